This is an optimization exercise on Yosys and OpenROAD, whose aim is small area, not a production implementation.
Where RTL was checked, it was by simulation tests only, not by an equivalence proof against the original.
Runs are listed by start time; runs that overlapped did not see each other's results, and the first one shown may already differ from the original design.
Some runs may be left out. An edit can pass the tests and still lose a function that they never use.
The RTL of run 4 was laid out without a check of its function.
In runs 11, 13 and 14 the design's own scripts or RTL, not TritonCTS, make the clock network.
The clock input has no modelled driver; a real chip could not lean on it and would need a root buffer or a full tree.
Power figures rest on the tool's default switching activity, not on a simulated workload.

$ cat design/flow/run.sh
#!/bin/bash
# synth_recipe.tcl (not shown) runs the flow's synth.tcl, then flattens the netlist and writes it again
# the make line also repeats each setting of config.mk as NAME=value (left out here)
make -C /OpenROAD-flow-scripts/flow DESIGN_CONFIG=/design/flow/config.mk WORK_HOME=/design/flow/orfs CLKGATE_MAP_FILE= SYNTH_SCRIPT=/design/flow/synth_recipe.tcl finish
$ cat design/flow/config.mk
export PLATFORM = sky130hd
export DESIGN_NAME = lab4_2
export DESIGN_NICKNAME = lab4_2
export VERILOG_FILES = /design/flow/design.v
export SDC_FILE = /design/flow/constraint.sdc
export NUM_CORES = 4
export LEC_CHECK = 0
export CAP_MARGIN = 20
export CORE_MARGIN = 2
export CORE_UTILIZATION = 25
export SLEW_MARGIN = 20
$ cat design/flow/constraint.sdc
create_clock -name core_clock -period 12.0 [get_ports {CLK}]
set_input_delay 2.4000 -clock core_clock [delete_from_list [all_inputs] [get_ports {CLK}]]
set_output_delay 2.4000 -clock core_clock [all_outputs]
set_load 0.01 [all_outputs]
$ cat design/flow/design.v
`timescale 1ns / 1ps
module lab4_2(
			input[2:0] studentID,
			input[2:0] credit,
			input [1:0] mode,
			input  incTime,
			input CLK, 
			input rst,
			output reg [4:0]  stime,
			output reg  [2:0] idOutput,
			output reg endOfListWar,
			output reg  [3:0] studentCount,
			output reg  [6:0] totalCredits
	);
	reg [14:0]students[1:7];
	always @(posedge CLK) 
	begin
	if (rst == 1)
	begin
		stime = 0;
		idOutput = 0;
		endOfListWar = 0;
		studentCount = 0;
		totalCredits = 0;
		students[1] = 15'b0;
		students[2] = 15'b0;
		students[3] = 15'b0;
		students[4] = 15'b0;
		students[5] = 15'b0;
		students[6] = 15'b0;
		students[7] = 15'b0;
	end
	else if (incTime == 1)
	begin
		if(stime < 24)
		begin
		stime = stime +1;
		end
		if(stime == 24)
		begin
		stime = 0;
		end
		if (students[1][14:12] == 3'b001)
		begin
		students[1][4:0] = 5'b00000;
		end
		if (students[2][14:12] == 3'b010)
		begin
		students[2][4:0] = 5'b00000;
		end
		if (students[3][14:12] == 3'b011)
		begin
		students[3][4:0] = 5'b00000;
		end
		if (students[4][14:12] == 3'b100)
		begin
		students[4][4:0] = 5'b00000;
		end
		if (students[5][14:12] == 3'b101)
		begin
		students[5][4:0] = 5'b00000;
		end
		if (students[6][14:12] == 3'b110)
		begin
		students[6][4:0] = 5'b00000;
		end
		if (students[7][14:12] == 3'b111)
		begin
		students[7][4:0] = 5'b00000;
		end
	end
	else if (mode==0)
	begin
		if (students[studentID[2]*4 + studentID[1]*2 + studentID[0]][14:12] != studentID && studentID[2]*4 + studentID[1]*2 + studentID[0] != 0)
		begin
		students[studentID[2]*4 + studentID[1]*2 + studentID[0]][14:12] = studentID;
		students[studentID[2]*4 + studentID[1]*2 + studentID[0]][11:6] = 6'b000000;
		students[studentID[2]*4 + studentID[1]*2 + studentID[0]][5] = 0;
		students[studentID[2]*4 + studentID[1]*2 + studentID[0]][4:0] = 5'b00000;
		studentCount = studentCount + 1;
		end
		idOutput = 0;
		endOfListWar = 0;
		students[1][5] = 0;
		students[2][5] = 0;
		students[3][5] = 0;
		students[4][5] = 0;
		students[5][5] = 0;
		students[6][5] = 0;
		students[7][5] = 0;
	end
	else if (mode==1)
	begin
		if (studentID[2]*4 + studentID[1]*2 + studentID[0] != 0 && students[studentID[2]*4 + studentID[1]*2 + studentID[0]][14:12] == studentID && students[studentID[2]*4 + studentID[1]*2 + studentID[0]][6] + students[studentID[2]*4 + studentID[1]*2 + studentID[0]][7]*2 + students[studentID[2]*4 + studentID[1]*2 + studentID[0]][8]*4 + students[studentID[2]*4 + studentID[1]*2 + studentID[0]][9]*8 + students[studentID[2]*4 + studentID[1]*2 + studentID[0]][10]*16 + students[studentID[2]*4 + studentID[1]*2 + studentID[0]][11]*32 > credit[2]*4 + credit[1]*2 + credit[0])
		begin
		students[studentID[2]*4 + studentID[1]*2 + studentID[0]][11:6] = students[studentID[2]*4 + studentID[1]*2 + studentID[0]][11:6] - credit;
		totalCredits = totalCredits - credit;
		students[studentID[2]*4 + studentID[1]*2 + studentID[0]][4:0] = students[studentID[2]*4 + studentID[1]*2 + studentID[0]][4:0] + credit;
		end
		idOutput = 0;
		endOfListWar = 0;
		students[1][5] = 0;
		students[2][5] = 0;
		students[3][5] = 0;
		students[4][5] = 0;
		students[5][5] = 0;
		students[6][5] = 0;
		students[7][5] = 0;
	end
	else if (mode==2)
	begin
		if (students[1][14:12] == 3'b001 && students[1][0] + students[1][1]*2 + students[1][2]*4 + students[1][3]*8 + students[1][4]*16 < 5)
		begin
		students[1][11:6] = students[1][11:6] + credit;
		totalCredits = totalCredits + credit;
		end
		if(students[1][0] + students[1][1]*2 + students[1][2]*4 + students[1][3]*8 + students[1][4]*16 > 4)
		begin
		students[1][4:0] = 5'b00000;
		end
		if (students[2][14:12] == 3'b010 && students[2][0] + students[2][1]*2 + students[2][2]*4 + students[2][3]*8 + students[2][4]*16 < 5)
		begin
		students[2][11:6] = students[2][11:6] + credit;
		totalCredits = totalCredits + credit;
		end
		if(students[2][0] + students[2][1]*2 + students[2][2]*4 + students[2][3]*8 + students[2][4]*16 > 4)
		begin
		students[2][4:0] = 5'b00000;
		end
		if (students[3][14:12] == 3'b011 && students[3][0] + students[3][1]*2 + students[3][2]*4 + students[3][3]*8 + students[3][4]*16 < 5)	
		begin
		students[3][11:6] = students[3][11:6] +  credit;
		totalCredits = totalCredits + credit;
		end
		if(students[3][0] + students[3][1]*2 + students[3][2]*4 + students[3][3]*8 + students[3][4]*16 > 4)
		begin
		students[3][4:0] = 5'b00000;
		end
		if (students[4][14:12] == 3'b100 && students[4][0] + students[4][1]*2 + students[4][2]*4 + students[4][3]*8 + students[4][4]*16 < 5)	
		begin
		students[4][11:6] = students[4][11:6] + credit;
		totalCredits = totalCredits + credit;
		end
		if(students[4][0] + students[4][1]*2 + students[4][2]*4 + students[4][3]*8 + students[4][4]*16 > 4)
		begin
		students[4][4:0] = 5'b00000;
		end
		if (students[5][14:12] == 3'b101 && students[5][0] + students[5][1]*2 + students[5][2]*4 + students[5][3]*8 + students[5][4]*16 < 5)	
		begin
		students[5][11:6] = students[5][11:6] + credit;
		totalCredits = totalCredits + credit;
		end
		if(students[5][0] + students[5][1]*2 + students[5][2]*4 + students[5][3]*8 + students[5][4]*16 > 4)
		begin
		students[5][4:0] = 5'b00000;
		end
		if (students[6][14:12] == 3'b110 && students[6][0] + students[6][1]*2 + students[6][2]*4 + students[6][3]*8 + students[6][4]*16 < 5)	
		begin
		students[6][11:6] = students[6][11:6] + credit;
		totalCredits = totalCredits + credit;
		end
		if(students[6][0] + students[6][1]*2 + students[6][2]*4 + students[6][3]*8 + students[6][4]*16 > 4)
		begin
		students[6][4:0] = 5'b00000;
		end
		if (students[7][14:12] == 3'b111 && students[7][0] + students[7][1]*2 + students[7][2]*4 + students[7][3]*8 + students[7][4]*16 < 5)	
		begin
		students[7][11:6] = students[7][11:6] + credit;
		totalCredits = totalCredits + credit;
		end
		if(students[7][0] + students[7][1]*2 + students[7][2]*4 + students[7][3]*8 + students[7][4]*16 > 4)
		begin
		students[7][4:0] = 5'b00000;
		end
		idOutput = 0;
		endOfListWar = 0;
		students[1][5] = 0;
		students[2][5] = 0;
		students[3][5] = 0;
		students[4][5] = 0;
		students[5][5] = 0;
		students[6][5] = 0;
		students[7][5] = 0;
	end
	else if (mode==3)
	begin
		if (((students[1][6] + students[1][7]*2 + students[1][8]*4 + students[1][9]*8 + students[1][10]*16 + students[1][11]*32) < (credit[2]*4 + credit[1]*2 + credit[0])) && (students[1][14:12] == 3'b001) && students[1][5] == 0)
		begin
		idOutput[2:0] = students[1][14:12];
		students[1][5] = 1;
		end
		else if (((students[2][6] + students[2][7]*2 + students[2][8]*4 + students[2][9]*8 + students[2][10]*16 + students[2][11]*32) < (credit[2]*4 + credit[1]*2 + credit[0])) && (students[2][14:12] == 3'b010) && students[2][5] == 0)
		begin
		idOutput[2:0] = students[2][14:12];
		students[2][5] = 1;
		end
		else if (((students[3][6] + students[3][7]*2 + students[3][8]*4 + students[3][9]*8 + students[3][10]*16 + students[3][11]*32) < (credit[2]*4 + credit[1]*2 + credit[0])) && (students[3][14:12] == 3'b011) && students[3][5] == 0)
		begin
		idOutput[2:0] = students[3][14:12];
		students[3][5] = 1;
		end
		else if (((students[4][6] + students[4][7]*2 + students[4][8]*4 + students[4][9]*8 + students[4][10]*16 + students[4][11]*32) < (credit[2]*4 + credit[1]*2 + credit[0])) && (students[4][14:12] == 3'b100) && students[4][5] == 0)
		begin
		idOutput[2:0] = students[4][14:12];
		students[4][5] = 1;
		end
		else if (((students[5][6] + students[5][7]*2 + students[5][8]*4 + students[5][9]*8 + students[5][10]*16 + students[5][11]*32) < (credit[2]*4 + credit[1]*2 + credit[0])) && (students[5][14:12] == 3'b101) && students[5][5] == 0)
		begin
		idOutput[2:0] = students[5][14:12];
		students[5][5] = 1;
		end
		else if (((students[6][6] + students[6][7]*2 + students[6][8]*4 + students[6][9]*8 + students[6][10]*16 + students[6][11]*32) < (credit[2]*4 + credit[1]*2 + credit[0])) && (students[6][14:12] == 3'b110) && students[6][5] == 0)
		begin
		idOutput[2:0] = students[6][14:12];
		students[6][5] = 1;
		end
		else if (((students[7][6] + students[7][7]*2 + students[7][8]*4 + students[7][9]*8 + students[7][10]*16 + students[7][11]*32) < (credit[2]*4 + credit[1]*2 + credit[0])) && (students[7][14:12] == 3'b111) && students[7][5] == 0)
		begin
		idOutput[2:0] = students[7][14:12];
		students[7][5] = 1;
		end
		else
		begin
		idOutput = 0;
		endOfListWar = 1;
		end
	end
	end
endmodule
==> results of run 1 <==
[cell type report]
type                       count  area (µm²)
sequential                   139        2920
inverter                      63         236
clock inverter                12         111
clock buffer                  20         447
fill                        4383       29100
tap                          532         666
multi-input combinational   1039        7040
timing repair buffer          49         430
[state kept, by name, indices dropped and copies added, names as in the netlist]
name and flops:
endOfListWar 1, stime 5, idOutput 3, students 119
studentCount 4, totalCredits 7
[tightest hold or removal path: stages, from the launching register on]
cell	delay (ns)
dfxtp_1	0.31
nand2_1	0.05
a21oi_1	0.05
[worst max-delay path by stage]
stage | end | slack [ns]
finish | totalCredits[6] | 2.49
global route | totalCredits[6] | 2.09
CTS | totalCredits[6] | 2.49
detailed placement | totalCredits[6] | 2.04
global placement | totalCredits[6] | 2.14
floorplan | totalCredits[6] | 3.20
[layer usage]
layer,vias up,global-route usage
met5,-,0
met4,0,0.0773
met3,75,0.0238
met2,283,0.256
met1,4611,0.177
li1,4646,-
[cells in the mapped netlist, drive strengths merged, types with 6 or more instances]
master   count
nor2b       25
a21oi      159
or3          7
o211ai      26
nor3        15
o31ai        9
a21o        11
a221oi      21
o21ai       75
o2bb2ai      6
and2        14
fa          17
ha          79
nand2      106
nand3       54
xor2        12
mux2i       19
a31oi        8
and3         8
nor4        12
nand4        7
edfxtp      14
a22oi        7
xnor2       31
nand4b       6
nand2b      25
a211oi      25
or2         44
nor2       116
inv         63
buf         19
mux2        19
dfxtp      125
clkbuf      39
[cells by family after synthesis]
group	after synthesis
DFF	139
and+or+nand+nor	459
adders and majority gates	97
xor gates and xnor gates	43
other	1
muxes	40
buffers and inverters	121
AOI/OAI and AO/OA	386
[power by group through the flow]
stage	logic [W]	clock network [W]	registers (W)
after floorplan	0.000154	0	0.000507
after global placement	0.000215	0	0.000511
after detailed placement	0.000220	0	0.000512
after CTS	0.000221	0.000521	0.000502
after global routing	0.000247	0.000540	0.000504
final	0.000222	0.000513	0.000502
[stage by stage]
stage / cell area (µm²) / utilization / hold slack (ns) / setup WS [ns] / total power [W]
floorplan: 10400 / - / 0.431 / 3.20 / 0.000661
global placement: 11300 / 0.276 / 0.450 / 2.14 / 0.000726
detailed placement: 11300 / 0.276 / 0.451 / 2.04 / 0.000732
CTS: 11900 / 0.290 / 0.459 / 2.49 / 0.00124
global route: 11900 / 0.290 / 0.495 / 2.09 / 0.00129
finish: 11900 / 0.290 / 0.455 / 2.49 / 0.00124
==> qor.csv, run 1 <==
stage,metric,value,unit
run_status,status,"complete, no violations",
placement,dpl cells,1822,
global_routing,total track usage,0.148,
global_routing,gr ovfl total,0,
global_routing,initial antenna violation count,0,
placement,post-DP HPWL,24000,µm
sta,fin crit share,0.793,
drt,via/cell ratio,5.19,
final_layout,"non-filler cells, final",1854,
placement,gp weighted congestion,0.864,
power_and_ir_drop,Net Switching,0.000377,W
floorplan,die area,43200,µm²
logic_synthesis,Post-Synth Adder-Cell Area,0.129,
worst_hold_path,worst hold start,idOutput[0],
drt,routed length per instance,17.6,µm
final_layout,Area growth syn-to-layout,14.1,%
logic_synthesis,dominant cell type by area after synthesis,dfxtp_1,
logic_synthesis,Simple-Gate Fraction of Synth Area,0.225,
sta,Final Max Tran Viols,0,
drt,final wirelength,32600,µm
critical_path,CP max-delay cell,or4b_1,
floorplan,initial core utilization,0.254,
critical_path,Worst Path Arrival,9.87,ns
drt,Highest Signal Layer,met4,
global_routing,largest net degree at the start of global routing,82,
logic_synthesis,"Cell Area, Synth",10400,µm²
drt,DRT met1 WL,13700,µm
clock_network,Post-CTS Hold Fix Bufs,0,
final_layout,nets@finish,1416,
logic_synthesis,"EDFF count, synth",14,
global_routing,first-pass GRT wire length,50700,µm
floorplan,Ports,31,
critical_path,Max Fanout on Critical Path,24,
final_layout,"commonest non-fill, non-tap cell in the layout",a21oi_1,
critical_path,"delay-heaviest family, CP",adder cells,
worst_hold_path,hold endpoint,idOutput[0],
logic_synthesis,main combinational cell family by area after synthesis,compound AO/OA/AOI/OAI gates,
clock_network,post-cts resize count,0,
sta,Setup TNS,0,ns
logic_synthesis,Synth Area in Compound Gates,0.236,
clock_network,Clock Tree Root,clkbuf_16,
placement,I/O Buffers,30,
logic_synthesis,Synth Area in XOR/XNOR,0.0377,
critical_path,RR Startpoint,students[1][12],
clock_network,CTS tree,done,
critical_path,R2R depth,25,
floorplan,core box area,40900,µm²
logic_synthesis,Async SR Flop Fraction,0,
floorplan,Rows,74,
critical_path,kind of start point of the critical path,input port,
floorplan,die height,208,µm
logic_synthesis,"Seq/Total Area, Yosys",0.281,
sta,Clock Skew,0.0118,ns
logic_synthesis,yosys warns,2,
logic_synthesis,Synth top area share,0.241,
worst_hold_path,hold path depth,2,
drt,DR DRC count,0,
clock_network,clock sink count,139,
flow_run,max cap viols,0,
logic_synthesis,Mapped Cells,1286,
power_and_ir_drop,switch share,0.305,
clock_network,CTS Buffer Depth,2,
clock_network,Inserted Clock Buffers,17,
power_and_ir_drop,peak supply drop,0.0828,mV
worst_hold_path,HP Class,reg2reg,
power_and_ir_drop,power share of the clock group,0.415,
power_and_ir_drop,internal power,0.000860,W
sta,final hold vios,0,
final_layout,Ant. Diodes,0,
drt,metal3 WL,1510,µm
global_routing,vias in the first global route,9090,
critical_path,Worst path max stage delay,0.48,ns
power_and_ir_drop,pwr/cell area,104,nW/µm²
critical_path,critical path required time,12.36,ns
power_and_ir_drop,sequential share of power,0.406,
final_layout,share of cells above drive strength 1,0.106,
clock_network,Max H-tree Level,4,
critical_path,R2R Path End,totalCredits[6],
critical_path,CP bufs+invs,3,
logic_synthesis,Netlist cell types,90,
logic_synthesis,mux cell area share after synthesis,0.0433,
final_layout,"commonest non-fill, non-tap cells in the layout","a21oi_1, dfxtp_1, nor2_1",
sta,minimum clock period after layout,9.51,ns
power_and_ir_drop,combinational group share of total power,0.180,
power_and_ir_drop,leakage power,4.38,nW
sta,RSZ-0062 raised after global routing,false,
logic_synthesis,top post-synthesis cells by area,"dfxtp_1, ha_1, a21oi_1",
critical_path,FF-to-FF setup slack,4.50,ns
drt,Vias,9615,
drt,met2 WL,15800,µm
drt,DRT Pass-1 Iters,6,
clock_network,worst skew pair latency,0.44,ns
drt,Detail Route Antenna Nets,0,
sta,Fmax,0.105,GHz
sta,# setup viols final,0,
critical_path,crit path from,credit[0],
clock_network,Clock transition at path regs,0.06,ns
sta,max_slew headroom,0.304,
logic_synthesis,ys flop type,dfxtp_1,
floorplan,Die Width,208,µm
drt,1st-iter DRT viols,860,
critical_path,CP endpoint kind,flop,
logic_synthesis,syn_area_per_cell,8.07,µm²
sta,Slew @ Worst Pin,1.04,ns
logic_synthesis,Seq cells post-synth,139,
critical_path,crit path kind,in2reg,
critical_path,Crit. path cell count,26,
clock_network,postcts setup bufs,0,
==> run 2, diff against run 1 <==
==> design/flow/design.v (replaced) <==
`timescale 1ns / 1ps
module lab4_2(
			input[2:0] studentID,
			input[2:0] credit,
			input [1:0] mode,
			input  incTime,
			input CLK,
			input rst,
			output reg [4:0]  stime,
			output reg  [2:0] idOutput,
			output reg endOfListWar,
			output [3:0] studentCount,
			output reg  [6:0] totalCredits
	);
	reg [7:1] rg, rp;
	reg [5:0] R [1:7];
	reg [4:0] S [1:7];
	function [7:0] radd;
		input [7:0] a, b;
		input ci;
		input integer n;
		integer i;
		reg c;
		begin
			radd = 8'd0;
			c = ci;
			for (i = 0; i < 8; i = i + 1)
				if (i < n) begin
					radd[i] = a[i] ^ b[i] ^ c;
					c = (a[i] & b[i]) | (c & (a[i] ^ b[i]));
				end else if (i == n)
					radd[i] = c;
		end
	endfunction
	function [2:0] pop7;
		input [6:0] x;
		reg s1, c1, s2, c2, c3;
		begin
			s1 = x[0] ^ x[1] ^ x[2]; c1 = (x[0] & x[1]) | (x[2] & (x[0] ^ x[1]));
			s2 = x[3] ^ x[4] ^ x[5]; c2 = (x[3] & x[4]) | (x[5] & (x[3] ^ x[4]));
			pop7[0] = s1 ^ s2 ^ x[6]; c3 = (s1 & s2) | (x[6] & (s1 ^ s2));
			pop7[1] = c1 ^ c2 ^ c3;
			pop7[2] = (c1 & c2) | (c3 & (c1 ^ c2));
		end
	endfunction
	wire sub = mode[0];      
	wire [5:0] opnd = {{3{sub}}, credit ^ {3{sub}}};
	reg [7:1] sel, spend, elig, big, low;
	reg [5:0] sum [1:7];
	reg [6:0] t;
	integer k;
	always @* begin
		for (k = 1; k <= 7; k = k + 1) begin
			t = radd({2'b0, R[k]}, {2'b0, opnd}, sub, 6);
			sum[k]   = t[5:0];
			sel[k]   = (studentID == k);
			spend[k] = sel[k] & rg[k] & t[6] & (|sum[k]);
			big[k]   = (S[k] > 4);
			elig[k]  = rg[k] & ~big[k];
			low[k]   = rg[k] & ~rp[k] & ~t[6];
		end
	end
	reg [4:0] Ssel;
	always @* begin
		Ssel = 5'd0;
		for (k = 1; k <= 7; k = k + 1)
			Ssel = Ssel | (S[k] & {5{sel[k]}});
	end
	wire [7:0] Sn = radd({3'b0, Ssel}, {5'b0, credit}, 1'b0, 5);
	wire [4:0] Snew = Sn[4:0];
	reg [7:1] win;
	reg [2:0] wid;
	always @* begin
		win = 7'd0;
		wid = 3'd0;
		for (k = 7; k >= 1; k = k - 1)
			if (low[k]) begin
				win = 7'd0;
				win[k] = 1'b1;
				wid = k;
			end
	end
	wire [2:0] N = pop7(elig);
	wire [5:0] P = ({3'b0, credit & {3{N[0]}}}) + ({2'b0, credit & {3{N[1]}}, 1'b0}) + ({1'b0, credit & {3{N[2]}}, 2'b0});
	wire anyspend = |spend;
	wire [6:0] tadd = mode[1] ? {1'b0, P} : {4'b1111, ~credit};
	wire [7:0] tn = radd({1'b0, totalCredits}, {1'b0, tadd}, ~mode[1], 7);
	assign studentCount = {1'b0, pop7(rg)};
	always @(posedge CLK) begin
		if (rst) begin
			stime <= 0;
			idOutput <= 0;
			endOfListWar <= 0;
			totalCredits <= 0;
			rg <= 0;
			rp <= 0;
			for (k = 1; k <= 7; k = k + 1) begin
				R[k] <= 0;
				S[k] <= 0;
			end
		end else if (incTime) begin
			stime <= (stime == 5'd23) ? 5'd0 : stime + 5'd1;
			for (k = 1; k <= 7; k = k + 1)
				S[k] <= 0;
		end else begin
			if (mode == 2'd3) begin
				idOutput <= wid;
				if (~|low) endOfListWar <= 1'b1;
				rp <= rp | win;
			end else begin
				idOutput <= 0;
				endOfListWar <= 0;
				rp <= 0;
			end
			if (mode == 2'd0)
				rg <= rg | sel;
			if (mode == 2'd2 || (mode == 2'd1 && anyspend))
				totalCredits <= tn[6:0];
			for (k = 1; k <= 7; k = k + 1) begin
				if ((mode == 2'd1 && spend[k]) || (mode == 2'd2 && elig[k]))
					R[k] <= sum[k];
				if (mode == 2'd1 && spend[k])
					S[k] <= Snew;
				if (mode == 2'd2 && big[k])
					S[k] <= 0;
			end
		end
	end
endmodule
--- a/design/flow/config.mk
+++ b/design/flow/config.mk
@@ -6,6 +6,8 @@
 export NUM_CORES = 4
 export LEC_CHECK = 0
-export CAP_MARGIN = 20
+export ABC_AREA = 1
+export CAP_MARGIN = 0
 export CORE_MARGIN = 2
-export CORE_UTILIZATION = 25
-export SLEW_MARGIN = 20
+export CORE_UTILIZATION = 50
+export CTS_BUF_LIST = sky130_fd_sc_hd__clkbuf_8
+export SLEW_MARGIN = 0
==> qor.csv, run 2 <==
stage,metric,value,unit
logic_synthesis,"Seq/Total Area, Yosys",0.332,
placement,worst slack at placement,4.79,ns
sta,final hold vios,0,
global_routing,total track usage,0.258,
final_layout,share of cells above drive strength 1,0.0613,
final_layout,Area growth syn-to-layout,10.0,%
critical_path,critical path required time,12.30,ns
worst_hold_path,worst hold start,rp[4],
clock_network,Max H-tree Level,3,
floorplan,Rows,41,
critical_path,RR Startpoint,S[1][1],
logic_synthesis,Async SR Flop Fraction,0,
worst_hold_path,hold path depth,2,
placement,I/O Buffers,29,
placement,post-DP HPWL,13300,µm
logic_synthesis,syn_area_per_cell,7.58,µm²
floorplan,Die Width,118,µm
floorplan,die height,118,µm
drt,via/cell ratio,5.31,
final_layout,Reg area,2140,µm²
final_layout,nets@finish,948,
power_and_ir_drop,pwr/cell area,100,nW/µm²
final_layout,Final Core Density,0.562,
sta,Clock Skew,0.0129,ns
clock_network,postcts setup bufs,0,
final_layout,max reg flops,42,
critical_path,R2R depth,20,
drt,DRT Pass-1 Iters,5,
sta,RSZ-0062 raised after global routing,false,
critical_path,Max Fanout on Critical Path,8,
drt,final wirelength,17100,µm
logic_synthesis,top post-synthesis cells by area,"dfxtp_1, fa_1, o21ai_0",
drt,Detail Route Antenna Nets,0,
floorplan,core box area,12600,µm²
drt,Vias,5589,
critical_path,crit path kind,in2reg,
critical_path,"most used cell, CP",fa_1,
final_layout,multi-input logic area,3680,µm²
drt,DR DRC count,0,
logic_synthesis,"EDFF count, synth",0,
critical_path,kind of start point of the critical path,input port,
sta,Fmax,0.146,GHz
critical_path,Worst path max stage delay,0.93,ns
final_layout,Ant. Diodes,0,
logic_synthesis,yosys warns,4,
power_and_ir_drop,leakage power,2.88,nW
drt,routed length per instance,16.2,µm
global_routing,largest net degree at the start of global routing,31,
power_and_ir_drop,peak supply drop,0.0751,mV
sta,Final Max Tran Viols,0,
logic_synthesis,Mapped Cells,850,
logic_synthesis,"Cell Area, Synth",6440,µm²
logic_synthesis,Post-synth top cells,"inv_1, nand2_1, dfxtp_1",
critical_path,CP endpoint kind,flop,
final_layout,"commonest non-fill, non-tap cells in the layout","inv_1, nand2_1, dfxtp_1",
critical_path,crit path from,credit[1],
sta,fin crit share,0.571,
critical_path,CP max-delay cell,xor2_1,
sta,Final WS setup,5.15,ns
logic_synthesis,Netlist cell types,36,
floorplan,initial core utilization,0.511,
sta,Setup TNS,0,ns
logic_synthesis,dominant cell type by area after synthesis,dfxtp_1,
floorplan,die area,13800,µm²
critical_path,critical path cell sequence,clkdlybuf4s50_1 -> xor2_1 -> fa_1 -> inv_1 -> fa_1 -> inv_1 -> fa_1 -> fa_1 -> inv_1 -> fa_1 -> nor3_1 -> nand3_2 -> o21ai_0 -> nand2_1 -> inv_2 -> o21ai_0 -> a21oi_1,
placement,gp weighted congestion,0.924,
sta,# setup viols final,0,
clock_network,Post-CTS Hold Fix Bufs,0,
clock_network,CTS tree,done,
run_status,status,"complete, no violations",
drt,1st-iter DRT viols,348,
logic_synthesis,Synth top area share,0.332,
final_layout,"commonest non-fill, non-tap cell in the layout",inv_1,
clock_network,Clock Tree Root,clkbuf_8,
logic_synthesis,Seq cells post-synth,107,
clock_network,CTS Buffer Depth,2,
clock_network,post-cts resize count,0,
global_routing,first-pass GRT wire length,28100,µm
worst_hold_path,HP Class,reg2reg,
sta,max_slew headroom,0.226,
global_routing,vias in the first global route,5469,
final_layout,fill cell count,1243,
floorplan,Ports,31,
clock_network,clock sink count,107,
sta,minimum clock period after layout,6.85,ns
sta,Slew @ Worst Pin,1.16,ns
global_routing,gr ovfl total,0,
clock_network,Inserted Clock Buffers,9,
critical_path,Worst Path Arrival,7.16,ns
flow_run,max cap viols,0,
logic_synthesis,ys flop type,dfxtp_1,
clock_network,worst skew pair latency,0.39,ns
clock_network,Clock transition at path regs,0.10,ns
global_routing,initial antenna violation count,0,
==> run 2: cell type report <==
class                   count  area share
repair buffers             31      0.0424
inverters                 140      0.0741
clock inverters             5      0.0108
flip-flops and latches    107       0.302
clock buffers              11      0.0214
well taps                 172      0.0304
multi-input cells         587       0.519
==> run 2: final timing paths <==
check             slack, ns               to
setup reg to reg       6.47  totalCredits[6]
setup / recovery       5.15          R[3][2]
hold reg to reg        0.47            rp[4]
hold / removal         0.47            rp[4]
==> run 2: layer usage <==
metal	GRT usage	part of all wire	wire (µm)
met4	0.0685	0.023	395
met1	0.337	0.44	7590
met5	0	0	0
met3	0.0533	0.039	670
met2	0.436	0.49	8400
==> run 2: cells by family (layout without fill, tap and decap cells) <==
family | count (synthesis) | count (layout) | share of synthesized area
XOR/XNOR | 7 | 7 | 0.00951
flip-flops | 107 | 107 | 0.332
adder cells (fa/ha/maj) | 61 | 61 | 0.180
AND/OR/NAND/NOR | 311 | 311 | 0.212
buffers and inverters | 156 | 187 | 0.0977
other | 1 | 1 | 0.000582
AO/OA/AOI/OAI | 207 | 207 | 0.167
==> run 2: per-stage QoR <==
stage	total power [W]	hold slack [ns]	cell area, µm²	cells
final	0.000709	0.466	7090	1053
after global routing	0.000741	0.496	7090	1053
after CTS	0.000716	0.465	7090	1053
after detailed placement	0.000462	0.450	6860	1037
after global placement	0.000461	0.443	6860	1037
after floorplan	0.000431	0.435	6440	850
==> run 2: power by group <==
group / total [W] / internal [W] / switching, W / leakage, nW
Combinational: 0.0000938 / 0.0000335 / 0.0000603 / 1.90
Clock: 0.000254 / 0.000128 / 0.000126 / 0.117
Sequential: 0.000360 / 0.000358 / 0.00000263 / 0.863
Total: 0.000709 / 0.000519 / 0.000189 / 2.88
==> run 2: worst max-delay path, delay by kind of cell <==
kind	cells	cell delay, ns
xor gates and xnor gates	1	0.93
adders and majority gates	5	1.52
AOI/OAI and AO/OA	3	0.45
and+or+nand+nor	3	0.85
buffers and inverters	5	1.01
==> run 3, diff against run 2 <==
==> design/flow/flow/run.sh (new file) <==
#!/bin/bash
# Own layout flow: the standard synthesis, then an area-oriented re-mapping of the
# combinational logic with ABC (registers, adder cells and tie cells kept as they are),
# then the rest of the standard layout (floorplan to finish) on that netlist.
set -euo pipefail
WORK=$(pwd)
RES=$WORK/orfs/results/$FLOW_PLATFORM/lab4_2/base
YOSYS=yosys
if [[ -x $FLOW_HOME/../tools/install/yosys/bin/yosys ]]; then
  YOSYS=$FLOW_HOME/../tools/install/yosys/bin/yosys
fi

# 1. standard synthesis, unchanged
bash standard.sh synth > $WORK/flow_1_synth.log 2>&1

# 2. re-map the combinational logic for area
cp $RES/1_2_yosys.v $WORK/1_2_yosys_standard.v
LIB=$FLOW_HOME/platforms/$FLOW_PLATFORM/lib/sky130_fd_sc_hd__tt_025C_1v80.lib
DU=$(sed -n '/DONT_USE_CELLS +=/,/^$/p' $FLOW_HOME/platforms/$FLOW_PLATFORM/config.mk \
  | grep -o 'sky130_fd_sc_hd__[A-Za-z0-9_]*' | sed 's/^/-dont_use /' | tr '\n' ' ')
sed -e "s#@LIB@#$LIB#g" -e "s#@IN@#$WORK/1_2_yosys_standard.v#g" \
    -e "s#@OUT@#$WORK/1_2_yosys_remap.v#g" -e "s#@ABC@#$WORK/flow/area.abc#g" \
    -e "s#@DU@#$DU#g" flow/remap.ys > $WORK/remap.ys
$YOSYS -s $WORK/remap.ys > $WORK/flow_2_remap.log 2>&1
cp $WORK/1_2_yosys_remap.v $RES/1_2_yosys.v
rm -f $RES/1_synth.odb $RES/1_synth.sdc

# 3. the rest of the standard layout: ports buffered with the smallest buffer, and a clock
# tree without dummy loads
bash standard.sh \
  "BUFFER_PORTS_ARGS=-buffer_cell sky130_fd_sc_hd__buf_1" \
  "CTS_ARGS=-sink_clustering_enable -repair_clock_nets -dont_use_dummy_load -buf_list sky130_fd_sc_hd__clkbuf_8" \
  finish > $WORK/flow_3_layout.log 2>&1
==> design/flow/flow/area.abc (new file) <==
strash
&get -n
&dch -f
&nf -p -C 32 -R 1000
&put
topo
==> design/flow/flow/remap.ys (new file) <==
read_liberty -ignore_miss_func @LIB@
read_verilog @IN@
hierarchy -top lab4_2
setattr -mod -set keep_hierarchy 1 sky130_fd_sc_hd__*df* sky130_fd_sc_hd__conb_* sky130_fd_sc_hd__fa_* sky130_fd_sc_hd__ha_*
flatten -noscopeinfo
opt_clean
stat -liberty @LIB@
abc -script @ABC@ -liberty @LIB@ @DU@
opt_clean -purge
hilomap -singleton -hicell sky130_fd_sc_hd__conb_1 HI -locell sky130_fd_sc_hd__conb_1 LO
insbuf -buf sky130_fd_sc_hd__buf_4 A X
splitnets
opt_clean -purge
stat -liberty @LIB@
blackbox sky130_fd_sc_hd__*
write_verilog -noattr -nohex -nodec @OUT@
==> design/flow/standard.sh (new file) <==
#!/bin/bash
# synth_recipe.tcl (not shown) runs the flow's synth.tcl, then flattens the netlist and writes it again
# the make line also repeats each setting of config.mk as NAME=value (left out here)
make -C /OpenROAD-flow-scripts/flow DESIGN_CONFIG=/design/flow/config.mk WORK_HOME=/design/flow/orfs CLKGATE_MAP_FILE= SYNTH_SCRIPT=/design/flow/synth_recipe.tcl "${@:-finish}"
--- a/design/flow/config.mk
+++ b/design/flow/config.mk
@@ -10,4 +10,3 @@
 export CORE_MARGIN = 2
 export CORE_UTILIZATION = 50
-export CTS_BUF_LIST = sky130_fd_sc_hd__clkbuf_8
 export SLEW_MARGIN = 0
removed: design/flow/run.sh
==> qor.csv, run 3 <==
stage,metric,value,unit
sta,Setup TNS,0,ns
final_layout,Area growth syn-to-layout,5.47,%
clock_network,Clock Tree Root,clkbuf_8,
drt,DR DRC count,0,
clock_network,post-cts resize count,0,
floorplan,Ports,31,
power_and_ir_drop,pwr/cell area,96.7,nW/µm²
sta,Slew @ Worst Pin,1.09,ns
final_layout,"commonest non-fill, non-tap cell in the layout",nor2_1,
worst_hold_path,HP Class,reg2reg,
sta,Fmax,0.137,GHz
drt,via/cell ratio,5.66,
drt,metal3 WL,540,µm
global_routing,first-pass GRT wire length,24000,µm
final_layout,nets@finish,755,
floorplan,Die Width,114,µm
power_and_ir_drop,peak supply drop,0.0648,mV
sta,WHS,0.482,ns
sta,final hold vios,0,
drt,1st-iter DRT viols,354,
clock_network,postcts setup bufs,0,
sta,minimum clock period after layout,7.33,ns
critical_path,critical path required time,12.22,ns
sta,fin crit share,0.610,
global_routing,gr ovfl total,0,
logic_synthesis,"Cell Area, Synth",6010,µm²
flow_run,max cap viols,0,
logic_synthesis,syn_area_per_cell,9.18,µm²
clock_network,CTS tree,done,
floorplan,core box area,11900,µm²
global_routing,largest net degree at the start of global routing,47,
global_routing,initial antenna violation count,0,
power_and_ir_drop,Final Power,0.000613,W
drt,met2 WL,6810,µm
drt,final wirelength,14100,µm
critical_path,Max Fanout on Critical Path,22,
drt,Detail Route Antenna Nets,0,
floorplan,die height,114,µm
clock_network,Post-CTS Hold Fix Bufs,0,
worst_hold_path,hold path depth,1,
clock_network,Inserted Clock Buffers,9,
drt,Vias,4686,
final_layout,max reg flops,42,
placement,post-DP HPWL,10700,µm
sta,Clock Skew,0.0318,ns
floorplan,Rows,40,
floorplan,die area,12900,µm²
logic_synthesis,yosys warns,4,
clock_network,clock sink count,107,
drt,Highest Signal Layer,met4,
clock_network,CTS Buffer Depth,2,
clock_network,worst skew pair latency,0.38,ns
final_layout,"non-filler cells, final",828,
power_and_ir_drop,leakage power,2.07,nW
sta,# setup viols final,0,
sta,RSZ-0062 raised after global routing,false,
clock_network,Clock transition at path regs,0.10,ns
sta,Final Max Tran Viols,0,
logic_synthesis,Mapped Cells,655,
placement,dpl cells,819,
critical_path,kind of start point of the critical path,input port,
final_layout,share of cells above drive strength 1,0.0220,
global_routing,total track usage,0.240,
drt,DRT Pass-1 Iters,5,
drt,DRT met1 WL,6450,µm
drt,routed length per instance,17.0,µm
final_layout,"commonest non-fill, non-tap cells in the layout","nor2_1, dfxtp_1, clkinv_1",
run_status,status,"complete, no violations",
critical_path,Worst Path Arrival,7.55,ns
critical_path,R2R depth,19,
placement,I/O Buffers,29,
sta,max_slew headroom,0.273,
clock_network,Max H-tree Level,3,
critical_path,crit path kind,in2reg,
placement,gp weighted congestion,0.844,
critical_path,CP endpoint kind,flop,
global_routing,vias in the first global route,4733,
final_layout,Ant. Diodes,0,
floorplan,initial core utilization,0.507,
run 3: final timing paths:
| kind | slack [ns] | from | endpoint |
|---|---|---|---|
| worst max-delay path | 4.67 | mode[0] | R[1][1] |
| worst min-delay path | 0.48 | idOutput[2] | idOutput[2] |
| worst max register to register | 6.25 | S[1][1] | totalCredits[6] |
| worst min register to register | 0.48 | idOutput[2] | idOutput[2] |
run 3: critical path: stages:
cell and delay [ns]:
clkbuf_2 0.07, buf_4 0.38, xor2_1 0.90, fa_1 0.33, clkinv_1 0.08, fa_1 0.37, clkinv_1 0.07, fa_1 0.17
fa_1 0.16, clkinv_1 0.07, fa_1 0.47, nand3b_1 0.11, nor3_1 0.05, nand2_1 0.09, nand4b_1 0.18, nor2_1 0.60
a31oi_1 0.10, nor2_1 0.58, mux2i_1 0.30, nor2_1 0.05
run 3: cell type report:
type | count | area [µm²]
inverter | 65 | 244
sequential | 107 | 2140
tap | 147 | 184
clock buffer | 9 | 124
timing repair buffer | 33 | 141
fill | 1127 | 5520
multi-input combinational | 467 | 3500
run 3: per-layer routing:
metal | track usage | vias to the layer above
li1 | - | 2296
met1 | 0.313 | 2275
met2 | 0.397 | 95
met3 | 0.0558 | 20
met4 | 0.0748 | 0
met5 | 0 | -
run 3: power breakdown:
part            total, W  switching, W  internal (W)
Sequential      0.000361    0.00000280      0.000358
Combinational  0.0000729     0.0000482     0.0000247
Clock           0.000179      0.000112     0.0000677
run 3: per-stage QoR:
step | worst slack [ns] | cell area, µm² | utilization
floorplan | 5.58 | 6010 | -
global placement | 4.34 | 6220 | 0.524
detailed placement | 4.22 | 6220 | 0.524
CTS | 4.62 | 6340 | 0.534
global route | 4.07 | 6340 | 0.534
finish | 4.67 | 6340 | 0.534
==> run 4, diff against run 3 <==
--- a/design/flow/design.v
+++ b/design/flow/design.v
@@ -44,9 +44,14 @@
 		end
 	endfunction
+	wire live = ~rst & ~incTime;
+	wire m0 = live & (mode == 2'd0);
+	wire m1 = live & (mode == 2'd1);
+	wire m2 = live & (mode == 2'd2);
+	wire m3 = live & (mode == 2'd3);
 	wire sub = mode[0];      
 	wire [5:0] opnd = {{3{sub}}, credit ^ {3{sub}}};
-	reg [7:1] sel, spend, elig, big, low;
+	reg [7:1] sel, spend, elig, big, low, updR, holdR, updS, holdS;
 	reg [5:0] sum [1:7];
-	reg [6:0] t;
+	reg [7:0] t;
 	integer k;
 	always @* begin
@@ -59,4 +64,8 @@
 			elig[k]  = rg[k] & ~big[k];
 			low[k]   = rg[k] & ~rp[k] & ~t[6];
+			updR[k]  = (m1 & spend[k]) | (m2 & elig[k]);
+			holdR[k] = ~rst & ~updR[k];
+			updS[k]  = m1 & spend[k];
+			holdS[k] = live & ~updS[k] & ~(m2 & big[k]);
 		end
 	end
@@ -88,4 +97,8 @@
 	assign studentCount = {1'b0, pop7(rg)};
 	always @(posedge CLK) begin
+		for (k = 1; k <= 7; k = k + 1) begin
+			R[k] <= ({6{updR[k]}} & sum[k]) | ({6{holdR[k]}} & R[k]);
+			S[k] <= ({5{updS[k]}} & Snew) | ({5{holdS[k]}} & S[k]);
+		end
 		if (rst) begin
 			stime <= 0;
@@ -95,12 +108,6 @@
 			rg <= 0;
 			rp <= 0;
-			for (k = 1; k <= 7; k = k + 1) begin
-				R[k] <= 0;
-				S[k] <= 0;
-			end
 		end else if (incTime) begin
 			stime <= (stime == 5'd23) ? 5'd0 : stime + 5'd1;
-			for (k = 1; k <= 7; k = k + 1)
-				S[k] <= 0;
 		end else begin
 			if (mode == 2'd3) begin
@@ -117,12 +124,4 @@
 			if (mode == 2'd2 || (mode == 2'd1 && anyspend))
 				totalCredits <= tn[6:0];
-			for (k = 1; k <= 7; k = k + 1) begin
-				if ((mode == 2'd1 && spend[k]) || (mode == 2'd2 && elig[k]))
-					R[k] <= sum[k];
-				if (mode == 2'd1 && spend[k])
-					S[k] <= Snew;
-				if (mode == 2'd2 && big[k])
-					S[k] <= 0;
-			end
 		end
 	end
==> design/flow/flow/run.sh (replaced) <==
#!/bin/bash
# Own layout flow:
#  1. the standard synthesis, unchanged;
#  2. the combinational logic re-mapped for area with a few ABC scripts (registers, full-adder
#     and tie cells kept as they are); the smallest result that yosys proves equivalent to the
#     standard netlist is kept, else the standard netlist;
#  3. the rest of the standard layout, with the ports buffered by the smallest buffer and a
#     clock tree without dummy loads.
# Each tool's output goes to a log file of its own in this folder.
set -uo pipefail
WORK=$(pwd)
RES=$WORK/orfs/results/$FLOW_PLATFORM/lab4_2/base
YOSYS=yosys
if [[ -x $FLOW_HOME/../tools/install/yosys/bin/yosys ]]; then
  YOSYS=$FLOW_HOME/../tools/install/yosys/bin/yosys
fi

bash standard.sh synth > $WORK/flow_1_synth.log 2>&1 || exit 1

cp $RES/1_2_yosys.v $WORK/std.v
LIB=$FLOW_HOME/platforms/$FLOW_PLATFORM/lib/sky130_fd_sc_hd__tt_025C_1v80.lib
DU=$(sed -n '/DONT_USE_CELLS +=/,/^$/p' $FLOW_HOME/platforms/$FLOW_PLATFORM/config.mk \
  | grep -o 'sky130_fd_sc_hd__[A-Za-z0-9_]*' | sed 's/^/-dont_use /' | tr '\n' ' ')
mkdir -p $WORK/remap
for s in flow/abc_*.abc; do
  n=$(basename $s .abc)
  sed -e "s#@LIB@#$LIB#g" -e "s#@IN@#$WORK/std.v#g" -e "s#@OUT@#$WORK/remap/$n.v#g" \
      -e "s#@ABC@#$WORK/$s#g" -e "s#@DU@#$DU#g" flow/remap.ys > $WORK/remap/$n.ys
  ( $YOSYS -s $WORK/remap/$n.ys > $WORK/remap/$n.log 2>&1 ) &
done
wait
# smallest first
ls $WORK/remap/*.log | while read l; do
  a=$(grep "Chip area for top module" $l | tail -1 | awk '{print $NF}')
  [[ -n "$a" && -s ${l%.log}.v ]] && echo "$a ${l%.log}"
done | sort -g > $WORK/remap/areas.txt
cat $WORK/remap/areas.txt
chosen=""
while read a base; do
  sed -e "s#@LIB@#$LIB#g" -e "s#@GOLD@#$WORK/std.v#g" -e "s#@GATE@#$base.v#g" flow/equiv.ys > $base.eq.ys
  if timeout 900 $YOSYS -s $base.eq.ys > $base.eq.log 2>&1; then chosen=$base; break; fi
done < $WORK/remap/areas.txt
if [[ -n "$chosen" ]]; then
  echo "remap: using $chosen"
  cp $chosen.v $RES/1_2_yosys.v
  rm -f $RES/1_synth.odb $RES/1_synth.sdc
else
  echo "remap: none proven, keeping the standard netlist"
fi

bash standard.sh \
  "BUFFER_PORTS_ARGS=-buffer_cell sky130_fd_sc_hd__buf_1" \
  "CTS_ARGS=-sink_clustering_enable -repair_clock_nets -dont_use_dummy_load -buf_list sky130_fd_sc_hd__clkbuf_8" \
  finish > $WORK/flow_3_layout.log 2>&1
==> design/flow/flow/abc_amap.abc (new file) <==
strash
dch -f
amap
topo
==> design/flow/flow/abc_ds3_nf.abc (new file) <==
strash
&get -n
&deepsyn -T 20 -S 3
&dch -f
&nf -p -C 32 -R 1000
&put
topo
==> design/flow/flow/abc_ds_amap.abc (new file) <==
strash
&get -n
&deepsyn -T 20
&put
dch -f
amap
topo
==> design/flow/flow/abc_ds_nf.abc (new file) <==
strash
&get -n
&deepsyn -T 20
&dch -f
&nf -p -C 32 -R 1000
&put
topo
==> design/flow/flow/abc_nf.abc (new file) <==
strash
&get -n
&dch -f
&nf -p -C 32 -R 1000
&put
topo
==> design/flow/flow/equiv.ys (new file) <==
read_liberty -ignore_miss_func @LIB@
read_verilog @GOLD@
rename lab4_2 gold
read_verilog @GATE@
rename lab4_2 gate
flatten -noscopeinfo gold gate
opt_clean
equiv_make gold gate equiv
hierarchy -top equiv
equiv_simple -seq 2
equiv_induct
equiv_status -assert
--- a/design/flow/flow/remap.ys
+++ b/design/flow/flow/remap.ys
@@ -2,8 +2,7 @@
 read_verilog @IN@
 hierarchy -top lab4_2
-setattr -mod -set keep_hierarchy 1 sky130_fd_sc_hd__*df* sky130_fd_sc_hd__conb_* sky130_fd_sc_hd__fa_* sky130_fd_sc_hd__ha_*
+setattr -mod -set keep_hierarchy 1 sky130_fd_sc_hd__*df* sky130_fd_sc_hd__conb_* sky130_fd_sc_hd__fa_*
 flatten -noscopeinfo
 opt_clean
-stat -liberty @LIB@
 abc -script @ABC@ -liberty @LIB@ @DU@
 opt_clean -purge
removed: design/flow/flow/area.abc
==> qor.csv, run 4 <==
stage,metric,value,unit
global_routing,vias in the first global route,4680,
clock_network,Post-CTS Hold Fix Bufs,0,
global_routing,first-pass GRT wire length,23700,µm
sta,final hold vios,0,
critical_path,Max Fanout on Critical Path,27,
clock_network,Clock Tree Root,clkbuf_8,
global_routing,largest net degree at the start of global routing,28,
flow_run,max cap viols,0,
floorplan,die area,12200,µm²
sta,Clock Skew,0.0295,ns
clock_network,postcts setup bufs,0,
final_layout,Ant. Diodes,0,
floorplan,Die Width,110,µm
placement,I/O Buffers,29,
drt,Vias,4565,
clock_network,post-cts resize count,0,
logic_synthesis,Mapped Cells,636,
sta,# setup viols final,0,
critical_path,kind of start point of the critical path,input port,
power_and_ir_drop,pwr/cell area,103,nW/µm²
final_layout,"commonest non-fill, non-tap cells in the layout","clkinv_1, dfxtp_1, o22ai_1",
clock_network,worst skew pair latency,0.40,ns
drt,DRT Pass-1 Iters,5,
drt,Detail Route Antenna Nets,0,
critical_path,critical path required time,12.28,ns
sta,Slew @ Worst Pin,1.14,ns
clock_network,Inserted Clock Buffers,9,
power_and_ir_drop,peak supply drop,0.0878,mV
clock_network,clock sink count,107,
final_layout,nets@finish,728,
floorplan,Rows,38,
floorplan,initial core utilization,0.518,
run_status,status,"complete, no violations",
power_and_ir_drop,Final Power,0.000614,W
worst_hold_path,HP Class,reg2reg,
logic_synthesis,yosys warns,4,
final_layout,share of cells above drive strength 1,0.0211,
power_and_ir_drop,leakage power,1.96,nW
sta,Setup TNS,0,ns
clock_network,Max H-tree Level,3,
final_layout,Area growth syn-to-layout,5.64,%
placement,post-DP HPWL,11100,µm
floorplan,core box area,10900,µm²
critical_path,CP endpoint kind,flop,
final_layout,"non-filler cells, final",802,
sta,minimum clock period after layout,8.37,ns
sta,RSZ-0062 raised after global routing,false,
final_layout,max reg flops,42,
clock_network,CTS tree,done,
clock_network,CTS Buffer Depth,2,
logic_synthesis,syn_area_per_cell,8.90,µm²
logic_synthesis,"Cell Area, Synth",5660,µm²
global_routing,total track usage,0.246,
sta,fin crit share,0.697,
drt,via/cell ratio,5.69,
critical_path,Worst Path Arrival,8.65,ns
drt,1st-iter DRT viols,375,
drt,routed length per instance,17.7,µm
drt,DR DRC count,0,
placement,gp weighted congestion,0.929,
drt,final wirelength,14200,µm
critical_path,crit path kind,in2reg,
final_layout,"commonest non-fill, non-tap cell in the layout",clkinv_1,
sta,Fmax,0.120,GHz
sta,Final Max Tran Viols,0,
final_layout,Final Core Density,0.547,
sta,max_slew headroom,0.230,
global_routing,gr ovfl total,0,
placement,dpl cells,793,
clock_network,Clock transition at path regs,0.08,ns
sta,WHS,0.468,ns
floorplan,Ports,31,
floorplan,die height,110,µm
global_routing,initial antenna violation count,0,
-- run 4: where the power goes --
group	internal (W)	leakage, nW	switching [W]
combinational	0.0000229	1.03	0.0000492
sequential	0.000358	0.863	0.00000214
clock	0.0000676	0.0647	0.000115
total	0.000448	1.96	0.000166
-- run 4: per-stage QoR --
| step | worst slack, ns | instance area (µm²) |
|---|---|---|
| 5_1_grt | 3.20 | 5980 |
| 6_report | 3.63 | 5980 |
| 3_5_place_dp | 3.38 | 5860 |
| 3_3_place_gp | 3.46 | 5860 |
| 2_1_floorplan | 5.32 | 5660 |
| 4_1_cts | 3.79 | 5980 |
-- run 4: worst paths after layout --
| path | slack [ns] | depth (start not counted) | end | from |
|---|---|---|---|---|
| setup reg to reg | 6.20 | 22 | totalCredits[6] | S[4][1] |
| setup / recovery | 3.63 | 19 | R[5][1] | mode[0] |
| hold reg to reg | 0.47 | 2 | idOutput[2] | idOutput[2] |
| hold / removal | 0.47 | 2 | idOutput[2] | idOutput[2] |
-- run 4: layout make-up --
type	count	area [µm²]
timing repair buffer	33	140
tap	140	175
multi-input combinational	375	2880
sequential	107	2140
inverter	138	518
fill	1048	4960
clock buffer	9	124
-- run 4: per-layer routing --
metal | part of all wire | up-vias | track usage
met1 | 0.45 | 2148 | 0.327
met2 | 0.47 | 145 | 0.397
li1 | - | 2250 | -
met4 | 0.017 | 0 | 0.0908
met3 | 0.060 | 22 | 0.0538
met5 | 0 | - | 0
-- run 4: worst max-delay path, stage by stage --
cell and delay (ns):
clkbuf_2 0.08, buf_4 0.39, clkinv_1 0.59, o22ai_1 0.91, fa_1 0.32, clkinv_1 0.09, fa_1 0.39, clkinv_1 0.07
fa_1 0.18, fa_1 0.17, clkinv_1 0.07, fa_1 0.49, nand2_1 0.11, nor4_1 0.08, a2111oi_0 0.79, nand4_1 0.46
o21ai_0 0.52, nor2_1 0.23, a22o_1 0.29
==> run 5, diff against run 4 <==
--- a/design/flow/design.v
+++ b/design/flow/design.v
@@ -90,9 +90,7 @@
 			end
 	end
-	wire [2:0] N = pop7(elig);
+	wire [2:0] N = pop7(updR);
 	wire [5:0] P = ({3'b0, credit & {3{N[0]}}}) + ({2'b0, credit & {3{N[1]}}, 1'b0}) + ({1'b0, credit & {3{N[2]}}, 2'b0});
-	wire anyspend = |spend;
-	wire [6:0] tadd = mode[1] ? {1'b0, P} : {4'b1111, ~credit};
-	wire [7:0] tn = radd({1'b0, totalCredits}, {1'b0, tadd}, ~mode[1], 7);
+	wire [7:0] tn = radd({1'b0, totalCredits}, {1'b0, sub, P ^ {6{sub}}}, sub, 7);
 	assign studentCount = {1'b0, pop7(rg)};
 	always @(posedge CLK) begin
@@ -101,9 +99,9 @@
 			S[k] <= ({5{updS[k]}} & Snew) | ({5{holdS[k]}} & S[k]);
 		end
+		totalCredits <= {7{~rst}} & tn[6:0];
 		if (rst) begin
 			stime <= 0;
 			idOutput <= 0;
 			endOfListWar <= 0;
-			totalCredits <= 0;
 			rg <= 0;
 			rp <= 0;
@@ -122,6 +120,4 @@
 			if (mode == 2'd0)
 				rg <= rg | sel;
-			if (mode == 2'd2 || (mode == 2'd1 && anyspend))
-				totalCredits <= tn[6:0];
 		end
 	end
==> qor.csv, run 5 <==
stage,metric,value,unit
run_status,status,"complete, no violations",
clock_network,Clock transition at path regs,0.10,ns
power_and_ir_drop,pwr/cell area,106,nW/µm²
floorplan,core box area,10900,µm²
sta,RSZ-0062 raised after global routing,false,
clock_network,Post-CTS Hold Fix Bufs,0,
critical_path,CP endpoint kind,flop,
global_routing,gr ovfl total,0,
sta,Final WS setup,1.01,ns
floorplan,Rows,38,
global_routing,total track usage,0.259,
sta,max_slew headroom,0.368,
power_and_ir_drop,peak supply drop,0.0882,mV
critical_path,"delay-heaviest family, CP",adder cells,
critical_path,Worst path max stage delay,0.54,ns
clock_network,worst skew pair latency,0.39,ns
placement,I/O Buffers,29,
drt,via/cell ratio,5.73,
sta,Setup TNS,0,ns
clock_network,post-cts resize count,0,
floorplan,initial core utilization,0.513,
drt,1st-iter DRT viols,319,
sta,Clock Skew,0.0227,ns
final_layout,nets@finish,732,
critical_path,R2R depth,35,
critical_path,CP bufs+invs,12,
critical_path,CP max-delay cell,fa_1,
floorplan,Die Width,110,µm
placement,gp weighted congestion,0.943,
drt,routed length per instance,17.4,µm
global_routing,first-pass GRT wire length,23300,µm
worst_hold_path,hold path depth,2,
clock_network,Inserted Clock Buffers,9,
flow_run,max cap viols,0,
final_layout,Final Core Density,0.554,
power_and_ir_drop,leakage power,1.99,nW
clock_network,Clock Tree Root,clkbuf_8,
global_routing,largest net degree at the start of global routing,28,
clock_network,postcts setup bufs,0,
sta,# setup viols final,0,
critical_path,kind of start point of the critical path,input port,
final_layout,Area growth syn-to-layout,7.86,%
sta,Final Max Tran Viols,0,
sta,final hold vios,0,
final_layout,fill cell count,1032,
logic_synthesis,Mapped Cells,625,
final_layout,max reg flops,42,
floorplan,die area,12000,µm²
critical_path,Max Fanout on Critical Path,15,
floorplan,Ports,31,
floorplan,die height,110,µm
global_routing,vias in the first global route,4554,
final_layout,"commonest non-fill, non-tap cells in the layout","clkinv_1, dfxtp_1, o22ai_1",
drt,DRT Pass-1 Iters,5,
critical_path,Worst Path Arrival,11.27,ns
sta,Slew @ Worst Pin,0.948,ns
sta,Fmax,0.0910,GHz
critical_path,crit path kind,in2reg,
logic_synthesis,syn_area_per_cell,8.94,µm²
clock_network,Max H-tree Level,3,
critical_path,critical path required time,12.29,ns
global_routing,initial antenna violation count,0,
worst_hold_path,HP Class,reg2reg,
logic_synthesis,"Cell Area, Synth",5590,µm²
drt,DR DRC count,0,
sta,fin crit share,0.916,
drt,Detail Route Antenna Nets,0,
drt,final wirelength,14100,µm
sta,minimum clock period after layout,10.99,ns
final_layout,Ant. Diodes,0,
critical_path,"most used cell, CP",fa_1,
power_and_ir_drop,Final Power,0.000639,W
clock_network,CTS Buffer Depth,2,
clock_network,clock sink count,107,
placement,post-DP HPWL,10900,µm
final_layout,share of cells above drive strength 1,0.0390,
placement,worst slack at placement,0.661,ns
logic_synthesis,yosys warns,4,
clock_network,CTS tree,done,
drt,Vias,4625,
critical_path,Crit. path cell count,39,
final_layout,"commonest non-fill, non-tap cell in the layout",clkinv_1,
run 5: per-stage QoR:
step	area, µm²	hold slack (ns)	cells
after floorplan	5590	0.426	625
after global placement	5900	0.451	798
final	6030	0.469	807
after CTS	6030	0.470	807
after global routing	6030	0.491	807
after detailed placement	5900	0.449	798
run 5: where the power goes:
part	total (W)	leakage [nW]	switching [W]	internal, W
logic	0.0000916	1.06	0.0000583	0.0000333
registers	0.000370	0.864	0.00000661	0.000364
clock network	0.000177	0.0647	0.000110	0.0000675
run 5: tightest hold or removal path, stage by stage (launching register included):
cell and delay [ns]:
dfxtp_1 0.32, nand2_1 0.05, o31ai_1 0.06
run 5: final timing paths:
kind | from | endpoint | slack (ns)
hold / removal | idOutput[1] | idOutput[1] | 0.47
hold reg to reg | idOutput[1] | idOutput[1] | 0.47
setup reg to reg | R[3][0] | totalCredits[6] | 3.32
setup / recovery | mode[0] | totalCredits[6] | 1.01
run 5: metal layers:
layer  GRT usage  vias to the layer above  part of all wire
li1            -                     2272                 -
met1       0.343                     2191              0.46
met2       0.412                      140              0.46
met3      0.0711                       22             0.064
met4      0.0814                        0             0.019
met5           0                        -                 0
run 5: area by class of cell:
| class | instances | area (µm²) | area share |
|---|---|---|---|
| clock buffer | 9 | 124 | 0.0205 |
| inverter | 136 | 510 | 0.0847 |
| multi-input combinational | 370 | 2850 | 0.472 |
| sequential | 107 | 2140 | 0.355 |
| tap | 140 | 175 | 0.0291 |
| timing repair buffer | 45 | 230 | 0.0382 |
==> run 6, diff against run 5 <==
--- a/design/flow/design.v
+++ b/design/flow/design.v
@@ -60,5 +60,5 @@
 			sum[k]   = t[5:0];
 			sel[k]   = (studentID == k);
-			spend[k] = sel[k] & rg[k] & t[6] & (|sum[k]);
+			spend[k] = sel[k] & t[6] & (|sum[k]);    
 			big[k]   = (S[k] > 4);
 			elig[k]  = rg[k] & ~big[k];
@@ -92,5 +92,5 @@
 	wire [2:0] N = pop7(updR);
 	wire [5:0] P = ({3'b0, credit & {3{N[0]}}}) + ({2'b0, credit & {3{N[1]}}, 1'b0}) + ({1'b0, credit & {3{N[2]}}, 2'b0});
-	wire [7:0] tn = radd({1'b0, totalCredits}, {1'b0, sub, P ^ {6{sub}}}, sub, 7);
+	wire [7:0] tn = radd({1'b0, totalCredits}, {1'b0, sub, P[5:3] | {3{sub}}, P[2:0] ^ {3{sub}}}, sub, 7);
 	assign studentCount = {1'b0, pop7(rg)};
 	always @(posedge CLK) begin
==> qor.csv, run 6 <==
stage,metric,value,unit
global_routing,first-pass GRT wire length,21300,µm
clock_network,post-cts resize count,0,
clock_network,Post-CTS Hold Fix Bufs,0,
global_routing,initial antenna violation count,0,
drt,Detail Route Antenna Nets,0,
drt,via/cell ratio,5.65,
power_and_ir_drop,Final Power,0.000637,W
clock_network,Max H-tree Level,3,
sta,minimum clock period after layout,11.30,ns
floorplan,Ports,31,
sta,Final Max Tran Viols,0,
power_and_ir_drop,combinational group share of total power,0.140,
sta,Setup TNS,0,ns
worst_hold_path,HP Class,reg2reg,
sta,max_slew headroom,0.229,
final_layout,Area growth syn-to-layout,7.21,%
power_and_ir_drop,internal power,0.000465,W
floorplan,Rows,38,
global_routing,largest net degree at the start of global routing,29,
placement,I/O Buffers,29,
drt,routed length per instance,17.4,µm
critical_path,Worst path max stage delay,0.92,ns
placement,post-DP HPWL,9930,µm
final_layout,"commonest non-fill, non-tap cells in the layout","dfxtp_1, clkinv_1, nand2_1",
floorplan,die area,12000,µm²
power_and_ir_drop,peak supply drop,0.0786,mV
drt,Vias,4264,
critical_path,FF-to-FF setup slack,3.44,ns
drt,metal3 WL,587,µm
flow_run,max cap viols,0,
logic_synthesis,"Cell Area, Synth",5570,µm²
power_and_ir_drop,sequential share of power,0.581,
logic_synthesis,syn_area_per_cell,9.64,µm²
power_and_ir_drop,leakage power,2.13,nW
logic_synthesis,Mapped Cells,578,
critical_path,CP endpoint kind,flop,
sta,fin crit share,0.942,
final_layout,max reg flops,42,
critical_path,kind of start point of the critical path,input port,
global_routing,gr ovfl total,0,
drt,final wirelength,13100,µm
critical_path,critical path required time,12.24,ns
clock_network,Clock transition at path regs,0.08,ns
sta,Fmax,0.0885,GHz
clock_network,postcts setup bufs,0,
power_and_ir_drop,switch share,0.271,
sta,Final WS setup,0.697,ns
run_status,status,"complete, no violations",
sta,Slew @ Worst Pin,1.15,ns
drt,Highest Signal Layer,met4,
placement,worst slack at placement,0.314,ns
clock_network,worst skew pair latency,0.40,ns
power_and_ir_drop,Net Switching,0.000172,W
final_layout,"commonest non-fill, non-tap cell in the layout",dfxtp_1,
logic_synthesis,yosys warns,4,
global_routing,vias in the first global route,4130,
floorplan,die height,110,µm
critical_path,R2R Path End,totalCredits[6],
clock_network,CTS tree,done,
sta,# setup viols final,0,
worst_hold_path,hold endpoint,R[1][1],
sta,RSZ-0062 raised after global routing,false,
clock_network,Inserted Clock Buffers,9,
clock_network,Clock Tree Root,clkbuf_8,
critical_path,crit path kind,in2reg,
final_layout,share of cells above drive strength 1,0.0341,
drt,1st-iter DRT viols,296,
critical_path,"most used cell, CP",fa_1,
drt,DRT met1 WL,6060,µm
power_and_ir_drop,power share of the clock group,0.279,
floorplan,core box area,10800,µm²
critical_path,CP max-delay cell,xnor2_1,
global_routing,total track usage,0.240,
placement,gp weighted congestion,0.913,
clock_network,CTS Buffer Depth,2,
critical_path,R2R depth,34,
sta,Clock Skew,0.0352,ns
floorplan,Die Width,110,µm
critical_path,Worst Path Arrival,11.54,ns
critical_path,Max Fanout on Critical Path,7,
drt,met2 WL,6090,µm
drt,DR DRC count,0,
worst_hold_path,hold path depth,2,
clock_network,clock sink count,107,
sta,final hold vios,0,
worst_hold_path,worst hold start,R[1][1],
drt,DRT Pass-1 Iters,5,
power_and_ir_drop,pwr/cell area,107,nW/µm²
critical_path,RR Startpoint,R[2][0],
floorplan,initial core utilization,0.514,
final_layout,nets@finish,680,
final_layout,Ant. Diodes,0,
run 6: cell count changes in the layout (fill, tap and decap cells not counted), moves of 19 or more:
cell and delta:
o21ai_0 +37, a32o_1 -19, clkinv_1 -67, nor2_1 -38, nand2_1 +45, a22o_1 +49, o22ai_1 -84
run 6: how the worst max path moves through the flow:
stage,endpoint,slack [ns],cells after the start,startpoint
final,totalCredits[6],0.70,35,credit[1]
after global routing,totalCredits[6],0.1,35,credit[1]
after CTS,totalCredits[6],0.68,35,credit[1]
after detailed placement,totalCredits[6],0.31,35,credit[1]
after global placement,totalCredits[6],0.41,35,credit[1]
after floorplan,totalCredits[6],1.38,33,mode[0]
run 6: power groups by stage:
stage	logic, W	registers (W)	clock network (W)
final	0.0000894	0.000370	0.000178
after global placement	0.0000885	0.000378	0
after global routing	0.000103	0.000372	0.000197
after CTS	0.0000900	0.000370	0.000185
after detailed placement	0.0000894	0.000379	0
after floorplan	0.0000598	0.000380	0
run 6: stage by stage:
step	std cells	instance area [µm²]	util	hold slack [ns]
6_report	755	5970	0.551	0.464
5_1_grt	755	5970	0.551	0.490
2_1_floorplan	578	5570	-	0.426
3_3_place_gp	746	5850	0.540	0.435
3_5_place_dp	746	5850	0.540	0.440
4_1_cts	755	5970	0.551	0.468
run 6: final cells by class:
class	count	area, µm²
clock buffer	9	124
fill	998	4870
inverter	69	259
multi-input combinational	390	3080
sequential	107	2140
tap	140	175
timing repair buffer	40	193
run 6: per-layer routing:
metal	track usage	up-vias
met5	0	-
met4	0.0913	0
met3	0.0569	19
met2	0.380	109
met1	0.320	2057
li1	-	2079
run 6: critical path, delay by kind of cell:
| kind | cells | cell delay, ns |
|---|---|---|
| adder cells (fa/ha/maj) | 13 | 5.18 |
| AO/OA/AOI/OAI | 2 | 0.17 |
| AND/OR/NAND/NOR | 7 | 1.39 |
| buffers and inverters | 11 | 1.33 |
| XOR/XNOR | 2 | 1.08 |
==> run 7, diff against run 6 <==
--- a/design/flow/config.mk
+++ b/design/flow/config.mk
@@ -10,3 +10,4 @@
 export CORE_MARGIN = 2
 export CORE_UTILIZATION = 50
+export GPL_TIMING_DRIVEN = 0
 export SLEW_MARGIN = 0
==> qor.csv, run 7 <==
stage,metric,value,unit
power_and_ir_drop,Final Power,0.000645,W
global_routing,busiest grt layer,met2,
global_routing,Global Route met2 Usage,0.394,
clock_network,clock sink count,107,
final_layout,nets@finish,681,
global_routing,largest net degree at the start of global routing,29,
critical_path,RR Startpoint,R[5][0],
critical_path,critical path required time,12.25,ns
worst_hold_path,worst hold start,endOfListWar,
final_layout,"non-filler cells, final",756,
flow_run,max cap viols,0,
global_routing,first-pass GRT wire length,22100,µm
global_routing,vias in the first global route,4334,
final_layout,fill cell count,993,
drt,Vias,4365,
critical_path,"most used cell, CP",fa_1,
critical_path,Max Fanout on Critical Path,25,
run_status,status,"complete, no violations",
critical_path,CP endpoint kind,flop,
final_layout,Ant. Diodes,0,
sta,Final Max Tran Viols,0,
drt,Detail Route Antenna Nets,0,
power_and_ir_drop,leakage power,2.15,nW
logic_synthesis,yosys warns,4,
final_layout,multi-input logic area,3120,µm²
logic_synthesis,syn_area_per_cell,9.64,µm²
global_routing,initial antenna violation count,0,
final_layout,"commonest non-fill, non-tap cell in the layout",dfxtp_1,
sta,Clock Skew,0.0327,ns
critical_path,crit path from,mode[0],
clock_network,Inserted Clock Buffers,9,
clock_network,worst skew pair latency,0.40,ns
logic_synthesis,"Cell Area, Synth",5570,µm²
sta,minimum clock period after layout,11.40,ns
worst_hold_path,hold path depth,1,
critical_path,Worst path max stage delay,0.66,ns
critical_path,CP max-delay cell,nor4_1,
drt,routed length per instance,17.9,µm
global_routing,met3 Track Usage GR,0.0634,
placement,gp weighted congestion,0.911,
floorplan,initial core utilization,0.514,
final_layout,Area growth syn-to-layout,8.22,%
sta,RSZ-0062 raised after global routing,false,
drt,1st-iter DRT viols,366,
clock_network,Clock Tree Root,clkbuf_8,
clock_network,postcts setup bufs,0,
floorplan,core box area,10800,µm²
global_routing,gr ovfl total,0,
worst_hold_path,HP Class,reg2reg,
final_layout,Reg area,2140,µm²
sta,# setup viols final,0,
final_layout,Final Core Density,0.556,
final_layout,share of cells above drive strength 1,0.0519,
sta,Slew @ Worst Pin,1.13,ns
sta,Fmax,0.0878,GHz
final_layout,max reg flops,42,
sta,max_slew headroom,0.242,
critical_path,kind of start point of the critical path,input port,
power_and_ir_drop,peak supply drop,0.0851,mV
drt,DRT Pass-1 Iters,5,
final_layout,"commonest non-fill, non-tap cells in the layout","dfxtp_1, clkinv_1, nand2_1",
global_routing,met1 usage,0.320,
clock_network,Max H-tree Level,3,
sta,final hold vios,0,
floorplan,Die Width,110,µm
floorplan,Ports,31,
sta,fin crit share,0.950,
logic_synthesis,Mapped Cells,578,
clock_network,CTS Buffer Depth,2,
power_and_ir_drop,pwr/cell area,107,nW/µm²
placement,dpl cells,747,
sta,Setup TNS,0,ns
clock_network,Post-CTS Hold Fix Bufs,0,
clock_network,Clock transition at path regs,0.11,ns
clock_network,CTS tree,done,
floorplan,Rows,38,
critical_path,Worst Path Arrival,11.65,ns
sta,WHS,0.461,ns
drt,final wirelength,13500,µm
floorplan,die height,110,µm
drt,DR DRC count,0,
global_routing,total track usage,0.247,
critical_path,crit path kind,in2reg,
placement,I/O Buffers,29,
floorplan,die area,12000,µm²
critical_path,R2R depth,33,
drt,via/cell ratio,5.77,
placement,post-DP HPWL,10100,µm
==> run 7: final timing paths <==
| check | to | slack (ns) |
|---|---|---|
| setup reg to reg | totalCredits[6] | 3.07 |
| setup / recovery | totalCredits[6] | 0.60 |
| hold / removal | endOfListWar | 0.46 |
| hold reg to reg | endOfListWar | 0.46 |
==> run 7: report_power, final <==
group          leakage (nW)  internal [W]  switching (W)
Combinational          1.22     0.0000369      0.0000582
Sequential            0.864      0.000364     0.00000615
Clock                0.0647     0.0000676       0.000112
Total                  2.15      0.000468       0.000177
==> run 7: routing by layer <==
| metal | vias up | wire (µm) |
|---|---|---|
| li1 | 2086 | - |
| met1 | 2133 | 6050 |
| met2 | 110 | 6420 |
| met3 | 36 | 632 |
| met4 | 0 | 437 |
| met5 | - | 0 |
==> run 7: repair_timing <==
item / in CTS / in global routing
gates resized for setup: 6 / 6
endpoints found under the hold margin: 0 / 0
setup endpoints to repair: 3 / 3
==> run 7: critical path, delay by kind of cell <==
family | cells | cell delay, ns
AO/OA/AOI/OAI | 2 | 0.18
XOR/XNOR | 2 | 0.78
adder cells (fa/ha/maj) | 13 | 5.17
buffers and inverters | 10 | 1.38
AND/OR/NAND/NOR | 7 | 1.75
==> run 7: cell type report <==
cell class	instances	area share
Buffer	12	0.0149
Clock buffer	9	0.0205
Inverter	69	0.0434
Multi-Input combinational cell	390	0.518
Sequential cell	107	0.355
Tap cell	140	0.0291
Timing Repair Buffer	29	0.0191
==> run 7: per-stage QoR <==
| stage | cell area, µm² | setup WS, ns |
|---|---|---|
| after floorplan | 5570 | 1.38 |
| after global placement | 5860 | -2.43 |
| after detailed placement | 5860 | -1.29 |
| after CTS | 6010 | 0.0518 |
| after global routing | 6030 | 0.159 |
| final | 6030 | 0.605 |
==> run 8, diff against run 7 <==
--- a/design/flow/flow/remap.ys
+++ b/design/flow/flow/remap.ys
@@ -4,9 +4,11 @@
 setattr -mod -set keep_hierarchy 1 sky130_fd_sc_hd__*df* sky130_fd_sc_hd__conb_* sky130_fd_sc_hd__fa_*
 flatten -noscopeinfo
-opt_clean
+rename -hide w:*.*
+opt_clean -purge
 abc -script @ABC@ -liberty @LIB@ @DU@
 opt_clean -purge
 hilomap -singleton -hicell sky130_fd_sc_hd__conb_1 HI -locell sky130_fd_sc_hd__conb_1 LO
-insbuf -buf sky130_fd_sc_hd__buf_4 A X
+opt_clean -purge
+insbuf -buf sky130_fd_sc_hd__buf_1 A X
 splitnets
 opt_clean -purge
==> qor.csv, run 8 <==
stage,metric,value,unit
global_routing,vias in the first global route,4150,
placement,gp weighted congestion,0.885,
final_layout,"commonest non-fill, non-tap cell in the layout",dfxtp_1,
sta,minimum clock period after layout,11.35,ns
sta,Fmax,0.0881,GHz
critical_path,CP endpoint kind,flop,
global_routing,largest net degree at the start of global routing,26,
power_and_ir_drop,pwr/cell area,107,nW/µm²
sta,final hold vios,0,
final_layout,share of cells above drive strength 1,0.0330,
clock_network,Clock Tree Root,clkbuf_8,
critical_path,CP bufs+invs,11,
final_layout,Final Core Density,0.554,
global_routing,initial antenna violation count,0,
final_layout,max reg flops,42,
sta,max_slew headroom,0.257,
final_layout,"non-filler cells, final",746,
critical_path,CP max-delay cell,nor4_1,
final_layout,Ant. Diodes,0,
floorplan,core box area,10800,µm²
drt,final wirelength,13000,µm
drt,DRT Pass-1 Iters,5,
drt,1st-iter DRT viols,392,
sta,Final Max Tran Viols,0,
sta,RSZ-0062 raised after global routing,false,
critical_path,Worst Path Arrival,11.62,ns
placement,dpl cells,737,
critical_path,"delay-heaviest family, CP",adder cells,
critical_path,crit path kind,in2reg,
logic_synthesis,yosys warns,4,
final_layout,nets@finish,671,
placement,post-DP HPWL,9790,µm
power_and_ir_drop,leakage power,2.09,nW
sta,WHS,0.461,ns
final_layout,Final Instance Area,5980,µm²
drt,routed length per instance,17.5,µm
floorplan,Die Width,109,µm
floorplan,die area,11800,µm²
floorplan,die height,109,µm
global_routing,total track usage,0.243,
floorplan,Rows,38,
critical_path,Max Fanout on Critical Path,25,
drt,DR DRC count,0,
sta,fin crit share,0.945,
critical_path,kind of start point of the critical path,input port,
critical_path,Worst path max stage delay,0.71,ns
clock_network,clock sink count,107,
clock_network,Post-CTS Hold Fix Bufs,0,
critical_path,"most used cell, CP",fa_1,
drt,Detail Route Antenna Nets,0,
power_and_ir_drop,peak supply drop,0.0926,mV
sta,Setup TNS,0,ns
sta,Clock Skew,0.0298,ns
placement,dpl cell area,5790,µm²
sta,Slew @ Worst Pin,1.11,ns
clock_network,CTS tree,done,
global_routing,first-pass GRT wire length,21500,µm
clock_network,Clock transition at path regs,0.11,ns
global_routing,gr ovfl total,0,
clock_network,CTS Buffer Depth,2,
drt,via/cell ratio,5.69,
floorplan,Ports,31,
logic_synthesis,syn_area_per_cell,9.67,µm²
flow_run,max cap viols,0,
final_layout,"commonest non-fill, non-tap cells in the layout","dfxtp_1, clkinv_1, nand2_1",
run_status,status,"complete, no violations",
worst_hold_path,HP Class,reg2reg,
clock_network,postcts setup bufs,0,
logic_synthesis,Mapped Cells,567,
floorplan,initial core utilization,0.508,
logic_synthesis,"Cell Area, Synth",5490,µm²
clock_network,Inserted Clock Buffers,9,
final_layout,fill cell count,1001,
clock_network,worst skew pair latency,0.39,ns
critical_path,critical path required time,12.27,ns
placement,I/O Buffers,29,
drt,Vias,4244,
clock_network,Max H-tree Level,3,
final_layout,Area growth syn-to-layout,9.01,%
sta,# setup viols final,0,
-- run 8: report_power, final --
part	internal [W]	leakage [nW]	switching (W)	total, W
clock	0.0000677	0.0647	0.000113	0.000181
sequential	0.000364	0.864	0.00000637	0.000370
combinational	0.0000334	1.16	0.0000566	0.0000901
total	0.000465	2.09	0.000176	0.000641
-- run 8: layer usage --
metal / GRT usage / wire length [µm]
met2: 0.358 / 5720
met1: 0.351 / 6410
met3: 0.0699 / 782
met5: 0 / 0
met4: 0.0641 / 141
-- run 8: area by class of cell --
| type | count | area, µm² | share of cell area |
|---|---|---|---|
| Sequential cell | 107 | 2140 | 0.358 |
| Timing Repair Buffer | 30 | 129 | 0.0216 |
| Buffer | 1 | 3.75 | 0.000628 |
| Inverter | 69 | 264 | 0.0442 |
| Clock buffer | 9 | 124 | 0.0207 |
| Multi-Input combinational cell | 390 | 3140 | 0.525 |
| Tap cell | 140 | 175 | 0.0293 |
-- run 8: worst paths after layout --
| path | startpoint | to | slack [ns] | cells past startpoint |
|---|---|---|---|---|
| worst max-delay path | mode[0] | totalCredits[6] | 0.65 | 36 |
| worst min-delay path | R[1][1] | R[1][1] | 0.46 | 2 |
| worst max register to register | R[6][0] | totalCredits[6] | 3.19 | 33 |
| worst min register to register | R[1][1] | R[1][1] | 0.46 | 2 |
-- run 8: worst register-to-register path, delay by kind of cell (launching register included) --
family / cells / cell delay, ns
buf+inv: 9 / 1.04
simple gates: 7 / 1.78
compound gates: 3 / 0.37
flops: 1 / 0.34
fa+ha+maj: 13 / 5.02
xor+xnor: 1 / 0.16
-- run 8: stage by stage --
step                power [W]  worst slack, ns
floorplan            0.000435             1.38
global placement     0.000464            -2.74
detailed placement   0.000466            -1.48
CTS                  0.000649           0.0744
global route         0.000676           0.0596
finish               0.000641            0.655
-- run 8: timing repair --
item | in CTS | in global routing
resized for setup | 6 | 8
endpoints found under the setup margin | 4 | 2
endpoints found under the hold margin | 0 | 0
==> run 9, diff against run 8 <==
--- a/design/flow/config.mk
+++ b/design/flow/config.mk
@@ -9,5 +9,5 @@
 export CAP_MARGIN = 0
 export CORE_MARGIN = 2
-export CORE_UTILIZATION = 50
+export CORE_UTILIZATION = 70
 export GPL_TIMING_DRIVEN = 0
 export SLEW_MARGIN = 0
==> qor.csv, run 9 <==
stage,metric,value,unit
run_status,status,"complete, no violations",
logic_synthesis,"Cell Area, Synth",5490,µm²
power_and_ir_drop,pwr/cell area,108,nW/µm²
sta,fin crit share,0.960,
floorplan,Ports,31,
final_layout,Final Core Density,0.771,
placement,I/O Buffers,29,
floorplan,die area,8560,µm²
final_layout,nets@finish,670,
final_layout,multi-input logic area,3130,µm²
final_layout,fill cell count,569,
global_routing,first-pass GRT wire length,21900,µm
critical_path,critical path required time,12.26,ns
global_routing,total track usage,0.331,
final_layout,Reg area,2140,µm²
clock_network,CTS Buffer Depth,2,
clock_network,CTS tree,done,
clock_network,Inserted Clock Buffers,9,
floorplan,Die Width,92.5,µm
sta,final hold vios,0,
critical_path,CP endpoint kind,flop,
final_layout,Ant. Diodes,0,
clock_network,Post-CTS Hold Fix Bufs,0,
drt,final wirelength,12800,µm
logic_synthesis,yosys warns,4,
final_layout,"non-filler cells, final",707,
placement,gp weighted congestion,1.00,
sta,max_slew headroom,0.274,
final_layout,max reg flops,42,
global_routing,met1 usage,0.434,
sta,Fmax,0.0868,GHz
final_layout,Area growth syn-to-layout,7.53,%
power_and_ir_drop,peak supply drop,0.0898,mV
sta,# setup viols final,0,
clock_network,clock sink count,107,
final_layout,"commonest non-fill, non-tap cell in the layout",dfxtp_1,
sta,Final Max Tran Viols,0,
logic_synthesis,syn_area_per_cell,9.67,µm²
critical_path,crit path kind,in2reg,
flow_run,max cap viols,0,
drt,DR DRC count,0,
drt,via/cell ratio,6.29,
global_routing,Global Route met2 Usage,0.533,
drt,DRT Pass-1 Iters,5,
critical_path,"most used cell, CP",fa_1,
sta,Slew @ Worst Pin,1.08,ns
floorplan,Rows,32,
drt,1st-iter DRT viols,288,
clock_network,Clock Tree Root,clkbuf_8,
global_routing,initial antenna violation count,0,
final_layout,"commonest non-fill, non-tap cells in the layout","dfxtp_1, clkinv_1, nand2_1",
drt,Detail Route Antenna Nets,0,
drt,Vias,4447,
clock_network,Clock transition at path regs,0.11,ns
clock_network,worst skew pair latency,0.38,ns
placement,post-DP HPWL,9620,µm
floorplan,die height,92.5,µm
clock_network,Max H-tree Level,3,
floorplan,core box area,7650,µm²
sta,minimum clock period after layout,11.52,ns
floorplan,initial core utilization,0.717,
logic_synthesis,Mapped Cells,567,
global_routing,largest net degree at the start of global routing,29,
sta,Clock Skew,0.0354,ns
global_routing,met3 Track Usage GR,0.0749,
critical_path,kind of start point of the critical path,input port,
global_routing,gr ovfl total,0,
power_and_ir_drop,leakage power,2.09,nW
drt,routed length per instance,18.1,µm
sta,RSZ-0062 raised after global routing,false,
global_routing,busiest grt layer,met2,
critical_path,Worst Path Arrival,11.78,ns
worst_hold_path,HP Class,reg2reg,
critical_path,Worst path max stage delay,0.68,ns
placement,dpl cells,698,
critical_path,CP max-delay cell,xnor2_2,
final_layout,share of cells above drive strength 1,0.0331,
critical_path,Max Fanout on Critical Path,23,
global_routing,vias in the first global route,4558,
[run 9: worst max-delay path, delay by kind of cell]
family	cells	cell delay, ns
buffers and inverters	10	1.32
AND/OR/NAND/NOR	7	1.76
AO/OA/AOI/OAI	2	0.22
adder cells (fa/ha/maj)	13	5.15
XOR/XNOR	2	0.86
[run 9: cell type report]
class / instances / share of cell area
well taps: 102 / 0.0216
clock buffers: 9 / 0.0210
repair buffers: 29 / 0.0195
multi-input cells: 391 / 0.530
flip-flops and latches: 107 / 0.363
inverters: 68 / 0.0441
plain buffers: 1 / 0.000636
[run 9: timing repair]
item                       CTS  global route
resized for setup            6             6
hold endpoints to repair     0             0
setup endpoints to repair    3             2
buffers inserted             0             0
[run 9: final timing paths]
| path | startpoint | to | slack, ns | cells past startpoint |
|---|---|---|---|---|
| worst max-delay path | mode[0] | totalCredits[6] | 0.48 | 34 |
| worst min-delay path | idOutput[2] | idOutput[2] | 0.46 | 2 |
| worst max register to register | R[2][0] | totalCredits[6] | 3.12 | 33 |
| worst min register to register | idOutput[2] | idOutput[2] | 0.46 | 2 |
[run 9: power by group]
group | total [W] | leakage [nW] | switching (W) | internal, W
Clock | 0.000177 | 0.0647 | 0.000110 | 0.0000677
Combinational | 0.0000904 | 1.16 | 0.0000570 | 0.0000334
Sequential | 0.000371 | 0.864 | 0.00000686 | 0.000364
Total | 0.000638 | 2.09 | 0.000173 | 0.000465
[run 9: through the flow]
step                area (µm²)  hold slack (ns)  setup slack [ns]  power, W  setup TNS, ns
floorplan                 5490            0.426              1.34  0.000436              0
global placement          5720            0.436             -2.04  0.000462          -7.46
detailed placement        5720            0.440             -1.10  0.000467          -2.74
CTS                       5870            0.468            0.0579  0.000641              0
global route              5900            0.492           0.00169  0.000668              0
finish                    5900            0.464             0.477  0.000638              0
[run 9: per-layer routing]
layer,vias up,part of all wire,wire length (µm)
li1,2067,-,-
met1,2133,0.40,5140
met2,210,0.47,6080
met3,37,0.092,1170
met4,0,0.031,401
met5,-,0,0
==> run 10, diff against run 9 <==
--- a/design/flow/flow/run.sh
+++ b/design/flow/flow/run.sh
@@ -2,6 +2,6 @@
 # Own layout flow:
 #  1. the standard synthesis, unchanged;
-#  2. the combinational logic re-mapped for area with a few ABC scripts (registers, full-adder
-#     and tie cells kept as they are); the smallest result that yosys proves equivalent to the
+#  2. the combinational logic re-mapped for area with a few ABC scripts (registers and tie
+#     cells kept as they are; full adders kept, or extracted again); the smallest result that yosys proves equivalent to the
 #     standard netlist is kept, else the standard netlist;
 #  3. the rest of the standard layout, with the ports buffered by the smallest buffer and a
@@ -23,11 +23,14 @@
   | grep -o 'sky130_fd_sc_hd__[A-Za-z0-9_]*' | sed 's/^/-dont_use /' | tr '\n' ' ')
 mkdir -p $WORK/remap
-for s in flow/abc_*.abc; do
-  n=$(basename $s .abc)
-  sed -e "s#@LIB@#$LIB#g" -e "s#@IN@#$WORK/std.v#g" -e "s#@OUT@#$WORK/remap/$n.v#g" \
-      -e "s#@ABC@#$WORK/$s#g" -e "s#@DU@#$DU#g" flow/remap.ys > $WORK/remap/$n.ys
-  ( $YOSYS -s $WORK/remap/$n.ys > $WORK/remap/$n.log 2>&1 ) &
+ADDERS=$FLOW_HOME/platforms/$FLOW_PLATFORM/cells_adders_hd.v
+for r in remap remapx; do
+  for s in flow/abc_*.abc; do
+    n=${r}_$(basename $s .abc)
+    sed -e "s#@LIB@#$LIB#g" -e "s#@IN@#$WORK/std.v#g" -e "s#@OUT@#$WORK/remap/$n.v#g" \
+        -e "s#@ABC@#$WORK/$s#g" -e "s#@DU@#$DU#g" -e "s#@ADDERS@#$ADDERS#g" flow/$r.ys > $WORK/remap/$n.ys
+    ( $YOSYS -s $WORK/remap/$n.ys > $WORK/remap/$n.log 2>&1 ) &
+  done
+  wait
 done
-wait
 # smallest first
 ls $WORK/remap/*.log | while read l; do
==> design/flow/flow/remapx.ys (new file) <==
read_liberty -ignore_miss_func @LIB@
read_verilog @IN@
hierarchy -top lab4_2
setattr -mod -set keep_hierarchy 1 sky130_fd_sc_hd__*df* sky130_fd_sc_hd__conb_*
flatten -noscopeinfo
rename -hide w:*.*
opt_clean -purge
techmap
opt -fast
extract_fa -fa
techmap -map @ADDERS@
techmap
opt -fast -purge
abc -script @ABC@ -liberty @LIB@ @DU@
opt_clean -purge
hilomap -singleton -hicell sky130_fd_sc_hd__conb_1 HI -locell sky130_fd_sc_hd__conb_1 LO
opt_clean -purge
insbuf -buf sky130_fd_sc_hd__buf_1 A X
splitnets
opt_clean -purge
stat -liberty @LIB@
blackbox sky130_fd_sc_hd__*
write_verilog -noattr -nohex -nodec @OUT@
==> qor.csv, run 10 <==
stage,metric,value,unit
logic_synthesis,yosys warns,4,
critical_path,CP max-delay cell,fa_1,
sta,# setup viols final,0,
power_and_ir_drop,peak supply drop,0.121,mV
sta,Slew @ Worst Pin,1.37,ns
floorplan,die area,8370,µm²
global_routing,met3 Track Usage GR,0.0581,
drt,routed length per instance,18.7,µm
worst_hold_path,hold path depth,2,
final_layout,fill cell count,487,
clock_network,Post-CTS Hold Fix Bufs,0,
critical_path,Worst path max stage delay,0.63,ns
final_layout,Final Instance Area,5760,µm²
final_layout,"commonest non-fill, non-tap cells in the layout","dfxtp_1, a22o_1, fa_1",
drt,via/cell ratio,6.60,
sta,final hold vios,0,
placement,gp weighted congestion,0.969,
logic_synthesis,"Cell Area, Synth",5360,µm²
critical_path,Crit. path cell count,26,
global_routing,largest net degree at the start of global routing,29,
sta,Final Max Tran Viols,0,
global_routing,initial antenna violation count,0,
critical_path,Max Fanout on Critical Path,22,
flow_run,max cap viols,0,
drt,Vias,4390,
logic_synthesis,syn_area_per_cell,10.2,µm²
worst_hold_path,HP Class,reg2reg,
clock_network,Clock transition at path regs,0.09,ns
drt,1st-iter DRT viols,478,
final_layout,Ant. Diodes,0,
placement,I/O Buffers,29,
critical_path,RR Startpoint,R[3][0],
clock_network,CTS tree,done,
sta,Setup TNS,0,ns
final_layout,Reg area,2140,µm²
critical_path,"most used cell, CP",fa_1,
critical_path,crit path from,credit[0],
floorplan,Rows,31,
final_layout,Area growth syn-to-layout,7.52,%
critical_path,critical path required time,12.28,ns
clock_network,clock sink count,107,
final_layout,multi-input logic area,3080,µm²
global_routing,met1 usage,0.432,
drt,Detail Route Antenna Nets,0,
placement,post-DP HPWL,9440,µm
power_and_ir_drop,pwr/cell area,110,nW/µm²
power_and_ir_drop,leakage power,2.16,nW
critical_path,R2R depth,25,
clock_network,CTS Buffer Depth,2,
critical_path,FF-to-FF setup slack,3.24,ns
critical_path,Worst Path Arrival,11.78,ns
final_layout,share of cells above drive strength 1,0.0247,
sta,Clock Skew,0.0242,ns
drt,DR DRC count,0,
sta,Fmax,0.0870,GHz
critical_path,crit path kind,in2reg,
worst_hold_path,worst hold start,rp[2],
final_layout,"commonest non-fill, non-tap cell in the layout",dfxtp_1,
drt,DRT Pass-1 Iters,6,
drt,final wirelength,12400,µm
floorplan,core box area,7330,µm²
clock_network,Max H-tree Level,3,
logic_synthesis,Mapped Cells,526,
sta,RSZ-0062 raised after global routing,false,
final_layout,max reg flops,42,
final_layout,nets@finish,631,
critical_path,kind of start point of the critical path,input port,
sta,max_slew headroom,0.0824,
floorplan,Die Width,91.5,µm
global_routing,total track usage,0.314,
global_routing,first-pass GRT wire length,20500,µm
sta,minimum clock period after layout,11.50,ns
global_routing,busiest grt layer,met2,
critical_path,"delay-heaviest family, CP",adder cells,
global_routing,vias in the first global route,4182,
sta,fin crit share,0.958,
clock_network,Clock Tree Root,clkbuf_8,
clock_network,worst skew pair latency,0.37,ns
global_routing,gr ovfl total,0,
run_status,status,"complete, no violations",
floorplan,die height,91.5,µm
critical_path,CP bufs+invs,3,
floorplan,Ports,31,
critical_path,CP endpoint kind,flop,
placement,dpl cell area,5610,µm²
power_and_ir_drop,Final Power,0.000637,W
floorplan,initial core utilization,0.731,
global_routing,Global Route met2 Usage,0.492,
clock_network,Inserted Clock Buffers,9,
## run 10: worst min-delay path, cell delays in order (launching register included)
cell,delay (ns)
dfxtp_1,0.33
nand2_1,0.05
o31ai_1,0.06
## run 10: worst paths after layout
path                                         to
worst min-delay path                      rp[2]
worst min register to register            rp[2]
worst max register to register  totalCredits[5]
worst max-delay path            totalCredits[5]
## run 10: what timing repair did
action	in CTS	in global routing
setup endpoints to repair	0	2
resized for setup	0	1
buffers inserted	0	0
## run 10: cell type report
class                   instances  share of cell area
plain buffers                   1            0.000651
well taps                      99              0.0215
multi-input cells             380               0.535
flip-flops and latches        107               0.372
clock buffers                   9              0.0215
inverters                      38              0.0248
repair buffers                 31              0.0252
## run 10: through the flow
stage	instances	util	setup WS (ns)	hold slack, ns
3_3_place_gp	654	0.763	-1.41	0.428
5_1_grt	665	0.786	0.00546	0.482
6_report	665	0.786	0.503	0.472
4_1_cts	664	0.783	0.372	0.467
3_5_place_dp	655	0.766	0.00202	0.446
2_1_floorplan	526	-	1.75	0.418
## run 10: power breakdown
part | internal, W | switching, W | total [W]
Sequential | 0.000364 | 0.00000675 | 0.000371
Combinational | 0.0000351 | 0.0000600 | 0.0000952
Clock | 0.0000676 | 0.000103 | 0.000171
## run 10: routing by layer
metal	routed length, µm	vias to the layer above	share of wire
met1	5170	2145	0.42
met5	0	-	0
met4	352	0	0.028
met3	992	40	0.080
met2	5920	218	0.48
li1	-	1987	-
==> run 11, diff against run 10 <==
--- a/design/flow/flow/run.sh
+++ b/design/flow/flow/run.sh
@@ -6,5 +6,5 @@
 #     standard netlist is kept, else the standard netlist;
 #  3. the rest of the standard layout, with the ports buffered by the smallest buffer and a
-#     clock tree without dummy loads.
+#     clock tree of four leaf buffers fed by the clock port (else CTS's tree without dummy loads).
 # Each tool's output goes to a log file of its own in this folder.
 set -uo pipefail
@@ -33,4 +33,18 @@
   wait
 done
+# a second pass of the re-extraction on the best of the first
+best=$(for l in $WORK/remap/*.log; do
+  a=$(grep "Chip area for top module" $l | tail -1 | awk '{print $NF}')
+  [[ -n "$a" && -s ${l%.log}.v ]] && echo "$a ${l%.log}"
+done | sort -g | head -1 | awk '{print $2}')
+if [[ -n "$best" ]]; then
+  for s in flow/abc_ds*.abc; do
+    n=pass2_$(basename $s .abc)
+    sed -e "s#@LIB@#$LIB#g" -e "s#@IN@#$best.v#g" -e "s#@OUT@#$WORK/remap/$n.v#g" \
+        -e "s#@ABC@#$WORK/$s#g" -e "s#@DU@#$DU#g" -e "s#@ADDERS@#$ADDERS#g" flow/remapx.ys > $WORK/remap/$n.ys
+    ( $YOSYS -s $WORK/remap/$n.ys > $WORK/remap/$n.log 2>&1 ) &
+  done
+  wait
+fi
 # smallest first
 ls $WORK/remap/*.log | while read l; do
@@ -52,6 +66,16 @@
 fi
 
-bash standard.sh \
-  "BUFFER_PORTS_ARGS=-buffer_cell sky130_fd_sc_hd__buf_1" \
-  "CTS_ARGS=-sink_clustering_enable -repair_clock_nets -dont_use_dummy_load -buf_list sky130_fd_sc_hd__clkbuf_8" \
-  finish > $WORK/flow_3_layout.log 2>&1
+ARGS=("BUFFER_PORTS_ARGS=-buffer_cell sky130_fd_sc_hd__buf_1"
+  "CTS_ARGS=-sink_clustering_enable -repair_clock_nets -dont_use_dummy_load -buf_list sky130_fd_sc_hd__clkbuf_8")
+bash standard.sh "${ARGS[@]}" place > $WORK/flow_3_place.log 2>&1 || exit 1
+# clock tree: four leaf buffers straight from the clock port (flow/my_cts.tcl, run after CTS);
+# if its clock-pin slew estimate is over 115 ps, CTS's own tree instead
+bash standard.sh "${ARGS[@]}" "POST_CTS_TCL=$WORK/flow/my_cts.tcl" cts > $WORK/flow_4_cts.log 2>&1 || exit 1
+w=$(grep "my_cts: worst clock pin slew" $WORK/orfs/logs/$FLOW_PLATFORM/lab4_2/base/4_1_cts.log | awk '{print $NF}')
+echo "my_cts slew: $w"
+if [[ -z "$w" ]] || awk "BEGIN{exit !($w > 0.115)}"; then
+  echo "my_cts: falling back to the standard clock tree"
+  rm -f $RES/4_1_cts.odb $RES/4_cts.odb $RES/4_cts.sdc
+  bash standard.sh "${ARGS[@]}" cts > $WORK/flow_4_cts_std.log 2>&1 || exit 1
+fi
+bash standard.sh "${ARGS[@]}" finish > $WORK/flow_5_finish.log 2>&1
==> design/flow/flow/my_cts.tcl (new file) <==
# Replace the clock tree built by CTS with K leaf buffers driven straight from the clock port,
# each driving the flip-flops of one cluster (k-means on their placement).
set K [expr {[info exists ::env(MY_CTS_K)] ? $::env(MY_CTS_K) : 4}]
set bufname [expr {[info exists ::env(MY_CTS_BUF)] ? $::env(MY_CTS_BUF) : "sky130_fd_sc_hd__clkbuf_16"}]
set block [ord::get_db_block]
set db [ord::get_db]
set master [$db findMaster $bufname]
set clkport_net [$block findNet CLK]
# sinks: every clock pin reached through the CTS buffers
set sinks {}
set oldbufs {}
foreach inst [$block getInsts] {
  set m [[$inst getMaster] getName]
  if {[string match "sky130_fd_sc_hd__df*" $m] || [string match "sky130_fd_sc_hd__edf*" $m]} {
    lappend sinks [$inst findITerm CLK]
  }
  if {[string match "clkbuf_*" [$inst getName]] || [string match "clkload*" [$inst getName]]} {
    lappend oldbufs $inst
  }
}
puts "my_cts: [llength $sinks] sinks, removing [llength $oldbufs] CTS cells"
set oldnets {}
foreach b $oldbufs {
  foreach it [$b getITerms] {
    set n [$it getNet]
    if {$n != "NULL" && [$n getName] != "CLK"} { lappend oldnets $n }
  }
}
foreach it $sinks { $it disconnect }
foreach b $oldbufs { odb::dbInst_destroy $b }
foreach n [lsort -unique $oldnets] { catch { odb::dbNet_destroy $n } }
# k-means
set pts {}
foreach it $sinks {
  set inst [$it getInst]
  set bb [$inst getBBox]
  lappend pts [list [expr {([$bb xMin]+[$bb xMax])/2}] [expr {([$bb yMin]+[$bb yMax])/2}]]
}
set n [llength $pts]
# initial centers: spread over sorted x then y
set sorted [lsort -integer -index 0 $pts]
set cent {}
for {set i 0} {$i < $K} {incr i} { lappend cent [lindex $sorted [expr {int(($i+0.5)*$n/$K)}]] }
for {set iter 0} {$iter < 50} {incr iter} {
  set assign {}
  foreach p $pts {
    set best 0; set bd 1e18
    for {set i 0} {$i < $K} {incr i} {
      set c [lindex $cent $i]
      set d [expr {abs([lindex $p 0]-[lindex $c 0]) + abs([lindex $p 1]-[lindex $c 1])}]
      if {$d < $bd} { set bd $d; set best $i }
    }
    lappend assign $best
  }
  # balance: nothing fancy
  set newc {}
  for {set i 0} {$i < $K} {incr i} {
    set sx 0; set sy 0; set cnt 0
    foreach p $pts a $assign { if {$a == $i} { incr sx [lindex $p 0]; incr sy [lindex $p 1]; incr cnt } }
    if {$cnt > 0} { lappend newc [list [expr {$sx/$cnt}] [expr {$sy/$cnt}]] } else { lappend newc [lindex $cent $i] }
  }
  set cent $newc
}
for {set i 0} {$i < $K} {incr i} {
  set b [odb::dbInst_create $block $master "myclkbuf_$i"]
  set c [lindex $cent $i]
  $b setLocation [lindex $c 0] [lindex $c 1]
  $b setPlacementStatus PLACED
  set net [odb::dbNet_create $block "myclknet_$i"]
  $net setSigType CLOCK
  [$b findITerm A] connect $clkport_net
  [$b findITerm X] connect $net
  set cnt 0
  foreach it $sinks a $assign { if {$a == $i} { $it connect $net; incr cnt } }
  puts "my_cts: buffer $i at $c drives $cnt sinks"
}
detailed_placement
estimate_parasitics -placement
set w 0
foreach pin [get_pins -hierarchical */CLK] { set s [get_property $pin slew_max]; if {$s > $w} {set w $s} }
puts "my_cts: worst clock pin slew $w"
==> qor.csv, run 11 <==
stage,metric,value,unit
run_status,status,"complete, no violations",
power_and_ir_drop,pwr/cell area,107,nW/µm²
logic_synthesis,syn_area_per_cell,10.3,µm²
sta,fin crit share,0.946,
sta,Setup TNS,0,ns
sta,max_slew headroom,0.0944,
drt,1st-iter DRT viols,323,
placement,I/O Buffers,29,
placement,dpl cell area,5620,µm²
final_layout,fill cell count,521,
critical_path,kind of start point of the critical path,input port,
sta,Fmax,0.0880,GHz
power_and_ir_drop,combinational group share of total power,0.153,
logic_synthesis,Mapped Cells,521,
sta,WHS,0.455,ns
critical_path,"delay-heaviest family, CP",adder cells,
global_routing,initial antenna violation count,0,
floorplan,Rows,31,
power_and_ir_drop,switch share,0.253,
floorplan,die height,91.5,µm
final_layout,nets@finish,621,
drt,Detail Route Antenna Nets,0,
critical_path,CP bufs+invs,3,
sta,Final Max Tran Viols,0,
sta,RSZ-0062 raised after global routing,false,
power_and_ir_drop,leakage power,2.18,nW
global_routing,largest net degree at the start of global routing,33,
drt,Vias,4362,
drt,final wirelength,13000,µm
clock_network,Clock transition at path regs,0.09,ns
power_and_ir_drop,internal power,0.000461,W
critical_path,critical path required time,12.02,ns
drt,DR DRC count,0,
sta,Slew @ Worst Pin,1.34,ns
sta,Clock Skew,0.0242,ns
sta,# setup viols final,0,
drt,routed length per instance,19.9,µm
final_layout,max reg flops,42,
power_and_ir_drop,peak supply drop,0.0838,mV
critical_path,CP endpoint kind,flop,
critical_path,Max Fanout on Critical Path,17,
global_routing,first-pass GRT wire length,21800,µm
final_layout,Final Instance Area,5740,µm²
critical_path,Worst path max stage delay,0.68,ns
floorplan,die area,8360,µm²
sta,minimum clock period after layout,11.36,ns
drt,DRT Pass-1 Iters,8,
clock_network,clock sink count,107,
power_and_ir_drop,power share of the clock group,0.245,
final_layout,Area growth syn-to-layout,7.17,%
critical_path,crit path kind,in2reg,
final_layout,Ant. Diodes,0,
floorplan,Die Width,91.5,µm
drt,via/cell ratio,6.66,
final_layout,"commonest non-fill, non-tap cell in the layout",dfxtp_1,
floorplan,initial core utilization,0.730,
worst_hold_path,HP Class,reg2reg,
global_routing,vias in the first global route,4439,
clock_network,worst skew pair latency,0.17,ns
critical_path,"most used cell, CP",fa_1,
final_layout,"commonest non-fill, non-tap cells in the layout","dfxtp_1, a22o_1, fa_1",
global_routing,gr ovfl total,0,
floorplan,core box area,7330,µm²
global_routing,total track usage,0.329,
power_and_ir_drop,Net Switching,0.000156,W
placement,gp weighted congestion,0.969,
power_and_ir_drop,sequential share of power,0.602,
final_layout,share of cells above drive strength 1,0.0198,
critical_path,CP max-delay cell,fa_1,
logic_synthesis,yosys warns,4,
placement,post-DP HPWL,9650,µm
critical_path,Worst Path Arrival,11.38,ns
sta,final hold vios,0,
flow_run,max cap viols,0,
logic_synthesis,"Cell Area, Synth",5350,µm²
floorplan,Ports,31,
-- run 11: final cells by class --
cell class,instances,area (µm²),share of cell area
multi-input combinational,378,3090,0.539
sequential,107,2140,0.373
inverter,35,131,0.0229
tap,99,124,0.0216
timing repair buffer,31,145,0.0253
buffer,5,104,0.0181
-- run 11: power by group through the flow --
stage | clock (W) | combinational [W] | sequential (W)
final | 0.000151 | 0.0000945 | 0.000371
after global routing | 0.000162 | 0.000109 | 0.000373
after detailed placement | 0 | 0.0000927 | 0.000379
after global placement | 0 | 0.0000874 | 0.000378
after floorplan | 0 | 0.0000567 | 0.000382
-- run 11: path summary, 6_finish.rpt --
kind | cells after the start | endpoint | slack [ns] | from
min reg2reg | 2 | rp[2] | 0.46 | rp[2]
min | 2 | rp[2] | 0.46 | rp[2]
max | 28 | totalCredits[6] | 0.64 | mode[0]
max reg2reg | 28 | totalCredits[6] | 3.37 | R[5][0]
-- run 11: worst min-delay path, delay by kind of cell, from the launching register on --
kind	cells	cell delay, ns
AO/OA/AOI/OAI	1	0.05
AND/OR/NAND/NOR	1	0.05
flip-flops	1	0.33
-- run 11: metrics by stage --
step            util  power, W  setup slack (ns)  instances
2_1_floorplan      -  0.000439              1.83        521
3_3_place_gp   0.762  0.000466             -1.37        649
3_5_place_dp   0.767  0.000472             0.194        651
5_1_grt        0.783  0.000644            0.0637        655
6_report       0.783  0.000616             0.642        655
-- run 11: metal layers --
layer / vias to the layer above / GRT usage / part of all wire
met5: - / 0 / 0
met4: 0 / 0.114 / 0.038
met3: 43 / 0.0622 / 0.077
met2: 223 / 0.541 / 0.47
met1: 2125 / 0.438 / 0.41
li1: 1971 / - / -
==> run 12, diff against run 11 <==
--- a/design/flow/flow/run.sh
+++ b/design/flow/flow/run.sh
@@ -68,5 +68,6 @@
 ARGS=("BUFFER_PORTS_ARGS=-buffer_cell sky130_fd_sc_hd__buf_1"
   "CTS_ARGS=-sink_clustering_enable -repair_clock_nets -dont_use_dummy_load -buf_list sky130_fd_sc_hd__clkbuf_8")
-bash standard.sh "${ARGS[@]}" place > $WORK/flow_3_place.log 2>&1 || exit 1
+# input port buffers sized for their fanout before repair_design (flow/my_resize.tcl)
+bash standard.sh "${ARGS[@]}" "PRE_RESIZE_TCL=$WORK/flow/my_resize.tcl" place > $WORK/flow_3_place.log 2>&1 || exit 1
 # clock tree: four leaf buffers straight from the clock port (flow/my_cts.tcl, run after CTS);
 # if its clock-pin slew estimate is over 115 ps, CTS's own tree instead
==> design/flow/flow/abc_dsi4.abc (new file) <==
strash
&get -n
&deepsyn -T 40 -I 4
&dch -f
&nf -p -C 32 -R 1000
&put
topo
==> design/flow/flow/my_resize.tcl (new file) <==
# Size the port input buffers for their fanout before repair_design, so that it need not add
# buffers after a minimum-size one.
set block [ord::get_db_block]
foreach inst [$block getInsts] {
  if {![string match "input*" [$inst getName]]} { continue }
  set net [[$inst findITerm X] getNet]
  if {$net == "NULL"} { continue }
  set n [expr {[llength [$net getITerms]] - 1}]
  set cell ""
  if {$n > 24} { set cell sky130_fd_sc_hd__buf_4 } elseif {$n > 12} { set cell sky130_fd_sc_hd__buf_2 }
  if {$cell != ""} {
    puts "my_resize: [$inst getName] drives $n pins, now $cell"
    replace_cell [get_cells [$inst getName]] [get_lib_cells */$cell]
  }
}
==> qor.csv, run 12 <==
stage,metric,value,unit
run_status,status,"complete, no violations",
drt,1st-iter DRT viols,311,
final_layout,nets@finish,625,
drt,metal3 WL,1000,µm
clock_network,worst skew pair latency,0.38,ns
clock_network,CTS tree,done,
critical_path,CP Capture Point,totalCredits[6],
critical_path,"most used cell, CP",fa_1,
drt,final wirelength,12900,µm
sta,RSZ-0062 raised after global routing,false,
floorplan,die area,8360,µm²
clock_network,Clock transition at path regs,0.07,ns
critical_path,crit path kind,in2reg,
floorplan,Ports,31,
global_routing,total track usage,0.330,
final_layout,Final Instance Area,5720,µm²
power_and_ir_drop,peak supply drop,0.0818,mV
power_and_ir_drop,Final Power,0.000642,W
placement,dpl cell area,5600,µm²
drt,DRT Pass-1 Iters,8,
drt,Vias,4374,
critical_path,R2R Path End,totalCredits[6],
final_layout,Reg area,2140,µm²
critical_path,kind of start point of the critical path,input port,
critical_path,R2R depth,28,
critical_path,Worst path max stage delay,0.70,ns
floorplan,Die Width,91.5,µm
final_layout,"commonest non-fill, non-tap cell in the layout",dfxtp_1,
critical_path,Worst Path Arrival,11.50,ns
global_routing,gr ovfl total,0,
floorplan,initial core utilization,0.730,
placement,dpl cells,650,
drt,via/cell ratio,6.64,
critical_path,CP max-delay cell,fa_1,
sta,Slew @ Worst Pin,1.40,ns
final_layout,Area growth syn-to-layout,6.92,%
logic_synthesis,yosys warns,4,
final_layout,Final Core Density,0.781,
drt,Highest Signal Layer,met4,
sta,Final Max Tran Viols,0,
critical_path,crit path from,mode[0],
clock_network,clock sink count,107,
placement,post-DP HPWL,9470,µm
critical_path,Max Fanout on Critical Path,31,
logic_synthesis,"Cell Area, Synth",5350,µm²
drt,routed length per instance,19.6,µm
sta,max_slew headroom,0.0548,
sta,WHS,0.451,ns
final_layout,Ant. Diodes,0,
global_routing,vias in the first global route,4361,
placement,I/O Buffers,29,
sta,Clock Skew,0.0386,ns
sta,minimum clock period after layout,11.29,ns
critical_path,FF-to-FF setup slack,3.33,ns
floorplan,Rows,31,
floorplan,die height,91.5,µm
drt,DR DRC count,0,
worst_hold_path,HP Class,reg2reg,
placement,gp weighted congestion,0.969,
sta,final hold vios,0,
critical_path,critical path required time,12.21,ns
flow_run,max cap viols,0,
global_routing,first-pass GRT wire length,21600,µm
final_layout,multi-input logic area,3080,µm²
power_and_ir_drop,pwr/cell area,112,nW/µm²
sta,# setup viols final,0,
global_routing,largest net degree at the start of global routing,32,
drt,Detail Route Antenna Nets,0,
drt,met2 WL,6120,µm
final_layout,max reg flops,42,
logic_synthesis,Mapped Cells,521,
final_layout,"commonest non-fill, non-tap cells in the layout","dfxtp_1, a22o_1, fa_1",
drt,DRT met1 WL,5380,µm
floorplan,core box area,7330,µm²
final_layout,fill cell count,518,
sta,fin crit share,0.941,
power_and_ir_drop,leakage power,2.18,nW
critical_path,RR Startpoint,R[5][0],
sta,Fmax,0.0886,GHz
logic_synthesis,syn_area_per_cell,10.3,µm²
critical_path,CP endpoint kind,flop,
global_routing,initial antenna violation count,0,
final_layout,"non-filler cells, final",659,
final_layout,share of cells above drive strength 1,0.0232,
-- run 12: worst min-delay path by stage --
stage / startpoint / end / depth (start not counted)
global route: rp[2] / rp[2] / 2
detailed placement: endOfListWar / endOfListWar / 2
global placement: rp[2] / rp[2] / 2
finish: rp[2] / rp[2] / 2
floorplan: rp[2] / rp[2] / 2
-- run 12: metal layers --
metal  vias up  track usage
met1      2146        0.445
met5         -            0
met2       197        0.531
met4         0        0.119
met3        47       0.0656
li1       1984            -
-- run 12: stage by stage --
stage / setup WS (ns) / TNS [ns]
global route: 0.156 / 0
global placement: -1.37 / -4.02
floorplan: 1.83 / 0
detailed placement: 0.395 / 0
finish: 0.710 / 0
-- run 12: final cells by class, clock buffers not listed --
class                   instances  area share
multi-input cells             378       0.537
flip-flops and latches        107       0.374
inverters                      35      0.0230
well taps                      99      0.0216
repair buffers                 30      0.0214
plain buffers                   1    0.000656
-- run 12: worst max-delay path, delay by kind of cell --
family | cells | cell delay [ns]
AOI/OAI and AO/OA | 3 | 0.69
adders and majority gates | 13 | 5.74
xor gates and xnor gates | 3 | 0.79
and+or+nand+nor | 6 | 1.26
buffers and inverters | 3 | 0.58
-- run 12: power breakdown --
part,internal (W),switching (W)
clock network,0.0000677,0.000111
logic,0.0000342,0.0000586
registers,0.000364,0.00000677
total,0.000466,0.000176
==> run 13, diff against run 12 <==
==> design/flow/flow/abc_ds11_nf.abc (new file) <==
strash
&get -n
&deepsyn -T 20 -S 11
&dch -f
&nf -p -C 32 -R 1000
&put
topo
--- a/design/flow/flow/my_cts.tcl
+++ b/design/flow/flow/my_cts.tcl
@@ -42,16 +42,27 @@
 set cent {}
 for {set i 0} {$i < $K} {incr i} { lappend cent [lindex $sorted [expr {int(($i+0.5)*$n/$K)}]] }
-for {set iter 0} {$iter < 50} {incr iter} {
-  set assign {}
+# balanced k-means: each cluster takes at most ceil(n/K) sinks, nearest pairs first
+set cap [expr {($n + $K - 1) / $K}]
+for {set iter 0} {$iter < 30} {incr iter} {
+  set pairs {}
+  set idx 0
   foreach p $pts {
-    set best 0; set bd 1e18
     for {set i 0} {$i < $K} {incr i} {
       set c [lindex $cent $i]
-      set d [expr {abs([lindex $p 0]-[lindex $c 0]) + abs([lindex $p 1]-[lindex $c 1])}]
-      if {$d < $bd} { set bd $d; set best $i }
+      set dx [expr {[lindex $p 0]-[lindex $c 0]}]
+      set dy [expr {[lindex $p 1]-[lindex $c 1]}]
+      lappend pairs [list [expr {double($dx)*$dx + double($dy)*$dy}] $idx $i]
     }
-    lappend assign $best
+    incr idx
   }
-  # balance: nothing fancy
+  set pairs [lsort -real -index 0 $pairs]
+  set assign [lrepeat $n -1]
+  set fill [lrepeat $K 0]
+  foreach pr $pairs {
+    lassign $pr d j i
+    if {[lindex $assign $j] >= 0 || [lindex $fill $i] >= $cap} { continue }
+    lset assign $j $i
+    lset fill $i [expr {[lindex $fill $i] + 1}]
+  }
   set newc {}
   for {set i 0} {$i < $K} {incr i} {
removed: design/flow/flow/abc_dsi4.abc
==> qor.csv, run 13 <==
stage,metric,value,unit
critical_path,Worst path max stage delay,0.66,ns
final_layout,"commonest non-fill, non-tap cells in the layout","dfxtp_1, a22o_1, fa_1",
run_status,status,"complete, no violations",
floorplan,Rows,31,
global_routing,largest net degree at the start of global routing,32,
critical_path,"most used cell, CP",fa_1,
critical_path,CP max-delay cell,fa_1,
final_layout,Final Core Density,0.779,
power_and_ir_drop,power share of the clock group,0.253,
final_layout,nets@finish,620,
power_and_ir_drop,sequential share of power,0.597,
clock_network,Clock transition at path regs,0.11,ns
final_layout,Reg area,2140,µm²
floorplan,core box area,7330,µm²
sta,Setup TNS,0,ns
sta,minimum clock period after layout,11.47,ns
final_layout,Area growth syn-to-layout,6.61,%
clock_network,worst skew pair latency,0.17,ns
final_layout,Ant. Diodes,0,
final_layout,multi-input logic area,3080,µm²
floorplan,die area,8360,µm²
global_routing,initial antenna violation count,0,
sta,Final WS setup,0.530,ns
power_and_ir_drop,Net Switching,0.000161,W
sta,max_slew headroom,0.0856,
placement,I/O Buffers,29,
global_routing,total track usage,0.326,
critical_path,Worst Path Arrival,11.51,ns
global_routing,first-pass GRT wire length,21600,µm
final_layout,share of cells above drive strength 1,0.0162,
critical_path,CP endpoint kind,flop,
drt,via/cell ratio,6.74,
global_routing,vias in the first global route,4295,
floorplan,Die Width,91.5,µm
sta,# setup viols final,0,
global_routing,gr ovfl total,0,
critical_path,Max Fanout on Critical Path,31,
sta,Clock Skew,0.0121,ns
placement,worst slack at placement,0.395,ns
logic_synthesis,yosys warns,4,
power_and_ir_drop,combinational group share of total power,0.150,
power_and_ir_drop,Final Power,0.000621,W
sta,fin crit share,0.956,
drt,DRT Pass-1 Iters,7,
placement,gp weighted congestion,0.969,
power_and_ir_drop,peak supply drop,0.123,mV
power_and_ir_drop,leakage power,2.16,nW
sta,Final Max Tran Viols,0,
final_layout,fill cell count,505,
sta,Slew @ Worst Pin,1.36,ns
drt,DR DRC count,0,
sta,Fmax,0.0872,GHz
drt,final wirelength,13100,µm
floorplan,Ports,31,
critical_path,critical path required time,12.04,ns
drt,routed length per instance,20.0,µm
final_layout,"commonest non-fill, non-tap cell in the layout",dfxtp_1,
worst_hold_path,HP Class,reg2reg,
power_and_ir_drop,pwr/cell area,109,nW/µm²
drt,1st-iter DRT viols,278,
floorplan,die height,91.5,µm
placement,post-DP HPWL,9470,µm
power_and_ir_drop,internal power,0.000460,W
drt,Vias,4409,
sta,RSZ-0062 raised after global routing,false,
power_and_ir_drop,switch share,0.259,
critical_path,kind of start point of the critical path,input port,
floorplan,initial core utilization,0.730,
clock_network,clock sink count,107,
sta,final hold vios,0,
drt,Detail Route Antenna Nets,0,
final_layout,max reg flops,42,
logic_synthesis,"Cell Area, Synth",5350,µm²
flow_run,max cap viols,0,
critical_path,crit path kind,in2reg,
logic_synthesis,Mapped Cells,521,
logic_synthesis,syn_area_per_cell,10.3,µm²
[run 13: worst paths after layout]
check	from	to	slack, ns	cells after the start
setup / recovery	mode[0]	totalCredits[6]	0.53	29
hold / removal	endOfListWar	endOfListWar	0.45	2
setup reg to reg	R[1][0]	totalCredits[6]	3.35	28
hold reg to reg	endOfListWar	endOfListWar	0.45	2
[run 13: power by group through the flow]
stage / registers [W] / clock network (W) / logic, W
finish: 0.000371 / 0.000157 / 0.0000935
global route: 0.000372 / 0.000166 / 0.000107
detailed placement: 0.000379 / 0 / 0.0000916
global placement: 0.000378 / 0 / 0.0000874
floorplan: 0.000382 / 0 / 0.0000567
[run 13: layer usage]
layer,up-vias,global-route usage,share of wire
met5,-,0,0
met4,0,0.104,0.025
met3,40,0.0349,0.066
met2,226,0.537,0.48
met1,2174,0.456,0.43
li1,1969,-,-
[run 13: area by class of cell]
class,count,area share
multi-input combinational,378,0.540
timing repair buffer,30,0.0215
inverter,35,0.0230
buffer,5,0.0182
sequential,107,0.375
tap,99,0.0217
[run 13: worst max-delay path, delay by kind of cell]
kind,cells,cell delay (ns)
xor gates and xnor gates,2,0.30
and+or+nand+nor,7,1.90
adders and majority gates,13,5.65
AOI/OAI and AO/OA,4,0.80
buffers and inverters,3,0.42
[run 13: stage by stage]
| stage | instance area, µm² | hold slack, ns | instances |
|---|---|---|---|
| 5_1_grt | 5710 | 0.492 | 654 |
| 2_1_floorplan | 5350 | 0.411 | 521 |
| 6_report | 5710 | 0.454 | 654 |
| 3_5_place_dp | 5600 | 0.435 | 650 |
| 3_3_place_gp | 5590 | 0.422 | 649 |
==> run 14, diff against run 13 <==
--- a/design/flow/config.mk
+++ b/design/flow/config.mk
@@ -7,7 +7,7 @@
 export LEC_CHECK = 0
 export ABC_AREA = 1
-export CAP_MARGIN = 0
+export CAP_MARGIN = 10
 export CORE_MARGIN = 2
 export CORE_UTILIZATION = 70
 export GPL_TIMING_DRIVEN = 0
-export SLEW_MARGIN = 0
+export SLEW_MARGIN = 10
==> qor.csv, run 14 <==
stage,metric,value,unit
run_status,status,"complete, no violations",
sta,Fmax,0.0880,GHz
placement,post-DP HPWL,9450,µm
sta,max_slew headroom,0.147,
sta,minimum clock period after layout,11.36,ns
placement,I/O Buffers,29,
final_layout,"commonest non-fill, non-tap cell in the layout",dfxtp_1,
sta,Clock Skew,0.0143,ns
placement,gp weighted congestion,0.969,
clock_network,Clock transition at path regs,0.10,ns
floorplan,die height,91.5,µm
final_layout,max reg flops,42,
placement,dpl cell area,5600,µm²
logic_synthesis,Mapped Cells,521,
drt,Vias,4350,
drt,routed length per instance,19.8,µm
critical_path,Worst Path Arrival,11.39,ns
sta,# setup viols final,0,
critical_path,crit path kind,in2reg,
sta,final hold vios,0,
critical_path,Max Fanout on Critical Path,31,
worst_hold_path,HP Class,reg2reg,
clock_network,worst skew pair latency,0.17,ns
logic_synthesis,syn_area_per_cell,10.3,µm²
critical_path,"most used cell, CP",fa_1,
final_layout,Area growth syn-to-layout,6.61,%
sta,RSZ-0062 raised after global routing,false,
logic_synthesis,yosys warns,4,
global_routing,total track usage,0.329,
global_routing,initial antenna violation count,0,
sta,WHS,0.458,ns
floorplan,Rows,31,
power_and_ir_drop,pwr/cell area,108,nW/µm²
global_routing,vias in the first global route,4417,
sta,Slew @ Worst Pin,1.27,ns
sta,Final Max Tran Viols,0,
power_and_ir_drop,leakage power,2.16,nW
power_and_ir_drop,peak supply drop,0.0970,mV
drt,final wirelength,13000,µm
final_layout,"commonest non-fill, non-tap cells in the layout","dfxtp_1, a22o_1, fa_1",
floorplan,Die Width,91.5,µm
global_routing,first-pass GRT wire length,21900,µm
drt,DRT Pass-1 Iters,7,
flow_run,max cap viols,0,
final_layout,share of cells above drive strength 1,0.0162,
drt,Detail Route Antenna Nets,0,
final_layout,Final Core Density,0.779,
critical_path,Worst path max stage delay,0.62,ns
clock_network,clock sink count,107,
final_layout,fill cell count,514,
power_and_ir_drop,Final Power,0.000619,W
critical_path,critical path required time,12.04,ns
global_routing,gr ovfl total,0,
global_routing,largest net degree at the start of global routing,32,
floorplan,core box area,7330,µm²
final_layout,Final Instance Area,5710,µm²
drt,DR DRC count,0,
sta,fin crit share,0.947,
floorplan,die area,8360,µm²
critical_path,CP max-delay cell,nor2_1,
drt,via/cell ratio,6.66,
drt,1st-iter DRT viols,340,
critical_path,CP endpoint kind,flop,
floorplan,Ports,31,
critical_path,kind of start point of the critical path,input port,
final_layout,nets@finish,619,
floorplan,initial core utilization,0.730,
final_layout,Ant. Diodes,0,
logic_synthesis,"Cell Area, Synth",5350,µm²
## run 14: cell type report
cell class              instances  area (µm²)  area share
plain buffers                   5         104      0.0182
inverters                      35         131      0.0230
multi-input cells             378        3090       0.541
flip-flops and latches        107        2140       0.375
well taps                      99         124      0.0217
repair buffers                 29         118      0.0206
## run 14: where the power goes
part           internal [W]  switching, W  leakage, nW
clock network     0.0000617     0.0000928       0.0493
logic             0.0000345     0.0000593         1.24
registers          0.000364    0.00000675        0.864
## run 14: critical path: cells and delay by family
family          cells  cell delay [ns]
fa+ha+maj          13             5.61
buf+inv             3             0.41
compound gates      4             0.86
xor+xnor            2             0.30
simple gates        7             1.79
## run 14: path summary, 6_finish.rpt
kind | start | to | slack [ns] | cells after the start
hold reg to reg | endOfListWar | endOfListWar | 0.46 | 2
setup reg to reg | R[5][0] | totalCredits[6] | 3.47 | 28
hold / removal | endOfListWar | endOfListWar | 0.46 | 2
setup / recovery | mode[0] | totalCredits[6] | 0.64 | 29
## run 14: layer usage
layer / global-route usage / routed length, µm / vias up
met5: 0 / 0 / -
met2: 0.561 / 6310 / 216
met3: 0.0432 / 930 / 39
met1: 0.439 / 5370 / 2125
li1: - / - / 1970
met4: 0.0985 / 341 / 0
## run 14: metrics by stage
step | TNS, ns | setup slack [ns] | instances
final | 0 | 0.641 | 653
after global routing | 0 | 0.203 | 653
after floorplan | 0 | 1.83 | 521
after detailed placement | 0 | 0.389 | 649
after global placement | -4.02 | -1.37 | 649

[separate check: timing with driven ports]
In the flow no input, the clock included, has a driving cell. The finished layouts below were timed again as built, in two steps. Step 1 sets driving cells, clkbuf_16 on the clock port and buf_2 on the other inputs (assumed; they add their load-dependent delay and slew). Step 2, shift: input delay + t, output delay - t, t = (earliest + latest rising clock arrival at the registers) / 2. This alone moves slack from input paths to output paths. a / b / c = ideal ports / drivers / drivers and shift; a / b = the first two.
| run | shift t [ns] | setup slack, ns | worst hold slack (ns) | worst setup path at the end | cell pins on the clock port's net |
|---|---|---|---|---|---|
| run 1 | 0.479 | 2.489 / 2.514 / 2.035 | 0.455 / 0.455 / 0.455 | input to register | 1 |
| run 2 | 0.417 | 5.148 / 5.161 / 4.743 | 0.466 / 0.466 / 0.466 | input to register | 1 |
| run 3 | 0.403 | 4.675 / 4.689 / 4.286 | 0.482 / 0.482 / 0.482 | input to register | 1 |
| run 4 | 0.420 | 3.635 / 3.621 / 3.200 | 0.468 / 0.468 / 0.468 | input to register | 1 |
| run 5 | 0.412 | 1.011 / 1.015 / 0.603 | 0.469 / 0.469 / 0.469 | input to register | 1 |
| run 6 | 0.412 | 0.697 / 0.704 / 0.291 | 0.464 / 0.464 / 0.464 | input to register | 1 |
| run 7 | 0.414 | 0.605 / 0.615 / 0.200 | 0.461 / 0.461 / 0.461 | input to register | 1 |
| run 8 | 0.417 | 0.655 / 0.670 / 0.253 | 0.461 / 0.461 / 0.461 | input to register | 1 |
| run 9 | 0.400 | 0.477 / 0.494 / 0.093 | 0.464 / 0.464 / 0.464 | input to register | 1 |
| run 10 | 0.390 | 0.503 / 0.519 / 0.129 | 0.472 / 0.472 / 0.472 | input to register | 1 |
| run 11 | 0.243 | 0.642 / 0.699 / 0.455 | 0.455 / 0.455 / 0.455 | input to register | 4 |
| run 12 | 0.398 | 0.710 / 0.711 / 0.312 | 0.451 / 0.451 / 0.451 | input to register | 1 |
| run 13 | 0.246 | 0.530 / 0.584 / 0.338 | 0.454 / 0.454 / 0.454 | input to register | 4 |
| run 14 | 0.244 | 0.641 / 0.690 / 0.446 | 0.458 / 0.458 / 0.458 | input to register | 4 |
After both steps every run listed still meets setup and hold. The setup slack of run 1, which loses most, moves by +0.025 ns with the drivers and by -0.454 ns with both steps.
